Context: an optimization exercise on an open-source flow, tuned for small area, a short achievable clock period and few clock cycles per item. The choices shown serve that exercise and are no tape-out recipe. Where RTL was checked, it was by simulation tests only, not by an equivalence proof against the original. The runs stand in the order in which they began. Some may have run side by side, so a run need not build on the results above it, and the first need not be the original design. Some runs may be left out. An edit can pass the tests and still lose a function that they never use. Only the layout flow was run in run 6; the RTL was not checked for function there.

$ cat run.sh
#!/bin/bash
# synth_recipe.tcl (not shown) runs the flow's synth.tcl, then flattens the netlist and writes it again
# the make line also repeats each setting of config.mk as NAME=value (left out here)
make -C /OpenROAD-flow-scripts/flow DESIGN_CONFIG=/design/flow/config.mk WORK_HOME=/design/flow/orfs CLKGATE_MAP_FILE= SYNTH_SCRIPT=/design/flow/synth_recipe.tcl finish
$ cat config.mk
export PLATFORM = sky130hd
export DESIGN_NAME = MDU
export DESIGN_NICKNAME = MDU
export VERILOG_FILES = /design/flow/design.v
export SDC_FILE = /design/flow/constraint.sdc
export NUM_CORES = 4
export LEC_CHECK = 0
export CAP_MARGIN = 20
export CORE_MARGIN = 2
export CORE_UTILIZATION = 40
export SETUP_SLACK_MARGIN = 0.5
export SLEW_MARGIN = 20
$ cat constraint.sdc
create_clock -name core_clock -period 8.0 [get_ports {clock}]
set_input_delay 1.6000 -clock core_clock [delete_from_list [all_inputs] [get_ports {clock}]]
set_output_delay 1.6000 -clock core_clock [all_outputs]
set_load 0.01 [all_outputs]
$ cat design.v
module MDU(
  input         clock,
  input         reset,
  input  [3:0]  io_mdu_op,
  input         io_rv64,
  input  [63:0] io_src1,
  input  [63:0] io_src2,
  output        io_result_ok,
  output [63:0] io_result,
  input         io_is_lsu,
  input         io_lsu_ok
);
  wire  w_signed = io_mdu_op == 4'h5 | io_mdu_op == 4'h7;
  wire [63:0] op_src1 = io_rv64 ? {{32{w_signed & io_src1[31]}}, io_src1[31:0]} : io_src1;
  wire [63:0] op_src2 = io_rv64 ? {{32{w_signed & io_src2[31]}}, io_src2[31:0]} : io_src2;
  wire  src1_is_neg = op_src1[63];  
  wire  src2_is_neg = op_src2[63];  
  wire [63:0] _src1_abs_T = ~op_src1;  
  wire [63:0] _src1_abs_T_2 = _src1_abs_T + 64'h1;  
  wire [63:0] src1_abs = src1_is_neg ? _src1_abs_T_2 : op_src1;  
  wire [63:0] _src2_abs_T = ~op_src2;  
  wire [63:0] _src2_abs_T_2 = _src2_abs_T + 64'h1;  
  wire [63:0] src2_abs = src2_is_neg ? _src2_abs_T_2 : op_src2;  
  wire  is_mul = io_mdu_op == 4'h1 | io_mdu_op == 4'h2 | io_mdu_op == 4'h3 | io_mdu_op == 4'h4;  
  wire  is_div = io_mdu_op == 4'h5 | io_mdu_op == 4'h6 | io_mdu_op == 4'h7 | io_mdu_op == 4'h8;  
  wire  _src1_need_neg_T_5 = 4'h3 == io_mdu_op ? src1_is_neg : 4'h2 == io_mdu_op & src1_is_neg;  
  wire  _src1_need_neg_T_7 = 4'h4 == io_mdu_op ? 1'h0 : _src1_need_neg_T_5;  
  wire  _src1_need_neg_T_9 = 4'h5 == io_mdu_op ? src1_is_neg : _src1_need_neg_T_7;  
  wire  _src1_need_neg_T_11 = 4'h6 == io_mdu_op ? 1'h0 : _src1_need_neg_T_9;  
  wire  _src1_need_neg_T_13 = 4'h7 == io_mdu_op ? src1_is_neg : _src1_need_neg_T_11;  
  wire  src1_need_neg = 4'h8 == io_mdu_op ? 1'h0 : _src1_need_neg_T_13;  
  wire [63:0] src1_final = src1_need_neg ? src1_abs : op_src1;  
    wire  _src2_need_neg_T_5 = 4'h3 == io_mdu_op ? 1'h0 : 4'h2 == io_mdu_op & src2_is_neg;  
  wire  _src2_need_neg_T_7 = 4'h4 == io_mdu_op ? 1'h0 : _src2_need_neg_T_5;  
  wire  _src2_need_neg_T_9 = 4'h5 == io_mdu_op ? src2_is_neg : _src2_need_neg_T_7;  
  wire  _src2_need_neg_T_11 = 4'h6 == io_mdu_op ? 1'h0 : _src2_need_neg_T_9;  
  wire  _src2_need_neg_T_13 = 4'h7 == io_mdu_op ? src2_is_neg : _src2_need_neg_T_11;  
  wire  src2_need_neg = 4'h8 == io_mdu_op ? 1'h0 : _src2_need_neg_T_13;  
  wire [63:0] src2_final = src2_need_neg ? src2_abs : op_src2;  
  wire  is_rem = io_mdu_op == 4'h7 | io_mdu_op == 4'h8;
  wire  result_is_neg = is_rem ? src1_need_neg : (src1_need_neg ^ src2_need_neg) & (is_mul | |op_src2);
  reg [1:0] state;  
  reg [5:0] count;  
  wire [5:0] count_reverse = 6'h3f - count;  
  reg [127:0] result_reg;  
  reg [127:0] divisor_reg;  
  reg [63:0] div_result_reg;  
  reg  wait_lsu;  
  wire  _GEN_0 = io_is_lsu & state == 2'h0 | wait_lsu;  
  wire  _T_2 = 2'h0 == state;  
  wire [127:0] _result_reg_T = {64'h0,src1_final};  
  wire [128:0] _result_reg_T_1 = {_result_reg_T, 1'h0};  
  wire [127:0] _divisor_reg_T = {src2_final,64'h0};  
  wire [128:0] _GEN_3 = is_div ? _result_reg_T_1 : {{1'd0}, result_reg};  
  wire [63:0] _GEN_5 = is_div ? 64'h0 : div_result_reg;  
  wire [128:0] _GEN_7 = is_mul ? 129'h0 : _GEN_3;  
  wire [63:0] _GEN_9 = is_mul ? div_result_reg : _GEN_5;  
  wire  _T_3 = 2'h1 == state;  
  wire [63:0] _T_4 = src2_final >> count_reverse;  
  wire [128:0] _result_reg_T_2 = {result_reg, 1'h0};  
  wire [128:0] _GEN_38 = {{65'd0}, src1_final};  
  wire [128:0] _result_reg_T_4 = _result_reg_T_2 + _GEN_38;  
  wire [128:0] _GEN_10 = _T_4[0] ? _result_reg_T_4 : _result_reg_T_2;  
  wire  _T_7 = count == 6'h3f;  
  wire [5:0] _count_T_1 = count + 6'h1;  
  wire [1:0] _GEN_11 = count == 6'h3f ? 2'h3 : state;  
  wire [5:0] _GEN_12 = count == 6'h3f ? count : _count_T_1;  
  wire  _T_8 = 2'h2 == state;  
  wire  _T_12 = result_reg[127:64] >= divisor_reg[127:64];  
  wire [127:0] _result_reg_T_7 = result_reg - divisor_reg;  
  wire [64:0] _div_result_reg_T = {div_result_reg, 1'h0};  
  wire [64:0] _div_result_reg_T_2 = _div_result_reg_T + 65'h1;  
  wire [127:0] _GEN_13 = result_reg[127:64] >= divisor_reg[127:64] ? _result_reg_T_7 : result_reg;  
  wire [64:0] _GEN_14 = result_reg[127:64] >= divisor_reg[127:64] ? _div_result_reg_T_2 : _div_result_reg_T;  
  wire [128:0] _result_reg_T_10 = {_result_reg_T_7, 1'h0};  
  wire [128:0] _GEN_15 = _T_12 ? _result_reg_T_10 : _result_reg_T_2;  
  wire [128:0] _GEN_18 = _T_7 ? {{1'd0}, _GEN_13} : _GEN_15;  
  wire [64:0] _GEN_19 = _T_7 ? _GEN_14 : _GEN_14;  
  wire  _T_16 = 2'h3 == state;  
  wire [1:0] _GEN_21 = ~wait_lsu | wait_lsu & io_lsu_ok ? 2'h0 : state;  
  wire [5:0] _GEN_22 = ~wait_lsu | wait_lsu & io_lsu_ok ? 6'h0 : count;  
  wire [1:0] _GEN_23 = _T_16 ? _GEN_21 : state;  
  wire [5:0] _GEN_24 = _T_16 ? _GEN_22 : count;  
  wire [128:0] _GEN_26 = _T_8 ? _GEN_18 : {{1'd0}, result_reg};  
  wire [64:0] _GEN_27 = _T_8 ? _GEN_19 : {{1'd0}, div_result_reg};  
  wire [128:0] _GEN_29 = _T_3 ? _GEN_10 : _GEN_26;  
  wire [64:0] _GEN_32 = _T_3 ? {{1'd0}, div_result_reg} : _GEN_27;  
  wire [128:0] _GEN_34 = _T_2 ? _GEN_7 : _GEN_29;  
  wire [64:0] _GEN_36 = _T_2 ? {{1'd0}, _GEN_9} : _GEN_32;  
  wire [63:0] _tmp_result_T_1 = ~result_reg[63:0];  
  wire [63:0] _tmp_result_T_3 = _tmp_result_T_1 + 64'h1;  
  wire [63:0] _tmp_result_T_5 = result_is_neg ? _tmp_result_T_3 : result_reg[63:0];  
  wire [63:0] _tmp_result_T_7 = ~result_reg[127:64];  
  wire [63:0] _tmp_result_T_9 = _tmp_result_T_7 + {63'h0, result_reg[63:0] == 64'h0};  
  wire [63:0] _tmp_result_T_11 = result_is_neg ? _tmp_result_T_9 : result_reg[127:64];  
  wire [63:0] _tmp_result_T_24 = ~div_result_reg;  
  wire [63:0] _tmp_result_T_26 = _tmp_result_T_24 + 64'h1;  
  wire [63:0] _tmp_result_T_27 = result_is_neg ? _tmp_result_T_26 : div_result_reg;  
  wire [63:0] _tmp_result_T_45 = 4'h1 == io_mdu_op ? _tmp_result_T_5 : 64'h0;  
  wire [63:0] _tmp_result_T_47 = 4'h2 == io_mdu_op ? _tmp_result_T_11 : _tmp_result_T_45;  
  wire [63:0] _tmp_result_T_49 = 4'h3 == io_mdu_op ? _tmp_result_T_11 : _tmp_result_T_47;  
  wire [63:0] _tmp_result_T_51 = 4'h4 == io_mdu_op ? _tmp_result_T_11 : _tmp_result_T_49;  
  wire [63:0] _tmp_result_T_53 = 4'h5 == io_mdu_op ? _tmp_result_T_27 : _tmp_result_T_51;  
  wire [63:0] _tmp_result_T_55 = 4'h6 == io_mdu_op ? _tmp_result_T_27 : _tmp_result_T_53;  
  wire [63:0] _tmp_result_T_57 = 4'h7 == io_mdu_op ? _tmp_result_T_11 : _tmp_result_T_55;  
  wire [63:0] tmp_result = 4'h8 == io_mdu_op ? _tmp_result_T_11 : _tmp_result_T_57;  
  wire [31:0] io_result_hi = tmp_result[31] ? 32'hffffffff : 32'h0;  
  wire [31:0] io_result_lo = tmp_result[31:0];  
  wire [63:0] _io_result_T_2 = {io_result_hi,io_result_lo};  
  assign io_result_ok = state == 2'h3;  
  assign io_result = io_rv64 ? _io_result_T_2 : tmp_result;  
  always @(posedge clock) begin
    if (reset) begin  
      state <= 2'h0;  
    end else if (_T_2) begin  
      if (is_mul) begin  
        state <= 2'h1;  
      end else if (is_div) begin  
        state <= 2'h2;  
      end
    end else if (_T_3) begin  
      state <= _GEN_11;
    end else if (_T_8) begin  
      state <= _GEN_11;
    end else begin
      state <= _GEN_23;
    end
    if (reset) begin  
      count <= 6'h0;  
    end else if (!(_T_2)) begin  
      if (_T_3) begin  
        count <= _GEN_12;
      end else if (_T_8) begin  
        count <= _GEN_12;
      end else begin
        count <= _GEN_24;
      end
    end
    if (reset) begin  
      result_reg <= 128'h0;  
    end else begin
      result_reg <= _GEN_34[127:0];
    end
    if (reset) begin  
      divisor_reg <= 128'h0;  
    end else if (_T_2) begin  
      if (!(is_mul)) begin  
        if (is_div) begin  
          divisor_reg <= _divisor_reg_T;  
        end
      end
    end
    if (reset) begin  
      div_result_reg <= 64'h0;  
    end else begin
      div_result_reg <= _GEN_36[63:0];
    end
    if (reset) begin  
      wait_lsu <= 1'h0;  
    end else if (io_lsu_ok) begin  
      wait_lsu <= 1'h0;  
    end else begin
      wait_lsu <= _GEN_0;
    end
  end
endmodule
==> results of run 1 <==
[tightest hold or removal path, delay by kind of cell, from the launching register on]
family,cells,cell delay [ps]
compound gates,1,50
flops,1,310
simple gates,1,50
[worst min-delay path by stage]
stage	to	slack [ps]	cells past startpoint
2_1_floorplan	divisor_reg[101]	430	2
3_3_place_gp	divisor_reg[124]	440	2
3_5_place_dp	divisor_reg[120]	450	2
4_1_cts	divisor_reg[101]	450	2
5_1_grt	divisor_reg[126]	470	2
6_report	divisor_reg[126]	450	2
[per-stage QoR]
stage	util [%]	worst slack (ps)	cells	area (sq um)	hold WS (ps)
final	47.6	476	5847	37500	454
after global routing	47.6	364	5845	37500	470
after CTS	47.2	393	5835	37100	454
after detailed placement	45.3	3.14	5768	35700	446
after global placement	45.3	126	5768	35700	442
after floorplan	-	802	4640	31700	432
[cell families after synthesis]
kind of cell	Yosys count	share of synthesized area, %
AOI/OAI and AO/OA	1660	34.0
muxes	63	2.16
buffers and inverters	506	6.14
and+or+nand+nor	1630	25.0
xor gates and xnor gates	376	10.4
adders and majority gates	140	5.58
DFF	265	16.7
[layout make-up]
cell class                      count  area [sq um]  area share [%]
Clock inverter                     11          92.6           0.247
Tap cell                         1050          1310            3.50
Inverter                          143           537            1.43
Sequential cell                   265          5310            14.1
Antenna cell                        2          5.00          0.0133
Clock buffer                       49          1020            2.72
Multi-Input combinational cell   3869         25100            67.1
Timing Repair Buffer              458          4070            10.9
[timing repair]
item	4_1_cts	5_1_grt
hold buffers	0	0
gates resized for setup	86	80
setup buffers	7	10
endpoints found under the setup margin	46	90
pin swaps	28	32
[cell usage in the layout (no fill, tap or decap), types with 55 or more instances in the layout]
master	n
ha_1	135
inv_1	141
nand3_1	117
xnor2_1	207
dfxtp_1	265
nor2_1	450
a221oi_1	80
and3_1	65
nand4_1	82
xor2_1	165
a21oi_1	450
o31ai_1	55
buf_4	247
nand2_1	422
nor4_1	55
o21ai_0	341
clkdlybuf4s50_1	176
nor3_1	130
a211oi_1	77
a31oi_1	80
a22oi_1	91
a21o_1	86
[layer usage]
metal | vias to the layer above | wire [um] | global-route usage, % | part of all wire [%]
met1 | 17940 | 58300 | 43.2 | 41
li1 | 17557 | - | - | -
met5 | - | 0 | 0 | 0
met2 | 1856 | 63800 | 54.0 | 44
met4 | 0 | 10600 | 21.3 | 7.4
met3 | 398 | 11000 | 4.68 | 7.7
==> summary.txt, run 1 <==
Setup path
  • Slowest CP cell: clkdlybuf4s50_1
  • Cells on worst reg2reg path: 17
  • Worst r2r src: result_reg[64]
  • Reg2reg end: result_reg[115]
  • Setup crit start kind: input port
  • Crit path cell chain: clkdlybuf4s50_1 -> or4_4 -> nor4_4 -> and3_4 -> o2111ai_2 -> o31ai_4 -> buf_12 -> nor2_1 -> xnor2_2 -> o22ai_1 -> a21oi_1 -> and2_1 -> buf_12 -> a41oi_1 -> clkdlybuf4s50_1
  • Setup CP Type: input port to output port
  • CP Max Fanout: 32
  • Crit path to: io_result[47]
  • Delay-heaviest family, CP: simple AND/OR/NAND/NOR gates
  • Worst Path Arrival: 5920 ps
  • R2R Setup Slk: 2480 ps
  • Critical path's largest stage delay: 630 ps
  • Worst path required time: 6400 ps
  • WP buf/inv: 4
  • CP Launch Point: io_src2[13]
  • Critical Path Stages: 15
  • Crit. End Element: output port

Placed design
  • DPL Wire Length: 110 mm
  • Routability cong.: 1.03
  • Port bufs: 201

Routing
  • Via density: 6.46
  • DRC viols: 0
  • Drt wl/cell: 24.6 um
  • Via count: 37751
  • Routed wire length: 144 mm
  • Starting DRT DRC Count: 4025
  • Post-route ant nets: 0
  • First drt pass iteration count: 6

Layout
  • Area grow syn2layout: 18.4%
  • Max reg flops: 128
  • Final #Nets: 5049
  • Fillers: 8057
  • Layout cells sized above 1: 10.8%

Flow run
  • Max-Cap Viols: 0

Die
  • Core ar.: 78700 sq um
  • Initial Util: 40.2%
  • Die X: 285 um
  • Num ports: 202
  • Die H: 285 um
  • Rows: 103
  • Die Area: 81500 sq um

Global routing
  • Initial antenna violation count: 1
  • Total global routing overflow: 0
  • GRT Overall Usage: 33.9%
  • Vias in the first global route: 34885
  • Largest net degree at the start of global routing: 89
  • First-pass GRT wire length: 217 mm

Synth
  • Async set-reset flop share out of synthesis: 0%
  • Cell area after synthesis: 31700 sq um
  • Post-synth EDFFs: 0
  • Syn Inst Count: 4640
  • Biggest area consumer among synthesized cells: dfxtp_1
  • Count leader, synth: nor2_1
  • Sequential share of the synthesized area: 16.7%
  • Mapped Nets: 4917
  • Synth Register Bits: 265
  • Synth warn: 1
  • Area share of the largest cell type after synthesis: 16.7%
  • Syn Area/Cell: 6.83 sq um
  • Synth top cells by count: nor2_1, a21oi_1, nand2_1, o21ai_0, clkbuf_1
  • Prevailing post-synth register cell: dfxtp_1
  • Cell variety after synth: 94
  • Top cells by area, synth: dfxtp_1, a21oi_1, xnor2_1, o21ai_0, nor2_1

Clock network
  • Worst-skew pair later-pin latency: 560 ps
  • Clk slew on worst S/H paths: 60 ps
  • CTS Buf Count: 35
  • Clock root buffer: clkbuf_16
  • CTS tree: built
  • CTS Buffer Depth: 3
  • CTS Sinks: 265
  • H-tree level count: 2

Timing
  • Fmax: 133 MHz
  • Final setup violation count: 0
  • Clk_skew: 36.0 ps
  • Fin crit share: 94.0%
  • RSZ-0062 raised after global routing: yes
  • Fin crit period: 7520 ps
  • Final Hold Vio Count: 0
  • Max-slew violations: 0
  • Setup TNS: 0 ps
  • Least-Margin Pin Slew: 1060 ps
  • Relative slew slack: 29.5%

Min path
  • Hold Crit Start: divisor_reg[126]
  • Hold crit path type: flip-flop to flip-flop

Run status
  • Status: complete, no violations
Testbench counts, summed over its fixed seeds: cycles 158,400, ops 2,400.
Power of run 1 is not shown: the default activity estimate is doubtful for this run.
==> run 2: changes to the inputs <==
==> design.v (replaced) <==
module MDU(
  input         clock,
  input         reset,
  input  [3:0]  io_mdu_op,
  input         io_rv64,
  input  [63:0] io_src1,
  input  [63:0] io_src2,
  output        io_result_ok,
  output [63:0] io_result,
  input         io_is_lsu,
  input         io_lsu_ok
);
  localparam K   = 8;           
  localparam NCH = 64 / K;      
  localparam CW  = 3;           
  localparam W   = 66 + K;      
  localparam RD  = 2;           
  localparam DW  = 68;          
  wire op_mul   = io_mdu_op == 4'h1;
  wire op_mulh  = io_mdu_op == 4'h2 | io_mdu_op == 4'h3 | io_mdu_op == 4'h4;
  wire op_div   = io_mdu_op == 4'h5 | io_mdu_op == 4'h6 | io_mdu_op == 4'h7 | io_mdu_op == 4'h8;
  wire op_valid = op_mul | op_mulh | op_div;
  wire div_sgn  = io_mdu_op == 4'h5 | io_mdu_op == 4'h7;
  wire div_rem  = io_mdu_op == 4'h7 | io_mdu_op == 4'h8;
  wire a_sgn    = io_mdu_op == 4'h2 | io_mdu_op == 4'h3;   
  wire b_sgn    = io_mdu_op == 4'h2;                       
  reg          busy;       
  reg          negc;       
  reg          done;       
  reg          first;      
  reg          lsu_seen;
  reg  [6:0]   cnt;
  reg  [W-1:0] T;          
  reg  [63:0]  X;          
  reg  [DW-1:0] Y;         
  reg          x_ext;      
  reg          o_mul, o_mulh, o_div, o_rem, o_neg, o_w, o_bsgn;
  wire idle     = ~busy & ~negc & ~done;
  wire start    = idle & op_valid;
  wire complete = done & (~io_is_lsu | lsu_seen | io_lsu_ok);
  wire [63:0] bm = (op_mul & io_rv64) ? {{32{io_src2[31]}}, io_src2[31:0]} : io_src2;
  wire [NCH:0] fits;    
  genvar g;
  generate
    for (g = 1; g < NCH; g = g + 1) begin : g_fit
      assign fits[g] = &bm[63:K*g-1] | ~|bm[63:K*g-1];
    end
  endgenerate
  assign fits[0] = 1'b0;
  assign fits[NCH] = 1'b1;
  reg  [CW-1:0] top_chunk;
  integer j;
  always @(*) begin
    top_chunk = NCH - 1;
    for (j = NCH - 1; j >= 1; j = j - 1)
      if (fits[j]) top_chunk = j - 1;
  end
  wire [CW-1:0] cidx   = cnt[CW-1:0];
  wire [K-1:0]  chunk  = Y[cidx*K +: K] & {K{~negc}};
  wire          negtop = o_mul ? first : (o_bsgn & (cidx == NCH - 1));
  wire [W-1:0]  a_ext  = {{(W-64){x_ext}}, X};
  wire [63:0]   dres   = o_rem ? X : T[63:0];
  wire [W-1:0]  acc_in = negc ? {{(W-64){1'b1}}, ~dres} :
                         first ? {W{1'b0}} :
                         o_mul ? {T[W-1-K:0], {K{1'b0}}} : {{K{T[W-1]}}, T[W-1:K]};
  reg  [W-1:0]  pp_sum;
  integer i;
  always @(*) begin
    pp_sum = acc_in + {{(W-1){1'b0}}, negc};
    for (i = 0; i < K - 1; i = i + 1)
      pp_sum = pp_sum + ((a_ext & {W{chunk[i]}}) << i);
    pp_sum = pp_sum + (((a_ext ^ {W{negtop}}) & {W{chunk[K-1]}}) << (K - 1))
                    + ({{(W-1){1'b0}}, negtop & chunk[K-1]} << (K - 1));
  end
  wire [63:0] da = io_rv64 ? {{32{div_sgn & io_src1[31]}}, io_src1[31:0]} : io_src1;
  wire [63:0] db = io_rv64 ? {{32{div_sgn & io_src2[31]}}, io_src2[31:0]} : io_src2;
  wire        sa = div_sgn & da[63];
  wire        sb = div_sgn & db[63];
  wire [63:0] absA = sa ? -da : da;
  wire [63:0] absB = sb ? -db : db;
  wire [63:0] ia = da ^ {64{sa}};
  wire [63:0] ib = db ^ {64{sb}};
  reg  [6:0]  blA0, blB;
  integer m;
  always @(*) begin
    blA0 = 7'd0; blB = 7'd0;
    for (m = 0; m < 64; m = m + 1) begin
      if (ia[m]) blA0 = m + 1;
      if (ib[m]) blB = m + 1;
    end
  end
  wire [6:0]  blA     = blA0 + {6'd0, sa};
  wire        divzero = ~|db;
  wire [6:0]  sdiff   = blA - blB;
  wire        noiter  = divzero | (blA < blB);
  wire [6:0]  sp      = sdiff | (RD - 1);           
  wire [6:0]  ncyc    = (sdiff + RD) / RD;
  wire [DW-1:0] Dinit = {{(DW-64){1'b0}}, absB} << sp;
  wire        neg_d   = div_rem ? sa : (sa ^ sb) & ~divzero;
  reg  [63:0] Rn;
  reg  [RD-1:0] qb;
  reg  [DW:0] df;
  integer u;
  always @(*) begin
    Rn = X;
    for (u = 0; u < RD; u = u + 1) begin
      df = {{(DW-63){1'b0}}, Rn} - {1'b0, Y >> u};
      qb[RD-1-u] = ~df[DW];
      if (~df[DW]) Rn = df[63:0];
    end
  end
  wire mul_last = o_mul ? cidx == 0 : cidx == NCH - 1;
  wire div_last = cnt == 7'd1;
  always @(posedge clock) begin
    if (reset) begin
      busy <= 1'b0;
      negc <= 1'b0;
      done <= 1'b0;
      lsu_seen <= 1'b0;
    end else begin
      lsu_seen <= ~complete & (lsu_seen | io_lsu_ok);
      if (complete) done <= 1'b0;
      if (start) begin
        busy <= ~(op_div & noiter);
        negc <= op_div & noiter & neg_d;
        done <= op_div & noiter & ~neg_d;
      end else if (busy) begin
        if (o_div ? div_last : mul_last) begin
          busy <= 1'b0;
          negc <= o_div & o_neg;
          done <= ~(o_div & o_neg);
        end
      end else if (negc) begin
        negc <= 1'b0;
        done <= 1'b1;
      end
    end
    if (start) begin
      o_mul  <= op_mul;
      o_mulh <= op_mulh;
      o_div  <= op_div;
      o_rem  <= div_rem;
      o_w    <= io_rv64;
      o_neg  <= neg_d;
      o_bsgn <= b_sgn;
      first  <= 1'b1;
      if (op_div) begin
        cnt <= ncyc;
        X <= absA;
        Y <= Dinit;
        T <= {W{divzero}};
        x_ext <= 1'b0;
      end else begin
        cnt <= op_mul ? {{(7-CW){1'b0}}, top_chunk} : 7'd0;
        X <= io_src1;
        Y <= {{(DW-64){1'b0}}, bm};
        x_ext <= a_sgn & io_src1[63];
      end
    end else if (busy) begin
      first <= 1'b0;
      if (o_div) begin
        cnt <= cnt - 1'b1;
        T[63:0] <= {T[63-RD:0], qb};
        X <= Rn;
        Y <= Y >> RD;
      end else begin
        cnt <= o_mul ? cnt - 1'b1 : cnt + 1'b1;
        T <= pp_sum;
      end
    end else if (negc) begin
      T <= pp_sum;
      o_rem <= 1'b0;
    end
  end
  wire [63:0] res = (o_div & o_rem) ? X : (o_mulh ? T[K+63:K] : T[63:0]);
  assign io_result    = o_w ? {{32{res[31]}}, res[31:0]} : res;
  assign io_result_ok = done;
endmodule
==> summary.txt, run 2 <==
Layout
  • Fillers: 12027 (+49%)
  • Multi-input logic area: 43800 sq um (+74%)
  • Finished Core Util: 50.9% (+3.2 points)
  • Layout cells sized above 1: 20.4% (+9.6 points)
  • Area grow syn2layout: 25.9%
  • Max reg flops: 74 (-42%)
  • Commonest non-fill, non-tap cell in the layout: nand2_1
  • Register area: 6740 sq um (+27%)
  • Final #Nets: 7982 (+58%)
  • Most frequent cells in the layout: nand2_1, buf_4, a21oi_1, fa_1, inv_1

Global routing
  • Most Crowded Layer GR: met2
  • First-pass GRT wire length: 332 mm (+53%)
  • Largest net degree at the start of global routing: 150 (+69%)
  • M2 GR Usage: 51.4% (-2.6 points)
  • Total global routing overflow: 0 (unchanged)
  • Initial antenna violation count: 9 (+8)
  • Met3 Track Usage GR: 4.25% (-0.43 points)
  • Met1 usage: 45.7% (+2.5 points)
  • GRT Overall Usage: 33.0% (-0.85 points)
  • Vias in the first global route: 51149 (+47%)

Die
  • Die Area: 132000 sq um (+62%)
  • Core ar.: 128000 sq um (+62%)
  • Num ports: 202 (unchanged)
  • Initial Util: 40.4% (+0.15 points)
  • Die X: 363 um (+27%)
  • Rows: 131 (+27%)
  • Die H: 363 um (+27%)

Setup path
  • Setup crit start kind: flip-flop
  • Worst path required time: 8360 ps (+1960 ps)
  • Worst Path Arrival: 8190 ps (+2270 ps)
  • Setup CP Type: flip-flop to flip-flop
  • CP most frequent cell: fa_1
  • Crit. End Element: flip-flop
  • CP Max Fanout: 8 (-75%)
  • Slowest CP cell: fa_1
  • Critical path's largest stage delay: 570 ps (-60 ps)

Synth
  • Synth warn: 1 (unchanged)
  • Synth top cells by count: nand2_1, a21oi_1, fa_1, inv_1, clkbuf_1
  • Sequential share of the synthesized area: 13.1% (-3.7 points)
  • Syn Area/Cell: 7.93 sq um (+16%)
  • Top cells by area, synth: fa_1, edfxtp_1, ha_1, nand2_1, a21oi_1
  • Cell variety after synth: 97 (+3.2%)
  • Cell area after synthesis: 51600 sq um (+63%)
  • Count leader, synth: nand2_1
  • Async set-reset flop share out of synthesis: 0% (unchanged)
  • Syn Inst Count: 6507 (+40%)
  • Post-synth EDFFs: 221 (+221)
  • Prevailing post-synth register cell: edfxtp_1
  • Biggest area consumer among synthesized cells: fa_1
  • Synth Register Bits: 226 (-15%)
  • Area share of the largest cell type after synthesis: 18.7% (+1.9 points)
  • Mapped Nets: 7414 (+51%)

Clock network
  • CTS Sinks: 226 (-15%)
  • H-tree level count: 1 (-1)
  • CTS Buffer Depth: 3 (unchanged)
  • CTS Buf Count: 31 (-11%)
  • Clk slew on worst S/H paths: 70 ps (about the same)
  • Clock root buffer: clkbuf_16
  • Worst-skew pair later-pin latency: 650 ps (+90 ps)
  • CTS tree: built

Flow run
  • Max-Cap Viols: 0 (unchanged)

Placed design
  • Routability cong.: 1.02 (-1.1%)
  • Port bufs: 201 (unchanged)
  • DPL Wire Length: 178 mm (+62%)

Routing
  • First drt pass iteration count: 6 (unchanged)
  • Via count: 53734 (+42%)
  • Via density: 6.13 (-5.0%)
  • Routed wire length: 228 mm (+59%)
  • Drt wl/cell: 26.1 um (+6.1%)
  • Starting DRT DRC Count: 5413 (+34%)
  • DRC viols: 0 (unchanged)
  • Post-route ant nets: 0 (unchanged)

Timing
  • Relative slew slack: 8.97% (-21 points)
  • Least-Margin Pin Slew: 1370 ps (+310 ps)
  • Final setup violation count: 0 (unchanged)
  • Fin crit period: 7820 ps (+301 ps)
  • Fmax: 128 MHz (-3.8%)
  • Fin crit share: 97.8% (+3.8 points)
  • Max-slew violations: 0 (unchanged)
  • Final Hold Vio Count: 0 (unchanged)
  • RSZ-0062 raised after global routing: yes
  • Clk_skew: 32.3 ps (-3.73 ps)

Min path
  • Hold crit path type: flip-flop to flip-flop

Run status
  • Status: complete, no violations
==> run 2: kinds of logic after synthesis <==
family / count (synthesis) / synth area share [%]
muxes: 346 / 7.41
buffers and inverters: 961 / 7.08
adders and majority gates: 770 / 25.7
and+or+nand+nor: 2076 / 18.8
xor gates and xnor gates: 343 / 5.86
AOI/OAI and AO/OA: 1785 / 22.1
DFF: 226 / 13.1
==> run 2: repair_timing <==
action | 4_1_cts | 5_1_grt
buffers inserted | 70 | 70
cloned | 10 | 9
gates resized for setup | 154 | 468
endpoints found under the setup margin | 115 | 144
pin swaps | 68 | 228
hold buffers | 0 | 0
==> run 2: through the flow <==
stage                     area, sq um  worst slack, ps  hold slack [ps]  instances  TNS, ps
after global routing            64900            -36.5              573       8760    -49.6
after detailed placement        59500             -348              517       8544    -4180
after global placement          59500             -350              498       8544    -3030
after CTS                       61900              132              532       8680        0
after floorplan                 51700              495              475       6507        0
final                           64900              176              523       8761        0
==> run 2: path summary, 6_finish.rpt <==
kind | start | endpoint | slack (ps) | depth (start not counted)
setup / recovery | cnt[0] | T[73] | 180 | 29
hold / removal | lsu_seen | lsu_seen | 520 | 2
setup reg to reg | cnt[0] | T[73] | 180 | 29
hold reg to reg | lsu_seen | lsu_seen | 520 | 2
==> run 2: layout make-up <==
cell class | instances | area share, %
clock buffer | 35 | 1.22
clock inverter | 21 | 0.326
antenna | 1 | 0.00385
inverter | 448 | 2.60
timing repair buffer | 1047 | 14.8
multi-input combinational | 5321 | 67.5
sequential | 226 | 10.4
tap | 1662 | 3.20
==> run 2: worst max-delay path, delay by kind of cell, from the launching register on <==
family                   cells  cell delay, ps
AO/OA/AOI/OAI               12            2260
XOR/XNOR                     1             130
adder cells (fa/ha/maj)      6            2700
buffers and inverters        5             810
flip-flops                   1             400
multiplexers                 2             720
AND/OR/NAND/NOR              3             500
==> run 2: routing by layer <==
| metal | share of wire, % | routed length [um] |
|---|---|---|
| met1 | 41 | 94700 |
| met3 | 8.7 | 19800 |
| met5 | 0.025 | 58 |
| met2 | 44 | 101000 |
| met4 | 5.8 | 13300 |
Testbench counts for the RTL of run 2, summed over its fixed seeds: cycles 17,893, ops 2,400.
Power of run 2 is not shown: default switching activity piles up to over one toggle a cycle in this logic, so the estimate is an artifact.
==> run 3: changes to the inputs <==
==> design.v (replaced) <==
module MDU(
  input         clock,
  input         reset,
  input  [3:0]  io_mdu_op,
  input         io_rv64,
  input  [63:0] io_src1,
  input  [63:0] io_src2,
  output        io_result_ok,
  output [63:0] io_result,
  input         io_is_lsu,
  input         io_lsu_ok
);
  localparam K   = 8;           
  localparam NCH = 64 / K;      
  localparam CW  = 3;           
  localparam W   = 64 + K;      
  localparam DW  = 68;          
  wire op_mul   = io_mdu_op == 4'h1;
  wire op_mulh  = io_mdu_op == 4'h2 | io_mdu_op == 4'h3 | io_mdu_op == 4'h4;
  wire op_div   = io_mdu_op == 4'h5 | io_mdu_op == 4'h6 | io_mdu_op == 4'h7 | io_mdu_op == 4'h8;
  wire op_valid = op_mul | op_mulh | op_div;
  wire div_sgn  = io_mdu_op == 4'h5 | io_mdu_op == 4'h7;
  wire div_rem  = io_mdu_op == 4'h7 | io_mdu_op == 4'h8;
  wire a_sgn    = div_sgn | io_mdu_op == 4'h2 | io_mdu_op == 4'h3;   
  wire b_sgn    = div_sgn | io_mdu_op == 4'h2;                       
  reg          busy;       
  reg          algn;       
  reg          fin;        
  reg          negc;       
  reg          done;       
  reg          first;      
  reg          lsu_seen;
  reg  [6:0]   cnt;        
  reg  [NCH-1:0] sel;      
  reg  [63:0]  X;          
  reg  [DW-1:0] Y;         
  reg  [W-1:0] S, C;       
  reg          z;          
  reg  [6:0]   blA, blB;   
  reg          dz;         
  reg          o_mul, o_mulh, o_div, o_rem, o_neg, o_w;
  wire idle     = ~busy & ~algn & ~fin & ~negc & ~done;
  wire start    = idle & op_valid;
  wire early;             
  wire rok      = done | early;
  wire complete = rok & (~io_is_lsu | lsu_seen | io_lsu_ok);
  wire [63:0] xa = (io_rv64 & op_div) ? {{32{div_sgn & io_src1[31]}}, io_src1[31:0]} : io_src1;
  wire [63:0] yb = io_rv64 ? {{32{(div_sgn | op_mul) & io_src2[31]}}, io_src2[31:0]} : io_src2;
  wire        sA = a_sgn & xa[63];
  wire        sB = b_sgn & yb[63];
  wire [63:0] absX = sA ? -xa : xa;
  wire [63:0] absY = sB ? -yb : yb;
  wire [NCH:0] fits;
  genvar g;
  generate
    for (g = 1; g < NCH; g = g + 1) begin : g_fit
      assign fits[g] = &yb[63:K*g-1] | ~|yb[63:K*g-1];
    end
  endgenerate
  assign fits[0] = 1'b0;
  assign fits[NCH] = 1'b1;
  reg  [CW-1:0] top_chunk;
  integer j;
  always @(*) begin
    top_chunk = NCH - 1;
    for (j = NCH - 1; j >= 1; j = j - 1)
      if (fits[j]) top_chunk = j - 1;
  end
  wire [63:0] ia = xa ^ {64{sA}};
  wire [63:0] ib = yb ^ {64{sB}};
  reg  [6:0]  bla0, blb0;
  integer m;
  always @(*) begin
    bla0 = 7'd0; blb0 = 7'd0;
    for (m = 0; m < 64; m = m + 1) begin
      if (ia[m]) bla0 = m + 1;
      if (ib[m]) blb0 = m + 1;
    end
  end
  wire [6:0]  bla_n   = bla0 + {6'd0, sA};
  wire        divzero = ~|yb;
  wire        neg_st  = op_div ? (div_rem ? sA : (sA ^ sB) & ~divzero) : op_mulh & (sA ^ sB);
  wire [K:0]    lo_sum = {1'b0, S[K-1:0]} + {1'b0, C[K-1:0]};
  wire          c_low  = lo_sum[K];
  wire          lo_zero = ~|lo_sum[K-1:0];
  reg  [K-1:0]  chunk;
  integer h;
  always @(*) begin
    chunk = {K{1'b0}};
    for (h = 0; h < NCH; h = h + 1)
      chunk = chunk | (Y[h*K +: K] & {K{sel[h]}});
  end
  wire          negtop = first;    
  wire [W-1:0]  accS = o_mul ? {S[W-1-K:0], {K{1'b0}}} : {{K{1'b0}}, S[W-1:K]};
  wire [W-1:0]  accC = o_mul ? {C[W-1-K:0], negtop & chunk[K-1], {(K-1){1'b0}}}
                             : {{K{1'b0}}, C[W-1:K]};
  wire [W-1:0]  xr   = {{(W-64){1'b0}}, X};
  wire [W-1:0]  rows [0:K-1];
  generate
    for (g = 0; g < K; g = g + 1) begin : g_row
      if (g == K - 1)
        assign rows[g] = ((xr ^ {W{negtop}}) & {W{chunk[g]}}) << g;
      else if (g == 1)
        assign rows[g] = ((xr & {W{chunk[g]}}) << g) | {{(W-1){1'b0}}, ~o_mul & c_low};
      else
        assign rows[g] = (xr & {W{chunk[g]}}) << g;
    end
  endgenerate
  function [2*W-1:0] csa(input [W-1:0] a, input [W-1:0] b, input [W-1:0] c);
    csa = {((a & b) | (a & c) | (b & c)) << 1, a ^ b ^ c};
  endfunction
  wire [2*W-1:0] l1a = csa(accS, accC, rows[0]);
  wire [2*W-1:0] l1b = csa(rows[1], rows[2], rows[3]);
  wire [2*W-1:0] l1c = csa(rows[4], rows[5], rows[6]);
  wire [2*W-1:0] l2a = csa(l1a[W-1:0], l1a[2*W-1:W], l1b[W-1:0]);
  wire [2*W-1:0] l2b = csa(l1b[2*W-1:W], l1c[W-1:0], l1c[2*W-1:W]);
  wire [2*W-1:0] l3a = csa(l2a[W-1:0], l2a[2*W-1:W], l2b[W-1:0]);
  wire [2*W-1:0] l4a = csa(l3a[W-1:0], l3a[2*W-1:W], l2b[2*W-1:W]);
  wire [2*W-1:0] l5a = csa(l4a[W-1:0], l4a[2*W-1:W], rows[K-1]);
  wire [W-1:0]   tS  = l5a[W-1:0];
  wire [W-1:0]   tC  = l5a[2*W-1:W];
  wire          dstep = busy & o_div;
  wire [63:0]   nv    = o_rem ? X : S[63:0];
  wire [DW-1:0] ap = dstep ? {{(DW-64){1'b0}}, X} :
                     negc  ? {{(DW-64){1'b0}}, ~nv} : S[DW-1:0];
  wire [DW-1:0] aq = dstep ? ~Y : fin ? C[DW-1:0] : {DW{1'b0}};
  wire          acin = dstep | (negc & (o_mulh ? z : 1'b1));
  wire [DW+1:0] asum2 = {1'b0, ap, 1'b1} + {1'b0, aq, acin};    
  wire [DW:0]   asum = asum2[DW+1:1];
  wire          q    = asum[DW];       
  wire mul_last = o_mul ? sel[0] : ~|sel;
  wire div_last = cnt == 7'd1;
  wire [6:0] sdiff = blA - blB;
  wire       noiter = dz | (blA < blB);    
  assign early = algn & noiter & ~(o_rem & o_neg);
  always @(posedge clock) begin
    if (reset) begin
      busy <= 1'b0;
      algn <= 1'b0;
      fin  <= 1'b0;
      negc <= 1'b0;
      done <= 1'b0;
      lsu_seen <= 1'b0;
    end else begin
      lsu_seen <= ~complete & (lsu_seen | io_lsu_ok);
      if (complete) done <= 1'b0;
      if (start) begin
        busy <= ~op_div;
        algn <= op_div;
      end
      if (algn) begin
        algn <= 1'b0;
        busy <= ~noiter;
        negc <= noiter & (o_rem ? o_neg : 1'b0);
        done <= early & ~complete;
      end
      if (busy & (o_div ? div_last : mul_last)) begin
        busy <= 1'b0;
        fin  <= ~o_div;
        negc <= o_div & o_neg;
        done <= o_div & ~o_neg;
      end
      if (fin) begin
        fin  <= 1'b0;
        negc <= o_neg;
        done <= ~o_neg;
      end
      if (negc) begin
        negc <= 1'b0;
        done <= 1'b1;
      end
    end
    if (start) begin
      o_mul  <= op_mul;
      o_mulh <= op_mulh;
      o_div  <= op_div;
      o_rem  <= div_rem;
      o_w    <= io_rv64;
      o_neg  <= neg_st;
      first  <= op_mul;
      z      <= 1'b1;
      X      <= absX;
      Y      <= {{(DW-64){1'b0}}, absY};
      S      <= {W{op_div & divzero}};
      C      <= {W{1'b0}};
      blA    <= bla_n;
      blB    <= blb0;
      dz     <= divzero;
      sel    <= op_mul ? ({{(NCH-1){1'b0}}, 1'b1} << top_chunk) : {{(NCH-1){1'b0}}, 1'b1};
    end
    if (algn) begin
      Y   <= Y << sdiff;
      cnt <= sdiff + 7'd1;
    end
    if (busy) begin
      first <= 1'b0;
      if (o_div) begin
        cnt <= cnt - 7'd1;
        if (q) X <= asum[63:0];
        Y <= Y >> 1;
        S <= {S[W-2:0], q};
      end else begin
        sel <= o_mul ? sel >> 1 : sel << 1;
        S <= tS;
        C <= tC;
        z <= z & lo_zero;
      end
    end
    if (fin | negc) begin
      S[63:0] <= asum[63:0];
      o_rem <= 1'b0;
    end
  end
  wire [63:0] res = o_rem ? X : S[63:0];
  assign io_result    = o_w ? {{32{res[31]}}, res[31:0]} : res;
  assign io_result_ok = rok;
endmodule
==> summary.txt, run 3 <==
Setup path
  • R2R Setup Slk: 1570 ps (+1390 ps)
  • Worst path required time: 8420 ps (+60 ps)
  • Worst Path Arrival: 6850 ps (-1340 ps)
  • Setup crit start kind: flip-flop
  • Setup CP Type: flip-flop to flip-flop
  • Worst r2r src: o_div
  • CP Max Fanout: 63 (+55)
  • Crit. End Element: flip-flop
  • Cells on worst reg2reg path: 16 (-45%)
  • CP Launch Point: o_div

Routing
  • Starting DRT DRC Count: 6630 (+22%)
  • Via count: 48602 (-9.6%)
  • Post-route ant nets: 0 (unchanged)
  • Routed wire length: 215 mm (-5.9%)
  • DRC viols: 0 (unchanged)
  • Drt wl/cell: 27.3 um (+4.6%)
  • Via density: 6.17 (+0.56%)
  • First drt pass iteration count: 6 (unchanged)

Placed design
  • Port bufs: 201 (unchanged)
  • DPL Wire Length: 166 mm (-6.8%)
  • Routability cong.: 1.00 (-1.5%)
  • Pre-CTS setup slack: 1180 ps (+1530 ps)

Layout
  • Finished Core Util: 43.6% (-7.3 points)
  • Area grow syn2layout: 8.24%
  • Commonest non-fill, non-tap cell in the layout: nand2_1
  • Final #Nets: 6952 (-13%)
  • Most frequent cells in the layout: nand2_1, inv_1, fa_1, and2_1, nor2_1
  • Layout cells sized above 1: 8.35% (-12 points)

Timing
  • Final Hold Vio Count: 0 (unchanged)
  • Max-slew violations: 0 (unchanged)
  • RSZ-0062 raised after global routing: no
  • Least-Margin Pin Slew: 1170 ps (-196 ps)
  • Fin crit period: 6430 ps (-1390 ps)
  • Setup TNS: 0 ps (unchanged)
  • Final setup violation count: 0 (unchanged)
  • Fin crit share: 80.4% (-17 points)
  • Fmax: 156 MHz (+22%)
  • PnR worst setup slack: 1570 ps (+1390 ps)
  • Relative slew slack: 21.4% (+12 points)
  • Hold WS: 464 ps (-59.5 ps)
  • Clk_skew: 26.8 ps (-5.53 ps)

Die
  • Die H: 362 um (-0.22%)
  • Num ports: 202 (unchanged)
  • Die Area: 131000 sq um (-0.43%)
  • Core ar.: 128000 sq um (-0.13%)
  • Die X: 362 um (-0.22%)
  • Rows: 131 (unchanged)
  • Initial Util: 40.3% (-0.12 points)

Clock network
  • CTS Buf Count: 42 (+35%)
  • H-tree level count: 2 (+1)
  • Setup Fix Bufs, Post-CTS: 0 (-100%)
  • CTS tree: built
  • Clock root buffer: clkbuf_16
  • # hold bufs at CTS: 0 (unchanged)
  • CTS Buffer Depth: 3 (unchanged)
  • CTS Sinks: 320 (+42%)
  • Clk slew on worst S/H paths: 60 ps (about the same)
  • Worst-skew pair later-pin latency: 600 ps (-50 ps)
  • Cts repair resizes: 0 (-100%)

Synth
  • Async set-reset flop share out of synthesis: 0% (unchanged)
  • Mapped Nets: 7159 (-3.4%)
  • Top cells by area, synth: fa_1, dfxtp_1, and2_1, edfxtp_1, nand2_1
  • Synth warn: 1 (unchanged)
  • Post-synth EDFFs: 92 (-58%)
  • Syn Area/Cell: 8.04 sq um (+1.4%)
  • Area share of the largest cell type after synthesis: 20.1% (+1.4 points)
  • Count leader, synth: nand2_1
  • Cell area after synthesis: 51300 sq um (-0.44%)
  • Synth Register Bits: 320 (+42%)
  • Cell variety after synth: 116 (+20%)
  • Biggest area consumer among synthesized cells: fa_1
  • Syn Inst Count: 6387 (-1.8%)
  • Synth top cells by count: nand2_1, inv_1, fa_1, and2_1, nor2_1
  • Sequential share of the synthesized area: 14.3% (+1.2 points)
  • Prevailing post-synth register cell: dfxtp_1

Global routing
  • M2 GR Usage: 46.4% (-5.0 points)
  • Most Crowded Layer GR: met2
  • Met1 usage: 46.3% (+0.58 points)
  • Vias in the first global route: 45981 (-10%)
  • Total global routing overflow: 0 (unchanged)
  • Met3 Track Usage GR: 6.87% (+2.6 points)
  • GRT Overall Usage: 32.2% (-0.82 points)
  • Largest net degree at the start of global routing: 87 (-42%)
  • Initial antenna violation count: 14 (+5)
  • First-pass GRT wire length: 318 mm (-4.0%)

Min path
  • Hold crit path type: flip-flop to flip-flop
  • Hold depth: 2 (unchanged)
  • Hold Crit Start: C[71]

Flow run
  • Max-Cap Viols: 0 (unchanged)

Run status
  • Status: complete, no violations
## run 3: per-layer routing
| layer | vias up | wire length (um) |
|---|---|---|
| li1 | 21344 | - |
| met1 | 23915 | 91100 |
| met2 | 2865 | 89000 |
| met3 | 460 | 23600 |
| met4 | 18 | 11100 |
| met5 | - | 98 |
## run 3: worst paths after layout
kind / to
worst max-delay path: X[14]
worst min register to register: C[71]
worst max register to register: X[14]
worst min-delay path: C[71]
## run 3: cell families (layout without fill, tap and decap cells)
logic type	Yosys count	count (layout)	synth area share (%)
xor+xnor	263	263	4.49
other cells	0	4	0
simple gates	2017	2017	19.5
buf+inv	1132	959	8.65
compound gates	1577	1577	19.7
fa+ha+maj	635	635	23.0
flops	320	320	14.3
mux	443	443	10.4
## run 3: worst max-delay path: stages, from the launching register on
cell and delay (ps):
edfxtp_1 480, buf_4 510, and2_4 740, a211o_1 190
o21a_1 120, ha_1 260, o21ai_0 140, a2111oi_0 710
o2111ai_1 200, a21oi_1 320, o21bai_1 210, o22ai_1 590
a221o_1 300, a31o_1 150, a21o_1 210, a22o_2 840
o21ai_0 210
## run 3: layout make-up
| type | instances | area, sq um |
|---|---|---|
| clock buffers | 58 | 1270 |
| fillers | 12752 | 71900 |
| inverters | 601 | 2270 |
| multi-input cells | 4935 | 39800 |
| flip-flops and latches | 320 | 7340 |
| clock inverters | 20 | 178 |
| repair buffers | 280 | 2650 |
| diodes | 4 | 10.0 |
| well taps | 1662 | 2080 |
## run 3: per-stage QoR
| step | instances | instance area, sq um |
|---|---|---|
| after global placement | 7798 | 54100 |
| final | 7880 | 55600 |
| after floorplan | 6387 | 51300 |
| after global routing | 7878 | 55600 |
| after CTS | 7876 | 55600 |
| after detailed placement | 7798 | 54100 |
Testbench counts for the RTL of run 3, summed over its fixed seeds: cycles 25,048, ops 2,400.
Power of run 3 is left out for the same reason.
==> run 4: changes to the inputs <==
==> design.v (replaced) <==
module MDU(
  input         clock,
  input         reset,
  input  [3:0]  io_mdu_op,
  input         io_rv64,
  input  [63:0] io_src1,
  input  [63:0] io_src2,
  output        io_result_ok,
  output [63:0] io_result,
  input         io_is_lsu,
  input         io_lsu_ok
);
  localparam K   = 8;           
  localparam NCH = 64 / K;      
  localparam CW  = 3;           
  localparam W   = 74;          
  localparam DW  = 68;          
  localparam YW  = 72;          
  localparam [63:0] KC = 64'h5555555555555556;   
  wire op_mul   = io_mdu_op == 4'h1;
  wire op_mulh  = io_mdu_op == 4'h2 | io_mdu_op == 4'h3 | io_mdu_op == 4'h4;
  wire op_div   = io_mdu_op == 4'h5 | io_mdu_op == 4'h6 | io_mdu_op == 4'h7 | io_mdu_op == 4'h8;
  wire op_valid = op_mul | op_mulh | op_div;
  wire div_sgn  = io_mdu_op == 4'h5 | io_mdu_op == 4'h7;
  wire div_rem  = io_mdu_op == 4'h7 | io_mdu_op == 4'h8;
  wire ma_sgn   = io_mdu_op == 4'h2 | io_mdu_op == 4'h3;   
  wire mb_sgn   = io_mdu_op == 4'h2;                       
  reg          busy;       
  reg          algn;       
  reg          fin;        
  reg          negc;       
  reg          done;       
  reg          lsu_seen;
  reg  [6:0]   cnt;        
  reg  [NCH:0] sel;        
  reg  [63:0]  X;          
  reg          xe;         
  reg  [YW-1:0] Y;         
  reg  [W-1:0] S, C;       
  reg          n3p;        
  reg  [6:0]   blA, blB;   
  reg          dz;         
  reg          o_mul, o_mulh, o_div, o_rem, o_neg, o_w;
  reg          o_qc;       
  wire idle     = ~busy & ~algn & ~fin & ~negc & ~done;
  wire start    = idle & op_valid;
  wire early;             
  wire rok      = done | early;
  wire complete = rok & (~io_is_lsu | lsu_seen | io_lsu_ok);
  wire [63:0] xa = (io_rv64 & op_div) ? {{32{div_sgn & io_src1[31]}}, io_src1[31:0]} : io_src1;
  wire [63:0] yb = io_rv64 ? {{32{(div_sgn | op_mul) & io_src2[31]}}, io_src2[31:0]} : io_src2;
  wire        sA = div_sgn & xa[63];
  wire        sB = div_sgn & yb[63];
  wire [63:0] absX = sA ? -xa : xa;
  wire [63:0] absY = sB ? -yb : yb;
  wire [NCH:0] fits;
  genvar g;
  generate
    for (g = 1; g < NCH; g = g + 1) begin : g_fit
      assign fits[g] = &yb[63:K*g-1] | ~|yb[63:K*g-1];
    end
  endgenerate
  assign fits[0] = 1'b0;
  assign fits[NCH] = 1'b1;
  reg  [CW-1:0] top_chunk;
  integer j;
  always @(*) begin
    top_chunk = NCH - 1;
    for (j = NCH - 1; j >= 1; j = j - 1)
      if (fits[j]) top_chunk = j - 1;
  end
  wire [64:0] ia = sA ? {~xa, 1'b1} : {1'b0, xa};
  wire [63:0] ib = yb ^ {64{sB}};
  reg  [6:0]  bla0, blb0;
  integer m;
  always @(*) begin
    bla0 = 7'd0; blb0 = 7'd0;
    for (m = 0; m < 65; m = m + 1)
      if (ia[m]) bla0 = m + 1;
    for (m = 0; m < 64; m = m + 1)
      if (ib[m]) blb0 = m + 1;
  end
  wire        divzero = ~|yb;
  wire        neg_st  = div_rem ? sA : (sA ^ sB) & ~divzero;
  wire [NCH:0]  sel_st = op_mul ? ({{NCH{1'b0}}, 1'b1} << top_chunk) : {{NCH{1'b0}}, 1'b1};
  wire [NCH:0]  sel_nx = o_mul ? sel >> 1 : sel << 1;
  wire [YW-1:0] ybx    = {{(YW-64){mb_sgn & yb[63]}}, yb};
  wire [YW-1:0] ysrc   = busy ? Y : ybx;
  wire [NCH:0]  ssrc   = busy ? sel_nx : sel_st;
  reg  [K:0]    cb;
  integer h;
  always @(*) begin
    cb = {(K+1){1'b0}};
    for (h = 0; h <= NCH; h = h + 1)
      cb = cb | ({ysrc[h*K +: K], (h == 0) ? 1'b0 : ysrc[h*K-1]} & {(K+1){ssrc[h]}});
  end
  wire [3:0]    b_one, b_two, b_neg;
  generate
    for (g = 0; g < 4; g = g + 1) begin : g_benc
      wire y0 = cb[2*g], y1 = cb[2*g+1], y2 = cb[2*g+2];
      assign b_one[g] = y1 ^ y0;
      assign b_two[g] = (y2 & ~y1 & ~y0) | (~y2 & y1 & y0);
      assign b_neg[g] = y2 & ~(y1 & y0);
    end
  endgenerate
  reg  [3:0]    bo, bt, bneg;
  wire          flush = sel[NCH];
  wire [65:0]   ax    = {xe, X, 1'b0};    
  wire [65:0]   a1    = {xe, xe, X};      
  wire [65:0]   brow [0:3];
  generate
    for (g = 0; g < 4; g = g + 1) begin : g_booth
      wire [65:0] mg = ({66{bo[g]}} & a1) | ({66{bt[g]}} & ax);
      wire [65:0] r  = mg ^ {66{bneg[g]}};
      assign brow[g] = {~r[65], r[64:0]};    
    end
  endgenerate
  wire [K:0]    lo_sum = {1'b0, S[K-1:0]} + {1'b0, C[K-1:0]} + {2'b0, n3p, 6'b0};
  wire          c_low  = lo_sum[K];
  wire [W-1:0]  accS = o_mul ? {S[W-1-K:0], {K{1'b0}}} : {{K{1'b0}}, S[W-1:K]};
  wire [W-1:0]  accC = o_mul ? {C[W-1-K:0], 1'b0, bneg[3], 6'b0} : {{K{1'b0}}, C[W-1:K]};
  wire [W-1:0]  row0 = {{(W-66){1'b0}}, brow[0]};
  wire [W-1:0]  row1 = flush ? {{(W-64){1'b0}}, KC}
                             : {{(W-68){1'b0}}, brow[1], 2'b00};
  wire [W-1:0]  row2 = flush ? {W{1'b0}}
                             : {{(W-70){1'b0}}, brow[2], 1'b0, bneg[1], 1'b0, bneg[0]};
  wire [W-1:0]  row3 = flush ? {{(W-1){1'b0}}, ~o_mul & c_low}
                             : {{(W-72){1'b0}}, brow[3], 1'b0, bneg[2], 3'b000, ~o_mul & c_low};
  function [2*W-1:0] csa(input [W-1:0] a, input [W-1:0] b, input [W-1:0] c);
    csa = {((a & b) | (a & c) | (b & c)) << 1, a ^ b ^ c};
  endfunction
  wire [2*W-1:0] l1a = csa(accS, accC, row0);
  wire [2*W-1:0] l1b = csa(row1, row2, row3);
  wire [2*W-1:0] l2a = csa(l1a[W-1:0], l1a[2*W-1:W], l1b[W-1:0]);
  wire [2*W-1:0] l3a = csa(l2a[W-1:0], l2a[2*W-1:W], l1b[2*W-1:W]);
  wire [W-1:0]   tS  = l3a[W-1:0];
  wire [W-1:0]   tC  = l3a[2*W-1:W];
  wire [DW:0]   dsub = {{(DW-63){1'b0}}, X} - {1'b0, Y[DW-1:0]};
  wire          q    = ~dsub[DW];      
  wire [63:0]   nv   = o_rem ? X : C[63:0];
  wire [63:0]   ap   = negc ? ~nv : S[63:0];
  wire [63:0]   aq   = negc ? 64'd0 : C[63:0];
  wire [64:0]   asum2 = {ap, 1'b1} + {aq, negc};    
  wire [63:0]   asum = asum2[64:1];
  wire mul_last = o_mul ? sel[0] : flush;
  wire div_last = cnt == 7'd1;
  wire [6:0] blAn  = blA;                 
  wire [6:0] sdiff = blAn - blB;
  reg        lt;
  reg        eqh;
  integer    e;
  always @(*) begin
    lt = 1'b0;
    eqh = 1'b1;
    for (e = 6; e >= 0; e = e - 1) begin
      lt  = lt | (eqh & ~blAn[e] & blB[e]);
      eqh = eqh & ~(blAn[e] ^ blB[e]);
    end
  end
  wire       noiter = dz | lt;             
  assign early = algn & noiter & ~(o_rem & o_neg);
  always @(posedge clock) begin
    if (reset) begin
      busy <= 1'b0;
      algn <= 1'b0;
      fin  <= 1'b0;
      negc <= 1'b0;
      done <= 1'b0;
      lsu_seen <= 1'b0;
    end else begin
      lsu_seen <= ~complete & (lsu_seen | io_lsu_ok);
      if (complete) done <= 1'b0;
      if (start) begin
        busy <= ~op_div;
        algn <= op_div;
      end
      if (algn) begin
        algn <= 1'b0;
        busy <= ~noiter;
        negc <= noiter & o_rem & o_neg;
        done <= early & ~complete;
      end
      if (busy & (o_div ? div_last : mul_last)) begin
        busy <= 1'b0;
        fin  <= ~o_div;
        negc <= o_div & o_neg;
        done <= o_div & ~o_neg;
      end
      if (fin | negc) begin
        fin  <= 1'b0;
        negc <= 1'b0;
        done <= 1'b1;
      end
    end
    if (idle) begin
      blA <= bla0;
      blB <= blb0;
      dz  <= divzero;
    end
    if (start | busy) begin
      bo   <= b_one;
      bt   <= b_two;
      bneg <= b_neg;
    end
    if (start) begin
      o_mul  <= op_mul;
      o_mulh <= op_mulh;
      o_div  <= op_div;
      o_rem  <= div_rem;
      o_w    <= io_rv64;
      o_neg  <= neg_st;
      n3p    <= 1'b0;
      S      <= {W{1'b0}};
      C      <= {W{op_div & divzero}};
      o_qc   <= op_div;
      sel    <= sel_st;
      if (op_div) begin
        X  <= absX;
        xe <= 1'b0;
        Y  <= {{(YW-64){1'b0}}, absY};
      end else begin
        X  <= io_src1;
        xe <= ma_sgn & io_src1[63];
        Y  <= {{(YW-64){mb_sgn & yb[63]}}, yb};
      end
    end
    if (algn) begin
      Y   <= Y << sdiff;
      cnt <= sdiff + 7'd1;
    end
    if (busy) begin
      if (o_div) begin
        cnt <= cnt - 7'd1;
        if (q) X <= dsub[63:0];
        Y <= Y >> 1;
        C <= {C[W-2:0], q};
      end else begin
        sel <= sel_nx;
        S <= tS;
        C <= tC;
        n3p <= bneg[3];
      end
    end
    if (fin | negc) begin
      S[63:0] <= asum[63:0];
      o_rem <= 1'b0;
      o_qc  <= 1'b0;
    end
  end
  wire [63:0] res = o_rem ? X : o_qc ? C[63:0] : S[63:0];
  assign io_result    = o_w ? {{32{res[31]}}, res[31:0]} : res;
  assign io_result_ok = rok;
endmodule
--- a/config.mk
+++ b/config.mk
@@ -8,5 +8,5 @@
 export CAP_MARGIN = 20
 export CORE_MARGIN = 2
-export CORE_UTILIZATION = 40
-export SETUP_SLACK_MARGIN = 0.5
+export CORE_UTILIZATION = 60
+export SETUP_SLACK_MARGIN = 3.6
 export SLEW_MARGIN = 20
==> summary.txt, run 4 <==
Run status
  • Status: complete, no violations

Setup path
  • Crit path cell chain: ha_4 -> nand2_2 -> o22ai_2 -> nand2_1 -> o21ai_2 -> a21oi_2 -> o22ai_2 -> a2bb2oi_2 -> nor2b_1 -> o31a_1 -> a21o_4 -> buf_6
  • R2R Setup Slk: 3430 ps (+1860 ps)
  • Worst path required time: 6400 ps (-2020 ps)
  • CP Max Fanout: 3 (-95%)
  • Crit. End Element: output port
  • Setup crit start kind: flip-flop
  • CP most frequent cell: o22ai_2
  • Worst r2r src: o_rem
  • Worst Path Arrival: 3000 ps (-3850 ps)
  • Reg2reg end: S[63]
  • Critical path's largest stage delay: 530 ps (-310 ps)
  • Setup CP Type: flip-flop to output port
  • WP buf/inv: 1 (unchanged)
  • Delay-heaviest family, CP: compound AO/OA/AOI/OAI gates
  • Cells on worst reg2reg path: 17 (+1)
  • Slowest CP cell: edfxtp_1

Routing
  • Via count: 58972 (+21%)
  • Post-route ant nets: 0 (unchanged)
  • Drt wl/cell: 31.6 um (+16%)
  • Routed wire length: 252 mm (+17%)
  • DRC viols: 0 (unchanged)
  • Via density: 7.39 (+20%)
  • First drt pass iteration count: 12 (+6)
  • Starting DRT DRC Count: 11058 (+67%)

Clock network
  • CTS Buf Count: 46 (+9.5%)
  • CTS Buffer Depth: 3 (unchanged)
  • H-tree level count: 2 (unchanged)
  • # hold bufs at CTS: 0 (unchanged)
  • Clock root buffer: clkbuf_16
  • CTS Sinks: 341 (+6.6%)
  • CTS tree: built
  • Clk slew on worst S/H paths: 70 ps (about the same)
  • Worst-skew pair later-pin latency: 680 ps (+80 ps)

Synth
  • Syn Area/Cell: 7.67 sq um (-4.6%)
  • Cell variety after synth: 109 (-6.0%)
  • Sequential share of the synthesized area: 15.1% (+0.80 points)
  • Biggest area consumer among synthesized cells: fa_1
  • Count leader, synth: nand2_1
  • Mapped Nets: 7406 (+3.5%)
  • Top cells by area, synth: fa_1, dfxtp_1, xnor2_1, edfxtp_1, mux2i_1
  • Syn Inst Count: 6824 (+6.8%)
  • Prevailing post-synth register cell: dfxtp_1
  • Synth warn: 1 (unchanged)
  • Async set-reset flop share out of synthesis: 0% (unchanged)
  • Area share of the largest cell type after synthesis: 10.4% (-9.7 points)
  • Synth top cells by count: nand2_1, a21oi_1, nor2_1, inv_1, clkbuf_1
  • Cell area after synthesis: 52300 sq um (+1.9%)
  • Post-synth EDFFs: 106 (+15%)
  • Synth Register Bits: 341 (+6.6%)

Placed design
  • Pre-CTS setup slack: 1680 ps (+508 ps)
  • DPL Wire Length: 172 mm (+3.4%)
  • Port bufs: 201 (unchanged)
  • Routability cong.: 1.08 (+7.1%)

Timing
  • Fin crit period: 4600 ps (-1830 ps)
  • Relative slew slack: 11.4% (-10 points)
  • Clk_skew: 51.7 ps (+25.0 ps)
  • Least-Margin Pin Slew: 1320 ps (+153 ps)
  • Fin crit share: 57.5% (-23 points)
  • Fmax: 217 MHz (+40%)
  • Setup TNS: 0 ps (unchanged)
  • PnR worst setup slack: 3400 ps (+1830 ps)
  • Max-slew violations: 0 (unchanged)
  • Final setup violation count: 0 (unchanged)
  • RSZ-0062 raised after global routing: yes
  • Final Hold Vio Count: 0 (unchanged)

Layout
  • Layout cells sized above 1: 14.3% (+5.9 points)
  • Most frequent cells in the layout: nand2_1, a21oi_1, nor2_1, inv_1, xnor2_1
  • Commonest non-fill, non-tap cell in the layout: nand2_1
  • Area grow syn2layout: 14.7%
  • Final #Nets: 7361 (+5.9%)

Die
  • Die H: 299 um (-17%)
  • Num ports: 202 (unchanged)
  • Die X: 299 um (-17%)
  • Rows: 108 (-18%)
  • Die Area: 89600 sq um (-32%)
  • Initial Util: 60.4% (+20 points)
  • Core ar.: 86600 sq um (-32%)

Flow run
  • Max-Cap Viols: 0 (unchanged)

Global routing
  • Initial antenna violation count: 18 (+4)
  • GRT Overall Usage: 53.4% (+21 points)
  • Largest net degree at the start of global routing: 152 (+75%)
  • First-pass GRT wire length: 361 mm (+13%)
  • Total global routing overflow: 0 (unchanged)
  • Vias in the first global route: 54641 (+19%)

Min path
  • Hold endpoint: S[67]
  • Hold crit path type: flip-flop to flip-flop
  • Hold Crit Start: S[67]
  • Hold depth: 2 (unchanged)
[run 4: cell count changes after synthesis, moves of 67 or more]
cell / previous run / this run
xnor2_1: 196 / 390
mux2i_1: 194 / 293
a31oi_1: 62 / 129
inv_1: 596 / 493
a21oi_1: 410 / 510
nor2_1: 438 / 510
nand2b_1: 18 / 212
a22oi_1: 45 / 342
fa_1: 515 / 272
clkbuf_1: 411 / 481
and2_1: 478 / 29
[run 4: repair_timing]
item,in CTS,in global routing
buffers inserted,94,72
gates cloned,18,5
resized for setup,328,254
endpoints found under the setup margin,327,243
pin swaps,76,93
[run 4: area by class of cell]
| class | count | area, sq um |
|---|---|---|
| repair buffers | 509 | 5240 |
| diodes | 11 | 27.5 |
| well taps | 1155 | 1450 |
| multi-input cells | 5385 | 41900 |
| flip-flops and latches | 341 | 7930 |
| inverters | 496 | 1890 |
| clock inverters | 16 | 121 |
| clock buffers | 70 | 1440 |
| fillers | 6889 | 26600 |
[run 4: cell families after synthesis]
kind of cell               share of synthesized area, %
xor gates and xnor gates                           8.23
and+or+nand+nor                                    17.8
muxes                                              12.0
DFF                                                15.1
AOI/OAI and AO/OA                                  24.3
adders and majority gates                          14.5
buffers and inverters                              8.04
[run 4: routing by layer]
metal	vias up	share of wire, %	track usage [%]
li1	24154	-	-
met1	27517	34	66.0
met2	5708	39	75.4
met3	1573	17	20.4
met4	20	9.9	39.7
met5	-	0.057	0.159
[run 4: worst reg2reg max path: cells and delay by family, from the launching register on]
family                   cells  cell delay (ps)
AO/OA/AOI/OAI                9             2510
multiplexers                 2              430
AND/OR/NAND/NOR              2              410
flip-flops                   1              370
buffers and inverters        2              310
adder cells (fa/ha/maj)      1              230
XOR/XNOR                     1              170
[run 4: worst max path at each step]
stage | endpoint | slack [ps] | cells past startpoint | start
floorplan | bo[0] | 3300 | 12 | io_rv64
finish | io_result_ok | 3400 | 12 | blA[1]
global placement | blA[0] | 1870 | 14 | io_mdu_op[0]
CTS | io_result_ok | 3370 | 12 | blA[1]
global route | io_result_ok | 3370 | 12 | blA[1]
detailed placement | blA[0] | 1680 | 14 | io_mdu_op[0]
[run 4: per-stage QoR]
| step | util (%) | std cells | hold WS [ps] | cell area [sq um] |
|---|---|---|---|---|
| 2_1_floorplan | - | 6824 | 433 | 52500 |
| 3_3_place_gp | 63.3 | 7697 | 444 | 54800 |
| 3_5_place_dp | 63.3 | 7697 | 457 | 54800 |
| 4_1_cts | 67.5 | 7895 | 463 | 58500 |
| 6_report | 69.3 | 7983 | 469 | 60000 |
| 5_1_grt | 69.3 | 7974 | 488 | 60000 |
Testbench counts for the RTL of run 4, summed over its fixed seeds: cycles 24,935, ops 2,400.
Power of run 4 is left out for the same reason.
==> run 5: changes to the inputs <==
--- a/config.mk
+++ b/config.mk
@@ -8,5 +8,5 @@
 export CAP_MARGIN = 20
 export CORE_MARGIN = 2
-export CORE_UTILIZATION = 60
-export SETUP_SLACK_MARGIN = 3.6
+export CORE_UTILIZATION = 70
+export SETUP_SLACK_MARGIN = 3.3
 export SLEW_MARGIN = 20
==> summary.txt, run 5 <==
Synth
  • Synth Register Bits: 341 (unchanged)
  • Post-synth EDFFs: 106 (unchanged)
  • Cell area after synthesis: 52300 sq um (unchanged)
  • Prevailing post-synth register cell: dfxtp_1
  • Async set-reset flop share out of synthesis: 0% (unchanged)
  • Syn Inst Count: 6824 (unchanged)
  • Mapped Nets: 7406 (unchanged)
  • Syn Area/Cell: 7.67 sq um (unchanged)
  • Sequential share of the synthesized area: 15.1% (unchanged)
  • Count leader, synth: nand2_1
  • Synth top cells by count: nand2_1, a21oi_1, nor2_1, inv_1, clkbuf_1
  • Top cells by area, synth: fa_1, dfxtp_1, xnor2_1, edfxtp_1, mux2i_1
  • Biggest area consumer among synthesized cells: fa_1
  • Cell variety after synth: 109 (unchanged)
  • Synth warn: 1 (unchanged)
  • Area share of the largest cell type after synthesis: 10.4% (unchanged)

Run status
  • Stopped at: global routing
  • Error: [ERROR GRT-0232] Routing congestion too high. Check the congestion heatmap in the GUI.
  • Status: stopped before the end

Die
  • Num ports: 202 (unchanged)
  • Die X: 277 um (-7.3%)
  • Initial Util: 70.5% (+10 points)
  • Die H: 277 um (-7.3%)
  • Rows: 100 (-7.4%)

Clock network
  • H-tree level count: 2 (unchanged)
  • # hold bufs at CTS: 0 (unchanged)
  • Clock root buffer: clkbuf_16
  • CTS Buffer Depth: 3 (unchanged)
  • CTS Buf Count: 46 (unchanged)
  • CTS Sinks: 341 (unchanged)

Global routing
  • Largest net degree at the start of global routing: 191
  • GRT Overall Usage: 76.7%
  • Total global routing overflow: 54
  • Initial antenna violation count: 46

Placed design
  • Pre-CTS setup slack: 1090 ps (-592 ps)
  • Port bufs: 201 (unchanged)
  • Routability cong.: 1.10 (+2.6%)
  • DPL Wire Length: 168 mm (-2.1%)

Timing
  • Critical endpoint after global-route timing repair: bt[2]$_DFFE_PP_/D
  • Worst EP kind: register input
## run 5: cell counts after synthesis
No cell type changed its count.
## run 5: metal layers
metal,track usage (%),overflow
met5,36.3,0
met4,71.8,20
met3,64.3,3
met2,90.4,29
met1,78.5,2
## run 5: what timing repair did
action	in CTS
buffers inserted	46
endpoints found under the hold margin	0
cloned	7
pin swaps	38
gates resized for setup	160
endpoints found under the setup margin	249
## run 5: cells by family after synthesis
family | after synthesis | synth area share (%)
muxes | 540 | 12.0
and+or+nand+nor | 1950 | 17.8
AOI/OAI and AO/OA | 1953 | 24.3
adders and majority gates | 445 | 14.5
DFF | 341 | 15.1
xor gates and xnor gates | 492 | 8.23
buffers and inverters | 1103 | 8.04
## run 5: how the worst max path moves through the flow
stage / startpoint / end / slack, ps / cells past startpoint
4_1_cts: io_src1[31] / blA[0] / 3270 / 12
3_5_place_dp: io_mdu_op[0] / blA[0] / 1090 / 14
3_3_place_gp: io_mdu_op[0] / blA[0] / 1240 / 14
2_1_floorplan: o_rem / S[63] / 3300 / 18
## run 5: through the flow
| stage | util, % | instances | hold slack, ps | area [sq um] |
|---|---|---|---|---|
| 2_1_floorplan | - | 6824 | 433 | 52400 |
| 4_1_cts | 76.9 | 7646 | 481 | 57100 |
| 3_5_place_dp | 73.4 | 7509 | 465 | 54400 |
| 3_3_place_gp | 73.4 | 7509 | 443 | 54400 |
==> run 6: changes to the inputs <==
--- a/design.v
+++ b/design.v
@@ -54,20 +54,31 @@
   wire [63:0] absX = sA ? -xa : xa;
   wire [63:0] absY = sB ? -yb : yb;
-  wire [NCH:0] fits;
+  wire [63:0] xs = io_rv64 ? {{32{io_src1[31]}}, io_src1[31:0]} : io_src1;
+  wire [NCH:0] fits, fitx;
   genvar g;
   generate
     for (g = 1; g < NCH; g = g + 1) begin : g_fit
       assign fits[g] = &yb[63:K*g-1] | ~|yb[63:K*g-1];
+      assign fitx[g] = &xs[63:K*g-1] | ~|xs[63:K*g-1];
     end
   endgenerate
   assign fits[0] = 1'b0;
   assign fits[NCH] = 1'b1;
-  reg  [CW-1:0] top_chunk;
+  assign fitx[0] = 1'b0;
+  assign fitx[NCH] = 1'b1;
+  reg  [CW-1:0] top_y, top_x;
   integer j;
   always @(*) begin
-    top_chunk = NCH - 1;
-    for (j = NCH - 1; j >= 1; j = j - 1)
-      if (fits[j]) top_chunk = j - 1;
-  end
+    top_y = NCH - 1;
+    top_x = NCH - 1;
+    for (j = NCH - 1; j >= 1; j = j - 1) begin
+      if (fits[j]) top_y = j - 1;
+      if (fitx[j]) top_x = j - 1;
+    end
+  end
+  wire          swp = op_mul & (top_x < top_y);
+  wire [CW-1:0] top_chunk = swp ? top_x : top_y;
+  wire [63:0]   mx = swp ? yb : io_src1;      
+  wire [63:0]   my = swp ? xs : yb;           
   wire [64:0] ia = sA ? {~xa, 1'b1} : {1'b0, xa};
   wire [63:0] ib = yb ^ {64{sB}};
@@ -85,5 +96,5 @@
   wire [NCH:0]  sel_st = op_mul ? ({{NCH{1'b0}}, 1'b1} << top_chunk) : {{NCH{1'b0}}, 1'b1};
   wire [NCH:0]  sel_nx = o_mul ? sel >> 1 : sel << 1;
-  wire [YW-1:0] ybx    = {{(YW-64){mb_sgn & yb[63]}}, yb};
+  wire [YW-1:0] ybx    = {{(YW-64){mb_sgn & my[63]}}, my};
   wire [YW-1:0] ysrc   = busy ? Y : ybx;
   wire [NCH:0]  ssrc   = busy ? sel_nx : sel_st;
@@ -220,7 +231,7 @@
         Y  <= {{(YW-64){1'b0}}, absY};
       end else begin
-        X  <= io_src1;
+        X  <= mx;
         xe <= ma_sgn & io_src1[63];
-        Y  <= {{(YW-64){mb_sgn & yb[63]}}, yb};
+        Y  <= ybx;
       end
     end
--- a/config.mk
+++ b/config.mk
@@ -8,5 +8,6 @@
 export CAP_MARGIN = 20
 export CORE_MARGIN = 2
-export CORE_UTILIZATION = 70
-export SETUP_SLACK_MARGIN = 3.3
+export CORE_UTILIZATION = 60
+export SETUP_SLACK_MARGIN = 3.6
 export SLEW_MARGIN = 20
+export TNS_END_PERCENT = 20
==> summary.txt, run 6 <==
Run status
  • Status: stopped before the end
  • Error: [ERROR GRT-0232] Routing congestion too high. Check the congestion heatmap in the GUI.
  • Stopped at: global routing

Clock network
  • CTS Buf Count: 46 (unchanged)
  • H-tree level count: 2 (unchanged)
  • CTS Sinks: 341 (unchanged)
  • Clock root buffer: clkbuf_16
  • # hold bufs at CTS: 0 (unchanged)
  • CTS Buffer Depth: 3 (unchanged)

Synth
  • Async set-reset flop share out of synthesis: 0% (unchanged)
  • Cell area after synthesis: 55100 sq um (+5.3%)
  • Area share of the largest cell type after synthesis: 9.88% (-0.52 points)
  • Biggest area consumer among synthesized cells: fa_1
  • Sequential share of the synthesized area: 14.3% (-0.75 points)
  • Syn Area/Cell: 7.48 sq um (-2.5%)
  • Synth top cells by count: nand2_1, nor2_1, a21oi_1, clkbuf_1, inv_1
  • Post-synth EDFFs: 106 (unchanged)
  • Count leader, synth: nand2_1
  • Synth warn: 1 (unchanged)
  • Mapped Nets: 7953 (+7.4%)
  • Cell variety after synth: 112 (+2.8%)
  • Syn Inst Count: 7369 (+8.0%)
  • Prevailing post-synth register cell: dfxtp_1
  • Synth Register Bits: 341 (unchanged)
  • Top cells by area, synth: fa_1, dfxtp_1, xnor2_1, edfxtp_1, a21oi_1

Timing
  • Worst EP kind: register input
  • Critical endpoint after global-route timing repair: bt[1]$_DFFE_PP_/D

Die
  • Die H: 307 um (+11%)
  • Num ports: 202 (unchanged)
  • Rows: 111 (+11%)
  • Initial Util: 60.3% (-10 points)
  • Die X: 307 um (+11%)

Placed design
  • Placed inst area: 58300 sq um (+7.0%)
  • Routability cong.: 1.19 (+8.0%)
  • Pre-CTS setup slack: 628 ps (-465 ps)
  • DPL Wire Length: 204 mm (+22%)
  • Port bufs: 201 (unchanged)

Global routing
  • GRT Overall Usage: 77.5%
  • Largest net degree at the start of global routing: 159
  • Initial antenna violation count: 66
  • Total global routing overflow: 35
-- run 6: cells by family after synthesis --
kind of cell,after synthesis,synth area share (%)
compound gates,2237,26.6
buf+inv,1141,7.94
simple gates,2247,19.2
xor+xnor,444,7.06
flops,341,14.3
mux,512,11.0
fa+ha+maj,447,13.9
-- run 6: worst max path at each step --
stage | start | endpoint | slack (ps) | depth (start not counted)
after floorplan | io_rv64 | bo[2] | 2440 | 18
after global placement | io_src1[55] | bo[1] | 580 | 18
after detailed placement | io_src1[55] | bo[1] | 630 | 18
after CTS | io_rv64 | bt[1] | 2300 | 22
-- run 6: repair_timing --
| item | in CTS |
|---|---|
| endpoints found under the hold margin | 0 |
| pin swaps | 164 |
| setup buffers | 196 |
| gates resized for setup | 688 |
| setup endpoints to repair | 374 |
| cloned | 25 |
-- run 6: stage by stage --
stage	instances	util, %	hold slack [ps]
4_1_cts	8643	70.4	465
3_5_place_dp	8336	63.8	459
3_3_place_gp	8336	63.8	441
2_1_floorplan	7369	-	433
-- run 6: routing by layer --
metal / overflow / global-route usage, %
met2: 9 / 93.0
met5: 4 / 40.5
met4: 14 / 76.5
met3: 7 / 62.2
met1: 1 / 77.9
==> run 7: changes to the inputs <==
--- a/design.v
+++ b/design.v
@@ -54,31 +54,20 @@
   wire [63:0] absX = sA ? -xa : xa;
   wire [63:0] absY = sB ? -yb : yb;
-  wire [63:0] xs = io_rv64 ? {{32{io_src1[31]}}, io_src1[31:0]} : io_src1;
-  wire [NCH:0] fits, fitx;
+  wire [NCH:0] fits;
   genvar g;
   generate
     for (g = 1; g < NCH; g = g + 1) begin : g_fit
       assign fits[g] = &yb[63:K*g-1] | ~|yb[63:K*g-1];
-      assign fitx[g] = &xs[63:K*g-1] | ~|xs[63:K*g-1];
     end
   endgenerate
   assign fits[0] = 1'b0;
   assign fits[NCH] = 1'b1;
-  assign fitx[0] = 1'b0;
-  assign fitx[NCH] = 1'b1;
-  reg  [CW-1:0] top_y, top_x;
+  reg  [CW-1:0] top_chunk;
   integer j;
   always @(*) begin
-    top_y = NCH - 1;
-    top_x = NCH - 1;
-    for (j = NCH - 1; j >= 1; j = j - 1) begin
-      if (fits[j]) top_y = j - 1;
-      if (fitx[j]) top_x = j - 1;
-    end
-  end
-  wire          swp = op_mul & (top_x < top_y);
-  wire [CW-1:0] top_chunk = swp ? top_x : top_y;
-  wire [63:0]   mx = swp ? yb : io_src1;      
-  wire [63:0]   my = swp ? xs : yb;           
+    top_chunk = NCH - 1;
+    for (j = NCH - 1; j >= 1; j = j - 1)
+      if (fits[j]) top_chunk = j - 1;
+  end
   wire [64:0] ia = sA ? {~xa, 1'b1} : {1'b0, xa};
   wire [63:0] ib = yb ^ {64{sB}};
@@ -96,5 +85,5 @@
   wire [NCH:0]  sel_st = op_mul ? ({{NCH{1'b0}}, 1'b1} << top_chunk) : {{NCH{1'b0}}, 1'b1};
   wire [NCH:0]  sel_nx = o_mul ? sel >> 1 : sel << 1;
-  wire [YW-1:0] ybx    = {{(YW-64){mb_sgn & my[63]}}, my};
+  wire [YW-1:0] ybx    = {{(YW-64){mb_sgn & yb[63]}}, yb};
   wire [YW-1:0] ysrc   = busy ? Y : ybx;
   wire [NCH:0]  ssrc   = busy ? sel_nx : sel_st;
@@ -231,7 +220,7 @@
         Y  <= {{(YW-64){1'b0}}, absY};
       end else begin
-        X  <= mx;
+        X  <= io_src1;
         xe <= ma_sgn & io_src1[63];
-        Y  <= ybx;
+        Y  <= {{(YW-64){mb_sgn & yb[63]}}, yb};
       end
     end
--- a/config.mk
+++ b/config.mk
@@ -8,6 +8,5 @@
 export CAP_MARGIN = 20
 export CORE_MARGIN = 2
-export CORE_UTILIZATION = 60
-export SETUP_SLACK_MARGIN = 3.6
+export CORE_UTILIZATION = 50
+export SETUP_SLACK_MARGIN = 3.8
 export SLEW_MARGIN = 20
-export TNS_END_PERCENT = 20
==> summary.txt, run 7 <==
Run status
  • Status: complete, no violations

Synth
  • Async set-reset flop share out of synthesis: 0% (unchanged)
  • Biggest area consumer among synthesized cells: fa_1
  • Synth Area in Adders: 14.5% (+0.68 points)
  • Sequential share of the synthesized area: 15.1% (+0.75 points)
  • Cell area after synthesis: 52300 sq um (-5.0%)
  • Syn Inst Count: 6824 (-7.4%)
  • Xor/xnor cell area share of the yosys netlist: 8.23% (+1.2 points)
  • Mapped Nets: 7406 (-6.9%)
  • Main combinational cell family by area after synthesis: compound AO/OA/AOI/OAI gates
  • Syn Area/Cell: 7.67 sq um (+2.6%)
  • Synth top cells by count: nand2_1, a21oi_1, nor2_1, inv_1, clkbuf_1
  • Count leader, synth: nand2_1
  • Post-synth EDFFs: 106 (unchanged)
  • Synth Register Bits: 341 (unchanged)
  • Synth warn: 1 (unchanged)
  • Area share of the largest cell type after synthesis: 10.4% (+0.52 points)
  • Synth Area in Simple Gates: 17.8% (-1.4 points)
  • Post-synthesis compound-gate area fraction: 24.3% (-2.4 points)
  • Mux contribution to synthesized area: 12.0% (+1.1 points)
  • Prevailing post-synth register cell: dfxtp_1
  • Cell variety after synth: 109 (-2.7%)
  • Top cells by area, synth: fa_1, dfxtp_1, xnor2_1, edfxtp_1, mux2i_1

Min path
  • Hold endpoint: S[72]
  • Hold crit path type: flip-flop to flip-flop
  • Hold depth: 2
  • Hold Crit Start: S[72]

Layout
  • Finished Core Util: 60.4%
  • Most frequent cells in the layout: nand2_1, inv_1, nor2_1, a21oi_1, xnor2_1
  • Layout Cells excl Fill: 8340
  • Layout cells sized above 1: 18.3%
  • Commonest non-fill, non-tap cell in the layout: nand2_1
  • Area grow syn2layout: 19.6%
  • Final #Nets: 7494
  • Final instance area: 62600 sq um

Timing
  • Clk_skew: 53.6 ps
  • Fin crit period: 4630 ps
  • Relative slew slack: 6.76%
  • Final setup violation count: 0
  • Setup TNS: 0 ps
  • Fin crit share: 57.9%
  • RSZ-0062 raised after global routing: yes
  • Max-slew violations: 0
  • Least-Margin Pin Slew: 1380 ps
  • Fmax: 216 MHz
  • Final Hold Vio Count: 0

Setup path
  • Reg2reg end: Y[59]
  • Worst path required time: 8480 ps
  • Worst Path Arrival: 5120 ps
  • Worst r2r src: blA[1]
  • CP Max Fanout: 8
  • R2R Setup Slk: 3530 ps
  • Cells on worst reg2reg path: 15
  • Crit. End Element: flip-flop
  • Setup CP Type: input port to flip-flop
  • Setup crit start kind: input port

Placed design
  • Cell count after placement: 7939 (-4.8%)
  • Port bufs: 201 (unchanged)
  • Placed inst area: 55300 sq um (-5.0%)
  • Routability cong.: 1.03 (-13%)
  • DPL Wire Length: 175 mm (-14%)

Routing
  • Via density: 6.80
  • Routed wire length: 252 mm
  • Post-route ant nets: 0
  • Starting DRT DRC Count: 7933
  • DRC viols: 0
  • First drt pass iteration count: 9
  • Via count: 56710
  • Drt wl/cell: 30.3 um

Die
  • Initial Util: 50.5% (-9.8 points)
  • Die Area: 107000 sq um
  • Die X: 328 um (+6.7%)
  • Rows: 118 (+6.3%)
  • Core ar.: 104000 sq um
  • Num ports: 202 (unchanged)
  • Die H: 328 um (+6.7%)

Flow run
  • Max-Cap Viols: 0

Global routing
  • First-pass GRT wire length: 356 mm
  • Largest net degree at the start of global routing: 163
  • GRT Overall Usage: 44.4%
  • Total global routing overflow: 0
  • Initial antenna violation count: 15
  • Vias in the first global route: 51272

Clock network
  • H-tree level count: 2 (unchanged)
  • CTS Sinks: 341 (unchanged)
  • # hold bufs at CTS: 0 (unchanged)
  • CTS tree: built
  • CTS Buffer Depth: 3 (unchanged)
  • Clk slew on worst S/H paths: 60 ps
  • CTS Buf Count: 47 (+2.2%)
  • Worst-skew pair later-pin latency: 680 ps
  • Clock root buffer: clkbuf_16
run 7: cell count changes after synthesis, sizes merged, moves of 29 or more:
cell | before | now
a21oi | 571 | 512
nor2 | 586 | 512
nand2 | 732 | 583
xor2 | 73 | 102
o211ai | 74 | 32
buf | 155 | 126
nand3 | 168 | 129
mux2i | 259 | 293
o21ai | 466 | 388
run 7: worst max-delay path: stages:
cell,delay [ps]
clkdlybuf4s15_1,420
nand2b_1,130
or3_1,460
and2_1,200
o311ai_1,570
a2bb2oi_4,150
buf_6,150
o211ai_4,90
or2_4,180
nor2_4,60
buf_4,180
buf_6,120
a221oi_2,290
nand2_2,140
or2_0,240
mux2i_1,130
run 7: worst max-delay path by stage:
stage | from | to | slack [ps] | cells past startpoint
finish | io_src2[46] | bt[3] | 3370 | 16
global route | io_rv64 | bt[3] | 3240 | 15
CTS | blA[1] | io_result_ok | 3430 | 12
detailed placement | io_src2[31] | bo[3] | 1560 | 11
global placement | io_src2[31] | bo[3] | 1630 | 11
floorplan | io_rv64 | bo[0] | 3300 | 12
run 7: layout make-up:
class                           instances  area, sq um
Multi-Input combinational cell       5391        42900
Fill cell                            9623        41100
Sequential cell                       341         7940
Timing Repair Buffer                  634         6420
Inverter                              496         1920
Tap cell                             1380         1730
Clock buffer                           57         1270
Clock inverter                         31          344
Antenna cell                            9         22.5
Timing Repair inverter                  1         5.00
run 7: cells by family after synthesis:
logic type,Yosys count
AO/OA/AOI/OAI,1953
XOR/XNOR,492
adder cells (fa/ha/maj),445
buffers and inverters,1103
flip-flops,341
multiplexers,540
AND/OR/NAND/NOR,1950
run 7: what timing repair did:
action / 4_1_cts / 5_1_grt
cloned: 21 / 15
gates resized for setup: 456 / 448
endpoints found under the hold margin: 0 / 0
buffers inserted: 155 / 113
pin swaps: 115 / 148
endpoints found under the setup margin: 476 / 333
run 7: through the flow:
stage | setup WS (ps) | hold slack (ps)
global route | 3240 | 493
finish | 3370 | 465
global placement | 1630 | 445
detailed placement | 1560 | 454
CTS | 3430 | 460
floorplan | 3300 | 433
run 7: layer usage:
layer  GRT usage, %  vias up  part of all wire (%)
met5              0        -                 0.029
met4           25.1       12                   6.7
met3           10.8      743                    13
met2           64.5     4161                    42
met1           60.2    27358                    39
li1               -    24436                     -
Testbench counts for the RTL of run 7, summed over its fixed seeds: cycles 24,935, ops 2,400.
Power of run 7 is left out for the same reason.
==> run 8: changes to the inputs <==
--- a/config.mk
+++ b/config.mk
@@ -8,5 +8,6 @@
 export CAP_MARGIN = 20
 export CORE_MARGIN = 2
-export CORE_UTILIZATION = 50
-export SETUP_SLACK_MARGIN = 3.8
+export CORE_UTILIZATION = 60
+export SETUP_SLACK_MARGIN = 3.6
 export SLEW_MARGIN = 20
+export TNS_END_PERCENT = 20
==> summary.txt, run 8 <==
Run status
  • Status: complete, no violations

Min path
  • Hold crit path type: flip-flop to flip-flop
  • Hold depth: 2 (unchanged)

Routing
  • Drt wl/cell: 30.6 um (+0.98%)
  • Starting DRT DRC Count: 10151 (+28%)
  • Post-route ant nets: 0 (unchanged)
  • Via density: 7.24 (+6.4%)
  • DRC viols: 0 (unchanged)
  • First drt pass iteration count: 10 (+1)
  • Via count: 57541 (+1.5%)
  • Routed wire length: 243 mm (-3.7%)

Synth
  • Synth Register Bits: 341 (unchanged)
  • Cell variety after synth: 109 (unchanged)
  • Mapped Nets: 7406 (unchanged)
  • Cell area after synthesis: 52300 sq um (unchanged)
  • Count leader, synth: nand2_1
  • Prevailing post-synth register cell: dfxtp_1
  • Post-synth EDFFs: 106 (unchanged)
  • Syn Area/Cell: 7.67 sq um (unchanged)
  • Biggest area consumer among synthesized cells: fa_1
  • Syn Inst Count: 6824 (unchanged)
  • Async set-reset flop share out of synthesis: 0% (unchanged)
  • Area share of the largest cell type after synthesis: 10.4% (unchanged)
  • Sequential share of the synthesized area: 15.1% (unchanged)
  • Synth warn: 1 (unchanged)
  • Synth top cells by count: nand2_1, a21oi_1, nor2_1, inv_1, clkbuf_1
  • Top cells by area, synth: fa_1, dfxtp_1, xnor2_1, edfxtp_1, mux2i_1

Setup path
  • Setup CP Type: flip-flop to output port
  • Setup crit start kind: flip-flop
  • Cells on worst reg2reg path: 13 (-2)
  • CP Max Fanout: 40 (+32)
  • Worst Path Arrival: 3030 ps (-2090 ps)
  • Crit. End Element: output port
  • Worst path required time: 6400 ps (-2080 ps)
  • Slowest CP cell: clkdlybuf4s50_1
  • Crit path cell chain: buf_12 -> mux2i_1 -> o21ai_0 -> clkdlybuf4s50_1
  • Critical path's largest stage delay: 660 ps (+90 ps)

Timing
  • Fin crit share: 57.9% (about the same)
  • Clk_skew: 46.1 ps (-7.59 ps)
  • Final setup violation count: 0 (unchanged)
  • Setup TNS: 0 ps (unchanged)
  • Relative slew slack: 6.47% (-0.29 points)
  • Fin crit period: 4630 ps (+3.13 ps)
  • Max-slew violations: 0 (unchanged)
  • Least-Margin Pin Slew: 1400 ps (+19.0 ps)
  • Fmax: 216 MHz (about the same)
  • Final Hold Vio Count: 0 (unchanged)
  • RSZ-0062 raised after global routing: yes
  • Hold WS: 468 ps (+2.93 ps)
  • PnR worst setup slack: 3370 ps (-3.13 ps)

Placed design
  • Cell count after placement: 7692 (-3.1%)
  • Port bufs: 201 (unchanged)
  • Pre-CTS setup slack: 1290 ps (-277 ps)
  • Routability cong.: 1.08 (+4.6%)
  • DPL Wire Length: 168 mm (-3.9%)

Die
  • Rows: 108 (-8.5%)
  • Initial Util: 60.4% (+9.9 points)
  • Die Area: 89600 sq um (-16%)
  • Die X: 299 um (-8.6%)
  • Die H: 299 um (-8.6%)
  • Core ar.: 86600 sq um (-16%)
  • Num ports: 202 (unchanged)

Layout
  • Layout Cells excl Fill: 7951 (-4.7%)
  • Final #Nets: 7327 (-2.2%)
  • Multi-input logic area: 41600 sq um (-3.0%)
  • Area grow syn2layout: 12.8%
  • Layout cells sized above 1: 13.3% (-5.0 points)
  • Commonest non-fill, non-tap cell in the layout: nand2_1
  • Most frequent cells in the layout: nand2_1, nor2_1, a21oi_1, inv_1, xnor2_1
  • Register area: 7940 sq um (about the same)
  • Fillers: 7160 (-26%)

Clock network
  • CTS Buffer Depth: 3 (unchanged)
  • CTS Sinks: 341 (unchanged)
  • Clk slew on worst S/H paths: 60 ps (about the same)
  • CTS tree: built
  • Clock root buffer: clkbuf_16
  • Worst-skew pair later-pin latency: 640 ps (-40 ps)
  • H-tree level count: 2 (unchanged)
  • CTS Buf Count: 46 (-2.1%)

Global routing
  • Initial antenna violation count: 17 (+2)
  • Largest net degree at the start of global routing: 159 (-2.5%)
  • First-pass GRT wire length: 350 mm (-1.8%)
  • Total global routing overflow: 0 (unchanged)
  • GRT Overall Usage: 51.6% (+7.1 points)
  • Vias in the first global route: 53259 (+3.9%)

Flow run
  • Max-Cap Viols: 0 (unchanged)
run 8: cell counts after synthesis:
Identical to the previous run, type by type.
run 8: repair_timing:
item,CTS,global route
resized for setup,246,256
hold buffers,0,0
pin swaps,53,73
setup buffers,76,74
endpoints found under the setup margin,344,266
cloned,7,2
run 8: routing by layer:
layer	GRT usage, %	part of all wire (%)
met5	0	0.038
met2	74.7	40
met4	34.8	9.0
met3	20.0	16
met1	63.3	34
run 8: critical path: cells and delay by family, from the launching register on:
family / cells / cell delay, ps
flip-flops: 1 / 620
multiplexers: 1 / 140
buffers and inverters: 2 / 1030
AO/OA/AOI/OAI: 1 / 550
run 8: logic make-up after synthesis:
logic type | count (synthesis) | synth area share (%)
buffers and inverters | 1103 | 8.04
DFF | 341 | 15.1
xor gates and xnor gates | 492 | 8.23
and+or+nand+nor | 1950 | 17.8
muxes | 540 | 12.0
AOI/OAI and AO/OA | 1953 | 24.3
adders and majority gates | 445 | 14.5
run 8: area by class of cell:
type	instances	share of cell area, %
antenna	13	0.0551
clock buffer	68	2.24
clock inverter	18	0.290
timing repair buffer	475	7.74
sequential	341	13.4
multi-input combinational	5385	70.5
tap	1155	2.45
inverter	496	3.25
run 8: path summary, 6_finish.rpt:
kind                                      end  slack (ps)  startpoint
worst max-delay path            io_result[15]        3370        o_qc
worst min-delay path                    S[70]         470       S[70]
worst max register to register          Y[63]        3470      blA[0]
worst min register to register          S[70]         470       S[70]
run 8: through the flow:
step | cell area, sq um | utilization [%]
after global placement | 54700 | 63.1
after global routing | 59000 | 68.1
after detailed placement | 54700 | 63.1
final | 59000 | 68.2
after CTS | 57600 | 66.5
after floorplan | 52400 | -
Power of run 8 is not shown: the default activity estimate is doubtful for this run.

-- separate check: timing with driven ports --
The results above use ideal ports. As a check the final layouts listed here were re-extracted and re-timed, cells and wires unchanged. Step 1 sets driving cells, clkbuf_16 on the clock port and buf_2 on the other inputs (assumed; they add their load-dependent delay and slew). Step 2 also shifts input and output timing later by t, the mid clock arrival at the registers, as if the neighbouring blocks saw the same clock. Slacks: ideal ports / drivers / drivers and shift; pairs: ideal ports / drivers.
run | t, ns | slack for setup (ns) | latest minus earliest clock arrival (ns) | worst data-port slew with drivers (ns)
run 1 | 0.609 | 0.476 / 0.447 / 0.179 | 0.036 / 0.036 | 0.06
run 2 | 0.698 | 0.176 / 0.176 / 0.104 | 0.032 / 0.033 | 0.23
run 3 | 0.652 | 1.570 / 1.570 / 1.090 | 0.027 / 0.026 | 0.16
run 4 | 0.734 | 3.398 / 3.323 / 2.711 | 0.052 / 0.051 | 0.16
run 7 | 0.733 | 3.368 / 3.403 / 2.670 | 0.054 / 0.054 | 0.12
run 8 | 0.693 | 3.365 / 3.292 / 2.809 | 0.046 / 0.047 | 0.09
After both steps setup and hold are still met in every run listed. For run 7, which loses most, drivers alone change the setup slack by +0.035 ns; drivers and shift together by -0.698 ns.
